Context: an optimization exercise on an open-source flow, tuned for small area, a short achievable clock period and few clock cycles per item. The choices shown serve that exercise and are no tape-out recipe. RTL that was checked went through simulation tests only; none was proved equivalent to the original. Order is by start time. A run may have started before the one above it ended, and the first run may already hold edits. The series may have gaps, and a smaller design here may also do less where the tests do not look. No functional check of the RTL was part of runs 1 and 5.

==> design.v <==
module sdiv_unit #(parameter STEP = 4) (
		input clk,
		input rst,
		input [63 : 0] data_in_bus,
		input [1 : 0] valid_in_bus,
		output [1 : 0] ready_in_bus,
		output [31 : 0] data_out_bus,
		output [0 : 0] valid_out_bus,
		input [0 : 0] ready_out_bus
);
	localparam NCH = 32 / STEP;           
	localparam CW = $clog2(NCH) > 0 ? $clog2(NCH) : 1;
	localparam S_IDLE = 2'd0, S_PREP = 2'd1, S_ITER = 2'd2, S_DONE = 2'd3;
	reg [1:0] st;
	reg got_a, got_b;
	reg [31:0] rem;       
	reg [31:0] aq;        
	reg [31:0] bd;        
	reg [CW-1:0] cnt;     
	reg qneg;
	wire accept = (st == S_IDLE) | (st == S_DONE);
	assign ready_in_bus = {accept & ~got_b, accept & ~got_a};
	assign valid_out_bus = (st == S_DONE);
	assign data_out_bus = rem;
	wire take_a = valid_in_bus[0] & accept & ~got_a;
	wire take_b = valid_in_bus[1] & accept & ~got_b;
	wire have_a = got_a | take_a;
	wire have_b = got_b | take_b;
	wire start = have_a & have_b & ((st == S_IDLE) | ready_out_bus[0]);
	wire aneg = aq[31];
	wire bneg = bd[31];
	wire [31:0] absa = aneg ? -aq : aq;
	wire [31:0] bx = bd ^ {32{bneg}};    
	function [5:0] blen(input [31:0] x);
		integer i;
		begin
			blen = 6'd0;
			for (i = 0; i < 32; i = i + 1)
				if (x[i]) blen = i + 1;
		end
	endfunction
	wire [5:0] la = blen(absa);
	wire [5:0] lb = blen(bx);
	wire signed [7:0] nq = $signed({2'b0, la}) - $signed({2'b0, lb}) + 8'sd1;  
	wire qzero = (nq <= 0);
	wire [7:0] nqc = (nq > 32) ? 8'd32 : nq[7:0];
	wire [CW:0] nch = (nqc + STEP - 1) / STEP;    
	wire [5:0] sh = 6'd32 - nch * STEP;           
	wire [63:0] fun = {32'd0, absa} << sh;
	reg [31:0] r_i, q_i;
	reg [32:0] t;
	wire [32:0] dneg = {1'b1, bd ^ {32{~bneg}}};    
	integer k;
	always @(*) begin
		r_i = rem;
		q_i = aq;
		for (k = 0; k < STEP; k = k + 1) begin
			t = {r_i, q_i[31]} + dneg + {32'd0, ~bneg};
			q_i = {q_i[30:0], ~t[32]};
			r_i = t[32] ? {r_i[30:0], aq[31-k]} : t[31:0];
		end
	end
	wire [31:0] qs = qneg ? -q_i : q_i;
	always @(posedge clk, posedge rst)
		if (rst) begin
			st <= S_IDLE;
			got_a <= 1'b0;
			got_b <= 1'b0;
		end else begin
			case (st)
				S_IDLE, S_DONE: begin
					if (start) begin
						st <= S_PREP;
						got_a <= 1'b0;
						got_b <= 1'b0;
					end else begin
						if (st == S_DONE && ready_out_bus[0]) st <= S_IDLE;
						got_a <= have_a;
						got_b <= have_b;
					end
				end
				S_PREP: st <= qzero ? S_DONE : S_ITER;
				S_ITER: if (cnt == 0) st <= S_DONE;
			endcase
		end
	always @(posedge clk) begin
		if (take_a) aq <= data_in_bus[31:0];
		if (take_b) bd <= data_in_bus[63:32];
		case (st)
			S_PREP: begin
				qneg <= aneg ^ bneg;
				cnt <= nch - 1'b1;
				rem <= qzero ? 32'd0 : fun[63:32];
				if (!qzero) aq <= fun[31:0];
			end
			S_ITER: begin
				cnt <= cnt - 1'b1;
				aq <= q_i;
				rem <= (cnt == 0) ? qs : r_i;
			end
			default: ;
		endcase
	end
endmodule
==> run.sh <==
#!/bin/bash
# synth_recipe.tcl (not shown) runs the flow's synth.tcl, then flattens the netlist and writes it again
# the make line also repeats each setting of config.mk as NAME=value (left out here)
make -C /OpenROAD-flow-scripts/flow DESIGN_CONFIG=/design/flow/config.mk WORK_HOME=/design/flow/orfs CLKGATE_MAP_FILE= SYNTH_SCRIPT=/design/flow/synth_recipe.tcl finish
==> config.mk <==
export PLATFORM = sky130hd
export DESIGN_NAME = sdiv_unit
export DESIGN_NICKNAME = sdiv_unit
export VERILOG_FILES = /design/flow/design.v
export SDC_FILE = /design/flow/constraint.sdc
export NUM_CORES = 4
export LEC_CHECK = 0
export CAP_MARGIN = 20
export CORE_MARGIN = 2
export CORE_UTILIZATION = 40
export SLEW_MARGIN = 20
==> constraint.sdc <==
create_clock -name core_clock -period 110.0 [get_ports {clk}]
set_input_delay 22.0000 -clock core_clock [delete_from_list [all_inputs] [get_ports {clk}]]
set_output_delay 22.0000 -clock core_clock [all_outputs]
set_load 0.01 [all_outputs]
==> flow_metrics.tcl, run 1 <==
set metrics [dict create \
    place.gp.congestion 1.02 \
    yosysUniqueCellTypes 91 \
    crit_required_ns 88.00 \
    dieArea_um2 44200 \
    post-cts-setup-buffers 0 \
    crit_family "buffers and inverters" \
    drc_errors 0 \
    cts_made_buffers 9 \
    cp-end-kind "output pin" \
    yosys_register_bits 104 \
    path_cells "inv_1 -> ha_2 -> nor2_1 -> clkdlybuf4s50_1" \
    setup_viol 0 \
    worst-setup-path-type "reg2out" \
    multi_input_area_um2 13500 \
    port_buffers 103 \
    die_width_um 210 \
    synth_cells 2292 \
    fin_crit_ns 23.96 \
    finalCritPeriodShare_pct 21.8 \
    clk_pin_slew_ns 0.07 \
    ys_seq_area_share_pct 16.3 \
    core_um2 41900 \
    regArea_um2 2780 \
    finalWirelength_um 70500 \
    synth_edf_count 68 \
    crit_buf_inv 2 \
    synthFlopType "edfxtp_1" \
    diodes 0 \
    die_h_um 210 \
    dp_hpwl_um 55300 \
    antenna_left 0 \
    final_core_util_pct 44.9 \
    gr-total-overflow 0 \
    pin_count 104 \
    rows 75 \
    worst_hold_slack_ns 0.559 \
    clock-root-buffer "clkbuf_16" \
    tns_ns 0 \
    cts_tree "built" \
    status "complete, no violations" \
    fin_area_um2 18800 \
    hold_viol_final 0 \
    worstPathMaxFanout 4 \
    drt_iter0_markers 1614 \
    dr.pass1.iters 7 \
    start_util_pct 40.6 \
    clk-insertion-delay-late_ns 0.40 \
    syn_area_um2 17000 \
    postCtsHoldBufs 0 \
    slew_violations 0 \
    cts_resized 0 \
    final_common_cell "nand2_1" \
    hold_path.class "reg2reg" \
    grt_max_degree 55 \
    grt_usage_pct 31.4 \
    start_kind "flop" \
    clock_skew_ns 0.0149 \
    maxCapViolations 0 \
    critPathArrivalTime_ns 1.96 \
    synth_nets 2500 \
    rsz0062_at_grt "false" \
    syn2layout_area_growth_pct 10.6 \
    cp_slowest_cell "clkdlybuf4s50_1" \
    clk_path_buf_depth 2 \
    tightest_slew_ns 1.12 \
    via_count 18300 \
    layout.nets 2528 \
    ys_warn_count 1 \
    avgSynthCellArea_um2 7.43 \
    antenna_found_initial 2 \
    nFillCells 4260 \
    clock-sinks 104 \
    place_area_um2 18500 \
    max_slew_margin_pct 24.9 \
    crit_path_max_incr_delay_ns 0.57 \
    layout-drive-gt1-share_pct 5.12 \
    grt_pass1_vias 17200 \
    cts_htree_levels 3 \
    vias_per_cell 6.39 \
    postSynth.asyncResetShare_pct 3.85 \
    clock.fmax_mhz 41.7 \
    grt_first_pass_wirelength_um 105000 \
    final_cell_mix "nand2_1, a21oi_1, nor2_1" \
    avgRoutedWirePerCell_um 24.6 \
]
-- state kept, by name (all words and copies together), names as in the netlist --
name and count:
st 2, aq 32, bd 32, got_b 1
qneg 1, got_a 1, cnt 3, rem 32
-- cell type report --
type | count | share of cell area, %
tap | 539 | 3.58
timing repair buffer | 145 | 7.13
sequential | 104 | 14.8
inverter | 71 | 1.41
clock inverter | 5 | 0.213
multi-input combinational | 1989 | 71.7
clock buffer | 11 | 1.24
-- tightest hold or removal path, delay by kind of cell (launching register included) --
| family | cells | cell delay [ns] |
|---|---|---|
| DFF | 1 | 0.39 |
| and+or+nand+nor | 1 | 0.07 |
| AOI/OAI and AO/OA | 1 | 0.06 |
-- cell usage after synthesis, types with 52 or more instances --
| master | count | area, um^2 |
|---|---|---|
| o22ai_1 | 52 | 325 |
| a21o_1 | 62 | 465 |
| edfxtp_1 | 68 | 2040 |
| inv_1 | 68 | 255 |
| xnor2_1 | 125 | 1090 |
| nor2_1 | 190 | 713 |
| nand2_1 | 231 | 867 |
| mux2i_1 | 92 | 921 |
| clkbuf_1 | 95 | 357 |
| nand3_1 | 59 | 295 |
| ha_1 | 134 | 1680 |
| xor2_1 | 82 | 718 |
| a21oi_1 | 228 | 1140 |
| o21ai_0 | 158 | 791 |
-- per-layer routing --
layer | part of all wire [%] | routed length, um | track usage [%] | vias to the layer above
met5 | 0 | 0 | 0 | -
met4 | 4.6 | 3240 | 14.1 | 0
met3 | 6.3 | 4430 | 4.23 | 147
met2 | 47 | 32800 | 52.5 | 766
met1 | 43 | 30000 | 40.4 | 8752
li1 | - | - | - | 8642
-- stage by stage --
step,worst slack [ns],cells
after global placement,85.92,2847
after floorplan,86.16,2292
final,86.04,2864
after detailed placement,85.84,2847
after CTS,86.00,2863
after global routing,85.91,2864
-- cells by family (layout without fill, tap and decap cells) --
group           after synthesis  count (layout)  synth area share [%]
compound gates              796             796                  29.9
xor+xnor                    208             208                  10.8
fa+ha+maj                   139             139                  10.4
buf+inv                     199             232                  4.70
flops                       104             104                  16.3
mux                         117             117                  7.39
simple gates                729             729                  20.5
-- worst paths after layout --
kind                             start               to  slack, ns  cells after the start
max in group asynchronous          rst            got_a      88.05                      2
worst max-delay path             st[0]  ready_in_bus[0]      86.04                      4
worst max register to register  bd[31]           rem[8]      89.66                     63
worst min register to register   got_a            got_a       0.56                      2
worst min-delay path             got_a            got_a       0.56                      2
min in group asynchronous          rst            st[0]      21.80                      2
Power of run 1 is not shown: default switching activity piles up to over one toggle a cycle in this logic, so the estimate is an artifact.
==> inputs of run 2 (changes only) <==
==> design.v (replaced) <==
module sdiv_unit #(parameter STEP = 4) (
		input clk,
		input rst,
		input [63 : 0] data_in_bus,
		input [1 : 0] valid_in_bus,
		output [1 : 0] ready_in_bus,
		output [31 : 0] data_out_bus,
		output [0 : 0] valid_out_bus,
		input [0 : 0] ready_out_bus
);
	localparam NCH = 32 / STEP;           
	localparam CW = 3;                    
	reg iter;             
	reg vout;             
	reg got_a, got_b;     
	reg rdy_a, rdy_b;     
	reg [31:0] rem;       
	reg [31:0] aq;        
	reg [31:0] bd;        
	reg [CW-1:0] cnt;     
	reg qneg;
	assign ready_in_bus = {rdy_b, rdy_a};
	assign valid_out_bus = vout;
	assign data_out_bus = aq;
	wire take_a = valid_in_bus[0] & rdy_a;
	wire take_b = valid_in_bus[1] & rdy_b;
	wire last = iter & (cnt == 0);
	wire prep = ~iter & got_a & got_b & (~vout | ready_out_bus[0]);
	function [32:0] bkadd(input [32:0] x, input [32:0] y, input ci);
		reg [32:0] g, p, p0;
		integer d, i;
		begin
			p0 = x ^ y;
			g = x & y;
			p = p0;
			g[0] = g[0] | (p[0] & ci);
			for (d = 1; d < 33; d = d * 2)
				for (i = 2 * d - 1; i < 33; i = i + 2 * d) begin
					g[i] = g[i] | (p[i] & g[i - d]);
					p[i] = p[i] & p[i - d];
				end
			for (d = 16; d >= 1; d = d / 2)
				for (i = 3 * d - 1; i < 33; i = i + 2 * d) begin
					g[i] = g[i] | (p[i] & g[i - d]);
					p[i] = p[i] & p[i - d];
				end
			bkadd = p0 ^ {g[31:0], ci};
		end
	endfunction
	function [31:0] cneg(input [31:0] x, input c);
		reg [31:0] o;
		integer d, i;
		begin
			o = {x[30:0], 1'b0};    
			for (d = 1; d < 32; d = d * 2)
				for (i = 31; i >= d; i = i - 1)
					o[i] = o[i] | o[i - d];
			cneg = x ^ ({32{c}} & o);
		end
	endfunction
	function [5:0] blen(input [31:0] x);
		integer i;
		begin
			blen = 6'd0;
			for (i = 0; i < 32; i = i + 1)
				if (x[i]) blen = i + 1;
		end
	endfunction
	wire aneg = rem[31];
	wire bneg = bd[31];
	wire [31:0] absa = cneg(rem, aneg);
	wire [31:0] bx = bd ^ {32{bneg}};    
	wire [5:0] la = blen(absa);
	wire [5:0] lb = blen(bx);
	wire qzero = (la < lb);                       
	wire [6:0] nq = la - lb + 1;                  
	wire [6:0] nqc = (nq > 32) ? 7'd32 : nq;
	wire [CW:0] nch = (nqc + STEP - 1) / STEP;    
	wire [CW-1:0] shc = NCH - nch;                
	wire [63:0] fun = {32'd0, absa} << (shc * STEP);
	reg [31:0] r_i, q_i;
	reg [32:0] t;
	wire [32:0] dneg = {1'b1, bd ^ {32{~bneg}}};    
	integer k;
	always @(*) begin
		r_i = rem;
		q_i = aq;
		for (k = 0; k < STEP; k = k + 1) begin
			t = bkadd({r_i, q_i[31]}, dneg, ~bneg);
			r_i = t[32] ? {r_i[30:0], q_i[31]} : t[31:0];
			q_i = {q_i[30:0], ~t[32]};
		end
	end
	wire got_a_n = ~prep & (got_a | take_a);
	wire got_b_n = ~prep & (got_b | take_b);
	wire iter_n = prep ? ~qzero : (iter & ~last);
	wire [CW-1:0] cnt_n = prep ? nch - 1'b1 : cnt - 1'b1;
	always @(posedge clk, posedge rst)
		if (rst) begin
			iter <= 1'b0;
			vout <= 1'b0;
			got_a <= 1'b0;
			got_b <= 1'b0;
			rdy_a <= 1'b1;
			rdy_b <= 1'b1;
		end else begin
			iter <= iter_n;
			vout <= prep ? qzero : (last | (vout & ~ready_out_bus[0]));
			got_a <= got_a_n;
			got_b <= got_b_n;
			rdy_a <= ~got_a_n & (~iter_n | (cnt_n == 0));
			rdy_b <= ~got_b_n & (~iter_n | (cnt_n == 0));
		end
	always @(posedge clk) begin
		if (take_b) bd <= data_in_bus[63:32];
		if (take_a) rem <= data_in_bus[31:0];
		else if (prep) rem <= fun[63:32];
		else if (iter) rem <= r_i;
		if (prep) begin
			qneg <= aneg ^ bneg;
			cnt <= nch - 1'b1;
			aq <= qzero ? 32'd0 : fun[31:0];
		end else if (iter) begin
			cnt <= cnt - 1'b1;
			aq <= cneg(q_i, last & qneg);
		end
	end
endmodule
==> flow_metrics.tcl, run 2 <==
set metrics [dict create \
    synth_cells 1778 \
    synth_nets 2045 \
    cts_htree_levels 3 \
    syn2layout_area_growth_pct 12.6 \
    maxCapViolations 0 \
    core_um2 37700 \
    rows 71 \
    yosysTopAreaCell "edfxtp_1" \
    synth_edf_count 100 \
    dieArea_um2 39800 \
    postSynth.asyncResetShare_pct 5.66 \
    synthTopCellsByArea "edfxtp_1, ha_1, fa_1, mux2i_1, xnor2_1" \
    clock-sinks 106 \
    die_h_um 199 \
    via_count 14000 \
    grt_first_pass_wirelength_um 76700 \
    grt_pass1_vias 13300 \
    ys_seq_area_share_pct 20.7 \
    max_slew_margin_pct 28.8 \
    worst-r2r-setup-slack_ns 93.47 \
    postCtsHoldBufs 0 \
    avgRoutedWirePerCell_um 21.3 \
    grt_max_degree 62 \
    port_buffers 103 \
    clk_path_buf_depth 2 \
    synthFlopType "edfxtp_1" \
    tns_ns 0 \
    slew_violations 0 \
    clock_skew_ns 0.0185 \
    cp-end-kind "flop" \
    drc_errors 0 \
    start_util_pct 40.5 \
    busiest_layer "met2" \
    drt_iter0_markers 1057 \
    dp_hpwl_um 40400 \
    yosys-top-cells-count "nand2_1, ha_1, o21ai_0" \
    gr-total-overflow 0 \
    antenna_found_initial 0 \
    place.gp.congestion 0.928 \
    hold_viol_final 0 \
    ys_warn_count 1 \
    worst-setup-path-type "in2reg" \
    yosysUniqueCellTypes 90 \
    tightest_slew_ns 1.07 \
    cts_resized 0 \
    grt_use_met1_pct 34.8 \
    die_width_um 199 \
    hold_path.class "reg2reg" \
    met2_usage_pct 41.9 \
    clk-insertion-delay-late_ns 0.40 \
    setup_viol 0 \
    yosysMostFrequentCell "nand2_1" \
    dr.pass1.iters 5 \
    vias_per_cell 5.94 \
    start_kind "primary input" \
    clock.fmax_mhz 39.7 \
    status "complete, no violations" \
    layout.nets 2114 \
    critPathArrivalTime_ns 25.32 \
    synth_top_area_share_pct 19.7 \
    use_met3_pct 3.27 \
    finalWirelength_um 50300 \
    rsz0062_at_grt "false" \
    layout-drive-gt1-share_pct 6.16 \
    worst_hold_slack_ns 0.559 \
    yosys_register_bits 106 \
    antenna_left 0 \
    reg.largest.list "aq x32, bd x32, rem x32" \
    nFillCells 3690 \
    syn_area_um2 15300 \
    finalCritPeriodShare_pct 22.9 \
    grt_usage_pct 25.4 \
    final_common_cell "nand2_1" \
    cts_tree "built" \
    cts_made_buffers 9 \
    crit_required_ns 110.14 \
    clk_pin_slew_ns 0.08 \
    diodes 0 \
    worstPathMaxFanout 61 \
    avgSynthCellArea_um2 8.59 \
    pin_count 104 \
    final_cell_mix "nand2_1, ha_1, o21ai_0" \
    clock-root-buffer "clkbuf_16" \
    fin_crit_ns 25.18 \
    post-cts-setup-buffers 0 \
]
## run 2: metal layers
metal,part of all wire (%),vias up
met5,0,-
met4,2.6,0
met3,6.3,50
met2,46,470
met1,45,6792
li1,-,6723
## run 2: metrics by stage
step	setup slack [ns]	cells	utilization (%)	area (um^2)
floorplan	86.01	1778	-	15300
global placement	84.56	2347	44.9	16900
detailed placement	84.44	2347	44.9	16900
CTS	84.84	2363	45.7	17200
global route	84.61	2363	45.7	17200
finish	84.82	2363	45.7	17200
## run 2: critical path, stage by stage
cell and delay (ns):
clkdlybuf4s50_1 0.39, nand2b_1 0.18, nand4_1 0.11, buf_4 0.53, inv_1 0.35, buf_4 0.32
and2_1 0.42, nand2_1 0.32, nor2_1 0.13, a32o_1 0.26, a311o_1 0.26
## run 2: final cells by class
type	instances	area, um^2	share of cell area, %
tap	511	639	3.72
clock inverter	7	63.8	0.371
sequential	106	3160	18.3
multi-input combinational	1474	11400	66.1
clock buffer	9	225	1.31
timing repair buffer	139	1300	7.57
inverter	117	442	2.57
## run 2: path summary, 6_finish.rpt
kind	startpoint	cells after the start	endpoint
max	ready_out_bus[0]	11	aq[4]
max reg2reg	bd[31]	54	aq[4]
min	got_b	2	rdy_b
min reg2reg	got_b	2	rdy_b
max in group asynchronous	rst	2	rdy_a
min in group asynchronous	rst	2	got_b
## run 2: cell families after synthesis
family / share of synthesized area (%)
muxes: 8.51
buffers and inverters: 5.23
adders and majority gates: 19.5
DFF: 20.7
xor gates and xnor gates: 7.57
and+or+nand+nor: 16.7
AOI/OAI and AO/OA: 21.9
Testbench counts for the RTL of run 2, summed over its fixed seeds: cycles 37,884, items 12,000.
Power of run 2 is left out for the same reason.
==> inputs of run 3 (changes only) <==
==> design.v (replaced) <==
module sdiv_unit #(parameter STEP = 4) (
		input clk,
		input rst,
		input [63 : 0] data_in_bus,
		input [1 : 0] valid_in_bus,
		output [1 : 0] ready_in_bus,
		output [31 : 0] data_out_bus,
		output [0 : 0] valid_out_bus,
		input [0 : 0] ready_out_bus
);
	localparam NCH = 32 / STEP;           
	localparam CW = 3;                    
	reg [31:0] ia, ib;
	reg fa, fb;           
	reg rdy_a, rdy_b;     
	reg iter;
	reg [31:0] rem;       
	reg [31:0] aq;        
	reg [31:0] bd;        
	reg [CW-1:0] cnt;     
	reg qneg;
	reg [1:0] nq;         
	reg vout;             
	reg hnz;              
	reg [31:0] odat;      
	assign ready_in_bus = {rdy_b, rdy_a};
	assign valid_out_bus = vout;
	assign data_out_bus = odat;
	function [32:0] bkadd(input [32:0] x, input [32:0] y, input ci);
		reg [32:0] g, p, p0;
		integer d, i;
		begin
			p0 = x ^ y;
			g = x & y;
			p = p0;
			g[0] = g[0] | (p[0] & ci);
			for (d = 1; d < 33; d = d * 2)
				for (i = 2 * d - 1; i < 33; i = i + 2 * d) begin
					g[i] = g[i] | (p[i] & g[i - d]);
					p[i] = p[i] & p[i - d];
				end
			for (d = 16; d >= 1; d = d / 2)
				for (i = 3 * d - 1; i < 33; i = i + 2 * d) begin
					g[i] = g[i] | (p[i] & g[i - d]);
					p[i] = p[i] & p[i - d];
				end
			bkadd = p0 ^ {g[31:0], ci};
		end
	endfunction
	function [31:0] cneg(input [31:0] x, input c);
		reg [31:0] o;
		integer d, i;
		begin
			o = {x[30:0], 1'b0};    
			for (d = 1; d < 32; d = d * 2)
				for (i = 31; i >= d; i = i - 1)
					o[i] = o[i] | o[i - d];
			cneg = x ^ ({32{c}} & o);
		end
	endfunction
	function [5:0] blen(input [31:0] x);
		integer i;
		begin
			blen = 6'd0;
			for (i = 0; i < 32; i = i + 1)
				if (x[i]) blen = i + 1;
		end
	endfunction
	wire aneg = ia[31];
	wire [31:0] absa = cneg(ia, aneg);
	wire [31:0] bx = ib ^ {32{ib[31]}};   
	wire [5:0] la = blen(absa);
	wire [5:0] lb = blen(bx);
	wire qzero = (la < lb);                       
	wire [6:0] nqb = la - lb + 1;                 
	wire [6:0] nqc = (nqb > 32) ? 7'd32 : nqb;
	wire [CW:0] nch = (nqc + STEP - 1) / STEP;    
	wire [CW-1:0] shc = NCH - nch;                
	wire [63:0] fun = {32'd0, absa} << (shc * STEP);
	wire bneg = bd[31];
	reg [31:0] r_i, q_i;
	reg [32:0] t;
	wire [32:0] dneg = {1'b1, bd ^ {32{~bneg}}};    
	integer k;
	always @(*) begin
		r_i = rem;
		q_i = aq;
		for (k = 0; k < STEP; k = k + 1) begin
			t = bkadd({r_i, q_i[31]}, dneg, ~bneg);
			r_i = t[32] ? {r_i[30:0], q_i[31]} : t[31:0];
			q_i = {q_i[30:0], ~t[32]};
		end
	end
	wire take_a = valid_in_bus[0] & rdy_a;
	wire take_b = valid_in_bus[1] & rdy_b;
	wire take_o = vout & ready_out_bus[0];
	wire last = iter & (cnt == 0);
	wire nzw = last & (nq == 2'd0);    
	wire unit_free = ~iter | nzw;
	wire consume = fa & fb & unit_free & (~qzero | (nq != 2'd3));
	wire start = consume & ~qzero;     
	wire zw = consume & qzero;         
	wire fa_n = (fa & ~consume) | take_a;
	wire fb_n = (fb & ~consume) | take_b;
	wire iter_n = start | (iter & ~nzw);
	wire [CW-1:0] cnt_n = start ? nch - 1'b1 : (iter & ~last) ? cnt - 1'b1 : cnt;
	wire [1:0] nq_n = nq - take_o + nzw + zw;
	wire sure_n = (~iter_n & (nq_n != 2'd3)) | (iter_n & (cnt_n == 0) & (nq_n == 2'd0));
	always @(posedge clk, posedge rst)
		if (rst) begin
			fa <= 1'b0;
			fb <= 1'b0;
			rdy_a <= 1'b1;
			rdy_b <= 1'b1;
			iter <= 1'b0;
			nq <= 2'd0;
			vout <= 1'b0;
			hnz <= 1'b0;
		end else begin
			fa <= fa_n;
			fb <= fb_n;
			rdy_a <= ~fa_n | (fb_n & sure_n);
			rdy_b <= ~fb_n | (fa_n & sure_n);
			iter <= iter_n;
			nq <= nq_n;
			vout <= (nq_n != 2'd0);
			hnz <= nzw | (hnz & ~take_o);
		end
	always @(posedge clk) begin
		if (rdy_a) ia <= data_in_bus[31:0];
		if (rdy_b) ib <= data_in_bus[63:32];
		cnt <= cnt_n;
		if (start) begin
			qneg <= ia[31] ^ ib[31];
			bd <= ib;
			rem <= fun[63:32];
			aq <= fun[31:0];
		end else if (iter & ~last) begin
			rem <= r_i;
			aq <= q_i;
		end
		if (nzw) odat <= cneg(q_i, qneg);
		else if ((take_o & hnz) | (zw & (nq == 2'd0))) odat <= 32'd0;
	end
endmodule
==> flow_metrics.tcl, run 3 <==
set metrics [dict create \
    synth_compound_area_share_pct 17.7 \
    clk-insertion-delay-late_ns 0.56 \
    final_common_cell "edfxtp_1" \
    clock.fmax_mhz 41.1 \
    place.gp.congestion 0.898 \
    multi_input_area_um2 11600 \
    synthTopCellsByArea "edfxtp_1, ha_1, fa_1, mux2i_1, xor2_1" \
    cp-end-kind "output pin" \
    dr.pass1.iters 5 \
    avgRoutedWirePerCell_um 19.2 \
    clock_skew_ns 0.0300 \
    drc_errors 0 \
    die_width_um 219 \
    cts_made_buffers 25 \
    postSynth.asyncResetShare_pct 4.39 \
    clock-sinks 205 \
    fin_crit_ns 24.31 \
    post-cts-setup-buffers 0 \
    clk_pin_slew_ns 0.06 \
    crit_required_ns 88.00 \
    finalWirelength_um 50200 \
    status "complete, no violations" \
    grt_pass1_vias 14600 \
    cts_htree_levels 1 \
    pin_count 104 \
    worstPathMaxFanout 34 \
    synthXorXnorAreaFrac_pct 7.54 \
    start_util_pct 40.6 \
    setup_viol 0 \
    port_buffers 103 \
    layout.nets 2267 \
    die_h_um 219 \
    avgSynthCellArea_um2 9.52 \
    rsz0062_at_grt "false" \
    final_cell_mix "edfxtp_1, nand2_1, ha_1" \
    hold_viol_final 0 \
    syn_area_um2 18500 \
    cts_tree "built" \
    hold_path.class "reg2reg" \
    yosysMostFrequentCell "edfxtp_1" \
    grt_max_degree 82 \
    grt_usage_pct 21.0 \
    antenna_found_initial 0 \
    ys_warn_count 1 \
    yosys_register_bits 205 \
    synth_nets 2211 \
    synth_top_family_by_area "compound AO/OA/AOI/OAI gates" \
    postCtsHoldBufs 0 \
    via_count 14800 \
    synth_adder_area_share_pct 16.3 \
    synthFlopType "edfxtp_1" \
    worst-setup-path-type "reg2out" \
    synth_top_area_share_pct 31.4 \
    yosysUniqueCellTypes 87 \
    diodes 0 \
    dp_hpwl_um 38900 \
    path_cells "clkdlybuf4s50_1" \
    dieArea_um2 47900 \
    rows 78 \
    critPathArrivalTime_ns 2.31 \
    muxShareOfSynthArea_pct 6.89 \
    crit_family "flip-flops" \
    vias_per_cell 5.65 \
    cts_resized 0 \
    cp_slowest_cell "dfstp_2" \
    layout-drive-gt1-share_pct 5.75 \
    maxCapViolations 0 \
    start_kind "flop" \
    antenna_left 0 \
    slew_violations 0 \
    worst_hold_slack_ns 0.481 \
    syn2layout_area_growth_pct 12.4 \
    crit_buf_inv 1 \
    clk_path_buf_depth 3 \
    synthSimpleGateAreaFrac_pct 14.1 \
    ys_seq_area_share_pct 32.9 \
    synth_edf_count 193 \
    regArea_um2 6080 \
    synth_cells 1942 \
    yosys-top-cells-count "edfxtp_1, nand2_1, ha_1" \
    gr-total-overflow 0 \
    finalCritPeriodShare_pct 22.1 \
    core_um2 45500 \
    yosysTopAreaCell "edfxtp_1" \
    clock-root-buffer "clkbuf_16" \
    tightest_slew_ns 1.05 \
    grt_first_pass_wirelength_um 79600 \
    drt_iter0_markers 1038 \
    crit_path_max_incr_delay_ns 1.04 \
    tns_ns 0 \
    max_slew_margin_pct 29.5 \
    nFillCells 4376 \
]
## run 3: kinds of logic (layout without fill, tap and decap cells)
logic type / Yosys count / after routing
buffers and inverters: 209 / 284
AND/OR/NAND/NOR: 543 / 543
flip-flops: 205 / 205
XOR/XNOR: 159 / 159
adder cells (fa/ha/maj): 200 / 200
AO/OA/AOI/OAI: 503 / 503
multiplexers: 123 / 123
## run 3: final timing paths
| check | start | to | slack [ns] | depth (start not counted) |
|---|---|---|---|---|
| worst max-delay path | rdy_b | ready_in_bus[1] | 85.69 | 1 |
| worst min-delay path | ib[0] | bd[0] | 0.48 | 0 |
| worst max register to register | bd[31] | rem[17] | 93.40 | 51 |
| worst min register to register | ib[0] | bd[0] | 0.48 | 0 |
| max in group asynchronous | rst | rdy_a | 88.00 | 2 |
| min in group asynchronous | rst | nq[1] | 21.70 | 2 |
## run 3: through the flow
step / setup WS (ns) / util (%) / instance area, um^2 / instances
after floorplan: 86.09 / - / 18500 / 1942
after global routing: 85.56 / 45.7 / 20800 / 2617
after global placement: 85.75 / 44.0 / 20000 / 2571
after detailed placement: 85.69 / 44.0 / 20000 / 2571
final: 85.69 / 45.7 / 20800 / 2617
after CTS: 85.61 / 45.7 / 20800 / 2617
## run 3: layer usage
| layer | wire (um) | track usage [%] | up-vias |
|---|---|---|---|
| met3 | 2600 | 2.62 | 66 |
| li1 | - | - | 7202 |
| met4 | 1290 | 5.83 | 0 |
| met1 | 22700 | 28.6 | 7160 |
| met2 | 23600 | 35.1 | 371 |
| met5 | 0 | 0 | - |
## run 3: final cells by class
class | instances | area share (%)
clock inverters | 15 | 0.554
flip-flops and latches | 205 | 29.3
clock buffers | 31 | 3.12
repair buffers | 121 | 5.61
inverters | 117 | 2.13
multi-input cells | 1528 | 55.7
well taps | 600 | 3.61
Testbench counts for the RTL of run 3, summed over its fixed seeds: cycles 27,293, items 12,000.
Power of run 3 is left out for the same reason.
==> inputs of run 4 (changes only) <==
--- a/design.v
+++ b/design.v
@@ -127,8 +127,8 @@
 			hnz <= nzw | (hnz & ~take_o);
 		end
 	always @(posedge clk) begin
-		if (rdy_a) ia <= data_in_bus[31:0];
-		if (rdy_b) ib <= data_in_bus[63:32];
+		if (~fa | consume) ia <= data_in_bus[31:0];
+		if (~fb | consume) ib <= data_in_bus[63:32];
 		cnt <= cnt_n;
 		if (start) begin
 			qneg <= ia[31] ^ ib[31];
--- a/config.mk
+++ b/config.mk
@@ -7,5 +7,5 @@
 export LEC_CHECK = 0
 export CAP_MARGIN = 20
 export CORE_MARGIN = 2
-export CORE_UTILIZATION = 40
+export CORE_UTILIZATION = 65
 export SLEW_MARGIN = 20
==> flow_metrics.tcl, run 4 <==
set metrics [dict create \
    status "complete, no violations" \
    slew_violations 0 \
    multi_input_area_um2 11300 \
    crit_path_max_incr_delay_ns 0.45 \
    clk_path_buf_depth 3 \
    final_common_cell "nand2_1" \
    cp_slowest_cell "clkdlybuf4s50_1" \
    die_width_um 171 \
    crit_required_ns 110.45 \
    setup_viol 0 \
    reg2regPathDepth 49 \
    clk-insertion-delay-late_ns 0.54 \
    yosysMostFrequentCell "nand2_1" \
    crit_start "ready_out_bus[0]" \
    die_h_um 171 \
    tns_ns 0 \
    postCtsHoldBufs 0 \
    hold_path.class "reg2reg" \
    hold_viol_final 0 \
    antenna_found_initial 0 \
    synth_edf_count 193 \
    max_slew_margin_pct 25.2 \
    clk_pin_slew_ns 0.06 \
    clock.fmax_mhz 42.0 \
    cts_made_buffers 23 \
    pin_count 104 \
    clock_skew_ns 0.0237 \
    cp-end-kind "flop" \
    gr-total-overflow 0 \
    pre_cts_slack_ns 85.62 \
    rr_startpoint "bd[31]" \
    dr.pass1.iters 5 \
    post-cts-setup-buffers 0 \
    rsz0062_at_grt "false" \
    maxCapViolations 0 \
    grt_max_degree 69 \
    place.gp.congestion 0.970 \
    fin_crit_ns 23.82 \
    ys_seq_area_share_pct 33.5 \
    crit_buf_inv 1 \
    tightest_slew_ns 1.12 \
    synth_top_area_share_pct 31.9 \
    grt_usage_pct 31.0 \
    grt_pass1_vias 13700 \
    layout-drive-gt1-share_pct 5.93 \
    antenna_left 0 \
    avgRoutedWirePerCell_um 19.0 \
    cp-endpoint "rdy_b" \
    syn_area_um2 18100 \
    cp.depth 10 \
    place_area_um2 19500 \
    clock-root-buffer "clkbuf_16" \
    dp_hpwl_um 34900 \
    synth_cells 1904 \
    fin_area_um2 20200 \
    rows 61 \
    via_count 14700 \
    setup_slack_ns 86.18 \
    rr_endpoint "rem[19]" \
    final_cell_mix "nand2_1, edfxtp_1, o21ai_0" \
    path_cells "clkdlybuf4s50_1 -> and2_1 -> ha_1 -> fa_1 -> xor2_1 -> xnor2_1 -> nand2b_1 -> nor4_1 -> nor2_1 -> o21ai_0" \
    synth_nets 2173 \
    worst-setup-path-type "in2reg" \
    finalWirelength_um 44900 \
    drc_errors 0 \
    synthFlopType "edfxtp_1" \
    clock-sinks 205 \
    synthTopCellsByArea "edfxtp_1, ha_1, fa_1, mux2i_1, xnor2_1" \
    core_um2 27600 \
    yosysTopAreaCell "edfxtp_1" \
    syn2layout_area_growth_pct 11.6 \
    ys_warn_count 1 \
    finalCritPeriodShare_pct 21.7 \
    nFillCells 2122 \
    drt_iter0_markers 1471 \
    port_buffers 103 \
    yosys_register_bits 205 \
    crit_family "simple AND/OR/NAND/NOR gates" \
    yosys-top-cells-count "nand2_1, edfxtp_1, o21ai_0" \
    cts_resized 0 \
    worst-r2r-setup-slack_ns 92.35 \
    cts_htree_levels 1 \
    start_util_pct 65.7 \
    grt_first_pass_wirelength_um 71100 \
    postSynth.asyncResetShare_pct 4.39 \
    diodes 0 \
    critPathArrivalTime_ns 24.27 \
    vias_per_cell 6.20 \
    avgSynthCellArea_um2 9.53 \
    cts_tree "built" \
    hold_depth 0 \
    start_kind "primary input" \
    dieArea_um2 29300 \
    layout.nets 2246 \
    worstPathMaxFanout 3 \
    regArea_um2 6080 \
    yosysUniqueCellTypes 87 \
]
-- run 4: cell types whose count changed after synthesis, moves of 8 or more --
cell,before,now
buf_1,14,4
xor2_1,89,80
nand4_1,21,13
nor2_1,123,132
mux2i_1,99,85
xnor2_1,70,84
o21ai_1,21,8
o21ai_0,122,146
nand2_1,174,195
nand3_1,60,32
a21oi_1,108,134
nor3_1,45,23
-- run 4: cells by family after synthesis --
| logic type | synth area share (%) |
|---|---|
| AOI/OAI and AO/OA | 17.8 |
| buffers and inverters | 4.25 |
| adders and majority gates | 16.6 |
| DFF | 33.5 |
| xor gates and xnor gates | 8.16 |
| and+or+nand+nor | 13.6 |
| muxes | 6.12 |
-- run 4: worst min-delay path by stage --
stage                     startpoint    end
after global routing           ib[0]  bd[0]
after CTS                      ib[0]  bd[0]
after floorplan                ib[0]  bd[0]
after global placement         ib[0]  bd[0]
final                          ib[0]  bd[0]
after detailed placement       ib[0]  bd[0]
-- run 4: per-stage QoR --
| stage | cells | hold slack, ns | util (%) |
|---|---|---|---|
| CTS | 2368 | 0.461 | 73.2 |
| global placement | 2330 | 0.444 | 70.7 |
| detailed placement | 2330 | 0.448 | 70.7 |
| finish | 2368 | 0.466 | 73.3 |
| global route | 2368 | 0.478 | 73.3 |
| floorplan | 1904 | 0.432 | - |
-- run 4: routing by layer --
metal / vias up / part of all wire [%] / track usage [%]
met3: 78 / 8.9 / 5.99
met4: 0 / 3.7 / 11.2
li1: 7048 / - / -
met5: - / 0 / 0
met2: 571 / 44 / 47.9
met1: 6983 / 43 / 43.7
-- run 4: final cells by class --
| class | instances | share of cell area [%] |
|---|---|---|
| clock buffers | 26 | 2.90 |
| clock inverters | 12 | 0.569 |
| inverters | 113 | 2.10 |
| multi-input cells | 1506 | 56.0 |
| flip-flops and latches | 205 | 30.0 |
| well taps | 378 | 2.34 |
| repair buffers | 128 | 6.02 |
Testbench counts for the RTL of run 4, summed over its fixed seeds: cycles 27,293, items 12,000.
Power of run 4 is left out for the same reason.
==> inputs of run 5 (changes only) <==
--- a/design.v
+++ b/design.v
@@ -104,8 +104,13 @@
 	wire fb_n = (fb & ~consume) | take_b;
 	wire iter_n = start | (iter & ~nzw);
 	wire [CW-1:0] cnt_n = start ? nch - 1'b1 : (iter & ~last) ? cnt - 1'b1 : cnt;
-	wire [1:0] nq_n = nq - take_o + nzw + zw;
-	wire sure_n = (~iter_n & (nq_n != 2'd3)) | (iter_n & (cnt_n == 0) & (nq_n == 2'd0));
+	wire [1:0] nq_s = nq + nzw + zw;
+	wire [1:0] nq_t = nq_s - 1'b1;
+	wire [1:0] nq_n = take_o ? nq_t : nq_s;
+	wire last_n = iter_n & (cnt_n == 0);
+	wire sure_s = (~iter_n & (nq_s != 2'd3)) | (last_n & (nq_s == 2'd0));
+	wire sure_t = (~iter_n & (nq_t != 2'd3)) | (last_n & (nq_t == 2'd0));
+	wire sure_n = take_o ? sure_t : sure_s;
 	always @(posedge clk, posedge rst)
 		if (rst) begin
 			fa <= 1'b0;
@@ -123,7 +128,7 @@
 			rdy_b <= ~fb_n | (fa_n & sure_n);
 			iter <= iter_n;
 			nq <= nq_n;
-			vout <= (nq_n != 2'd0);
+			vout <= take_o ? (nq_t != 2'd0) : (nq_s != 2'd0);
 			hnz <= nzw | (hnz & ~take_o);
 		end
 	always @(posedge clk) begin
==> flow_metrics.tcl, run 5 <==
set metrics [dict create \
    clock-root-buffer "clkbuf_16" \
    cts_made_buffers 24 \
    drc_errors 0 \
    vias_per_cell 6.34 \
    max_slew_margin_pct 35.8 \
    synth_nets 2293 \
    setup_viol 0 \
    port_buffers 103 \
    synth_top_area_share_pct 31.0 \
    crit_required_ns 88.00 \
    final_cell_mix "edfxtp_1, nand2_1, nor2_1" \
    grt_max_degree 83 \
    start_kind "flop" \
    post-cts-setup-buffers 0 \
    cp-end-kind "output pin" \
    place.gp.congestion 0.954 \
    yosysTopAreaCell "edfxtp_1" \
    gr-total-overflow 0 \
    hold_path.class "reg2reg" \
    dr.pass1.iters 9 \
    hold_depth 0 \
    pin_count 104 \
    clk_pin_slew_ns 0.06 \
    synth_cells 2021 \
    clk_path_buf_depth 3 \
    antenna_left 0 \
    yosysMostFrequentCell "edfxtp_1" \
    finalCritPeriodShare_pct 21.5 \
    crit_buf_inv 1 \
    postSynth.asyncResetShare_pct 4.39 \
    via_count 15700 \
    ys_warn_count 1 \
    cts_htree_levels 1 \
    grt_pass1_vias 15000 \
    grt_usage_pct 31.9 \
    drt_iter0_markers 1353 \
    syn2layout_area_growth_pct 11.3 \
    dp_hpwl_um 36500 \
    tns_ns 0 \
    cts_resized 0 \
    finalWirelength_um 48000 \
    reg2regPathDepth 49 \
    nFillCells 2199 \
    synthTopCellsByArea "edfxtp_1, ha_1, fa_1, mux2i_1, xor2_1" \
    dieArea_um2 30200 \
    synth_edf_count 193 \
    synthFlopType "edfxtp_1" \
    start_util_pct 65.6 \
    ys_seq_area_share_pct 32.5 \
    clock.fmax_mhz 42.3 \
    worstPathMaxFanout 2 \
    fin_crit_ns 23.61 \
    crit_family "flip-flops" \
    slew_violations 0 \
    cp_slowest_cell "dfstp_2" \
    grt_first_pass_wirelength_um 78200 \
    die_width_um 174 \
    die_h_um 174 \
    rsz0062_at_grt "false" \
    yosysUniqueCellTypes 89 \
    worst-setup-path-type "reg2out" \
    avgSynthCellArea_um2 9.26 \
    layout.nets 2353 \
    layout-drive-gt1-share_pct 5.77 \
    status "complete, no violations" \
    maxCapViolations 0 \
    yosys-top-cells-count "edfxtp_1, nand2_1, nor2_1" \
    antenna_found_initial 1 \
    clock-sinks 205 \
    clock_skew_ns 0.0226 \
    path_cells "clkdlybuf4s50_1" \
    postCtsHoldBufs 0 \
    syn_area_um2 18700 \
    tightest_slew_ns 0.963 \
    avgRoutedWirePerCell_um 19.3 \
    crit_path_max_incr_delay_ns 0.53 \
    clk-insertion-delay-late_ns 0.55 \
    final_common_cell "edfxtp_1" \
    cts_tree "built" \
    cp.depth 1 \
    critPathArrivalTime_ns 1.61 \
    diodes 0 \
    yosys_register_bits 205 \
    hold_viol_final 0 \
    core_um2 28500 \
    rows 62 \
]
[run 5: changes by cell type after synthesis, moves of 14 or more]
cell	change
nand3_1	+14
nor2_1	+39
nor3_1	+14
o211ai_1	+15
o21ai_0	-24
[run 5: cell type report]
cell class,instances,area (um^2),area share [%]
multi-input combinational,1597,11800,56.7
sequential,205,6080,29.2
timing repair buffer,128,1240,5.95
clock buffer,26,608,2.92
tap,384,480,2.31
inverter,125,469,2.25
clock inverter,17,141,0.679
[run 5: final timing paths]
| check | endpoint | slack [ns] | start |
|---|---|---|---|
| setup / recovery | ready_in_bus[1] | 86.39 | rdy_b |
| hold / removal | bd[0] | 0.48 | ib[0] |
| setup reg to reg | rem[9] | 93.20 | bd[31] |
| hold reg to reg | bd[0] | 0.48 | ib[0] |
| max in group asynchronous | rdy_b | 87.99 | rst |
| min in group asynchronous | vout | 21.71 | rst |
[run 5: cells by family (layout without fill, tap and decap cells)]
group | after synthesis | in the layout | synth area share, %
multiplexers | 92 | 92 | 5.05
AND/OR/NAND/NOR | 611 | 611 | 15.6
flip-flops | 205 | 205 | 32.5
buffers and inverters | 219 | 296 | 4.65
XOR/XNOR | 164 | 164 | 7.72
adder cells (fa/ha/maj) | 203 | 203 | 16.3
AO/OA/AOI/OAI | 527 | 527 | 18.3
[run 5: through the flow]
stage	utilization (%)	hold slack, ns	setup slack, ns	instances	cell area, um^2
3_3_place_gp	70.2	0.462	86.55	2438	20000
2_1_floorplan	-	0.424	85.79	2021	18700
5_1_grt	72.9	0.509	86.35	2482	20800
3_5_place_dp	70.2	0.467	86.50	2438	20000
4_1_cts	72.8	0.483	86.37	2481	20800
6_report	72.9	0.480	86.39	2482	20800
[run 5: metal layers]
metal / global-route usage (%) / routed length, um / vias to the layer above
met1: 46.4 / 21200 / 7474
met4: 7.74 / 1200 / 0
li1: - / - / 7465
met2: 50.0 / 21300 / 700
met3: 5.46 / 4260 / 95
met5: 0 / 0 / -
Power of run 5 is left out for the same reason.
==> inputs of run 6 (changes only) <==
--- a/design.v
+++ b/design.v
@@ -104,13 +104,8 @@
 	wire fb_n = (fb & ~consume) | take_b;
 	wire iter_n = start | (iter & ~nzw);
 	wire [CW-1:0] cnt_n = start ? nch - 1'b1 : (iter & ~last) ? cnt - 1'b1 : cnt;
-	wire [1:0] nq_s = nq + nzw + zw;
-	wire [1:0] nq_t = nq_s - 1'b1;
-	wire [1:0] nq_n = take_o ? nq_t : nq_s;
-	wire last_n = iter_n & (cnt_n == 0);
-	wire sure_s = (~iter_n & (nq_s != 2'd3)) | (last_n & (nq_s == 2'd0));
-	wire sure_t = (~iter_n & (nq_t != 2'd3)) | (last_n & (nq_t == 2'd0));
-	wire sure_n = take_o ? sure_t : sure_s;
+	wire [1:0] nq_n = nq - take_o + nzw + zw;
+	wire sure_n = (~iter_n & (nq_n != 2'd3)) | (iter_n & (cnt_n == 0) & (nq_n == 2'd0));
 	always @(posedge clk, posedge rst)
 		if (rst) begin
 			fa <= 1'b0;
@@ -128,7 +123,7 @@
 			rdy_b <= ~fb_n | (fa_n & sure_n);
 			iter <= iter_n;
 			nq <= nq_n;
-			vout <= take_o ? (nq_t != 2'd0) : (nq_s != 2'd0);
+			vout <= (nq_n != 2'd0);
 			hnz <= nzw | (hnz & ~take_o);
 		end
 	always @(posedge clk) begin
==> flow/run.sh (new file) <==
#!/bin/bash
# The standard layout (standard.sh, standard synthesis unchanged), with every port
# buffered by a plain sky130 buf_1 instead of the buffer the resizer picks by default.
set -euo pipefail
bash standard.sh 'BUFFER_PORTS_ARGS=-buffer_cell sky130_fd_sc_hd__buf_1' finish > flow_make.log 2>&1
==> standard.sh (new file) <==
#!/bin/bash
# synth_recipe.tcl (not shown) runs the flow's synth.tcl, then flattens the netlist and writes it again
# the make line also repeats each setting of config.mk as NAME=value (left out here)
make -C /OpenROAD-flow-scripts/flow DESIGN_CONFIG=/design/flow/config.mk WORK_HOME=/design/flow/orfs CLKGATE_MAP_FILE= SYNTH_SCRIPT=/design/flow/synth_recipe.tcl "${@:-finish}"
removed: run.sh
==> flow_metrics.tcl, run 6 <==
set metrics [dict create \
    max_slew_margin_pct 35.0 \
    rr_startpoint "bd[31]" \
    vias_per_cell 6.19 \
    cts_tree "built" \
    drt_iter0_markers 1423 \
    clock-root-buffer "clkbuf_16" \
    layout.nets 2249 \
    yosysMostFrequentCell "nand2_1" \
    antenna_found_initial 1 \
    start_util_pct 65.7 \
    grt_pass1_vias 13800 \
    die_h_um 171 \
    grt_max_degree 71 \
    clock-sinks 205 \
    drc_errors 0 \
    tns_ns 0 \
    setup_viol 0 \
    syn2layout_area_growth_pct 8.60 \
    hold_depth 0 \
    status "complete, no violations" \
    die_width_um 171 \
    postCtsHoldBufs 0 \
    grt_use_met1_pct 44.5 \
    clock_skew_ns 0.0192 \
    crit_required_ns 110.46 \
    grt_first_pass_wirelength_um 71500 \
    postSynth.asyncResetShare_pct 4.39 \
    finalCritPeriodShare_pct 21.4 \
    clk_path_buf_depth 3 \
    dr.pass1.iters 7 \
    reg2regPathDepth 51 \
    met2_usage_pct 47.8 \
    slew_violations 0 \
    nFillCells 2182 \
    min_from "ib[0]" \
    diodes 0 \
    yosysTopAreaCell "edfxtp_1" \
    use_met3_pct 5.02 \
    tightest_slew_ns 0.960 \
    hold_path.class "reg2reg" \
    avgRoutedWirePerCell_um 18.9 \
    cts_made_buffers 24 \
    yosys-top-cells-count "nand2_1, edfxtp_1, o21ai_0" \
    synth_nets 2173 \
    rr_endpoint "rem[20]" \
    hold_viol_final 0 \
    rows 61 \
    avgSynthCellArea_um2 9.53 \
    cts_htree_levels 1 \
    via_count 14700 \
    worst-setup-path-type "in2reg" \
    grt_usage_pct 30.9 \
    ys_seq_area_share_pct 33.5 \
    clk_pin_slew_ns 0.07 \
    final_cell_mix "nand2_1, edfxtp_1, o21ai_0" \
    cts_resized 0 \
    layout-drive-gt1-share_pct 6.36 \
    maxCapViolations 0 \
    whs_endpoint "bd[0]" \
    syn_area_um2 18100 \
    ys_warn_count 1 \
    synth_edf_count 193 \
    start_kind "primary input" \
    dp_hpwl_um 34700 \
    clock.fmax_mhz 42.4 \
    yosysUniqueCellTypes 87 \
    worst-r2r-setup-slack_ns 92.68 \
    port_buffers 103 \
    fin_crit_ns 23.58 \
    finalWirelength_um 44900 \
    critPathArrivalTime_ns 24.04 \
    cp-end-kind "flop" \
    place.gp.congestion 0.958 \
    clk-insertion-delay-late_ns 0.54 \
    synth_top_area_share_pct 31.9 \
    busiest_layer "met2" \
    gr-total-overflow 0 \
    post-cts-setup-buffers 0 \
    synthFlopType "edfxtp_1" \
    core_um2 27600 \
    final_common_cell "nand2_1" \
    antenna_left 0 \
    yosys_register_bits 205 \
    rsz0062_at_grt "false" \
    pin_count 104 \
    synthTopCellsByArea "edfxtp_1, ha_1, fa_1, mux2i_1, xnor2_1" \
    worstPathMaxFanout 3 \
    synth_cells 1904 \
    dieArea_um2 29300 \
]
==> run 6: area by class of cell <==
cell class              instances  area, um^2  share of cell area [%]
multi-input cells            1506       11300                    57.6
flip-flops and latches        205        6080                    30.9
clock buffers                  27         612                    3.10
repair buffers                130         589                    2.99
well taps                     378         473                    2.40
inverters                     113         424                    2.15
clock inverters                16         184                   0.933
==> run 6: per-stage QoR <==
step | hold slack [ns] | instances | util [%] | setup WS [ns] | cell area, um^2
2_1_floorplan | 0.432 | 1904 | - | 85.64 | 18100
3_3_place_gp | 0.446 | 2332 | 68.4 | 86.06 | 18900
3_5_place_dp | 0.460 | 2332 | 68.4 | 85.91 | 18900
4_1_cts | 0.489 | 2375 | 71.3 | 86.47 | 19700
5_1_grt | 0.511 | 2375 | 71.3 | 86.29 | 19700
6_report | 0.478 | 2375 | 71.3 | 86.42 | 19700
==> run 6: cells by family after synthesis <==
group                      count (synthesis)  share of synthesized area [%]
and+or+nand+nor                          523                           13.6
AOI/OAI and AO/OA                        509                           17.8
DFF                                      205                           33.5
adders and majority gates                200                           16.6
buffers and inverters                    193                           4.25
xor gates and xnor gates                 166                           8.16
muxes                                    108                           6.12
==> run 6: worst max-delay path by stage <==
stage                                start       to  slack (ns)  cells after the start
final                     ready_out_bus[0]    rdy_a       86.42                     10
after global routing      ready_out_bus[0]    rdy_a       86.29                     10
after CTS                 ready_out_bus[0]    rdy_a       86.47                     10
after detailed placement  ready_out_bus[0]    rdy_a       85.91                     10
after global placement    ready_out_bus[0]    rdy_b       86.06                     10
after floorplan           ready_out_bus[0]  odat[0]       85.64                      3
==> run 6: routing by layer <==
layer  vias to the layer above  share of wire (%)
met4                         0                3.4
met1                      6960                 44
li1                       7052                  -
met2                       610                 44
met3                        91                8.7
met5                         -                  0
==> run 6: critical path, cell delays in order <==
cell	delay, ns
buf_1	0.06
and2_1	0.16
ha_1	0.29
fa_1	0.38
xor2_1	0.18
xnor2_1	0.16
nand2b_1	0.18
nor4_1	0.31
nor2_1	0.11
o21ai_0	0.20
Testbench counts for the RTL of run 6, summed over its fixed seeds: cycles 27,293, items 12,000.
Power of run 6 is left out for the same reason.
==> inputs of run 7 (changes only) <==
--- a/config.mk
+++ b/config.mk
@@ -8,4 +8,5 @@
 export CAP_MARGIN = 20
 export CORE_MARGIN = 2
 export CORE_UTILIZATION = 65
+export CTS_BUF_LIST = sky130_fd_sc_hd__clkbuf_4
 export SLEW_MARGIN = 20
==> flow_metrics.tcl, run 7 <==
set metrics [dict create \
    tns_ns 0 \
    max_slew_margin_pct 34.0 \
    place.gp.congestion 0.958 \
    vias_per_cell 6.12 \
    dieArea_um2 29300 \
    dr.pass1.iters 7 \
    syn_area_um2 18100 \
    clock_skew_ns 0.0499 \
    synth_top_area_share_pct 31.9 \
    synth_adder_area_share_pct 16.6 \
    rows 61 \
    layout-drive-gt1-share_pct 8.77 \
    clk_pin_slew_ns 0.07 \
    synth_nets 2173 \
    cts_made_buffers 54 \
    grt_first_pass_wirelength_um 71700 \
    crit_path_max_incr_delay_ns 0.38 \
    finalCritPeriodShare_pct 21.3 \
    grt_usage_pct 31.1 \
    gr-total-overflow 0 \
    synth_compound_area_share_pct 17.8 \
    ys_seq_area_share_pct 33.5 \
    antenna_found_initial 2 \
    yosysUniqueCellTypes 87 \
    die_width_um 171 \
    rsz0062_at_grt "false" \
    via_count 14900 \
    worstPathMaxFanout 3 \
    antenna_left 0 \
    m1WireLength_um 19600 \
    cp-end-kind "flop" \
    critPathArrivalTime_ns 24.03 \
    synthTopCellsByArea "edfxtp_1, ha_1, fa_1, mux2i_1, xnor2_1" \
    dp_hpwl_um 34700 \
    path_cells "buf_1 -> and2_1 -> ha_1 -> fa_1 -> xor2_1 -> xnor2_1 -> nand2b_1 -> nor4_1 -> nor2_1 -> o21ai_0" \
    grt_pass1_vias 14000 \
    final_cell_mix "nand2_1, edfxtp_1, o21ai_0" \
    final_common_cell "nand2_1" \
    tightest_slew_ns 0.990 \
    slew_violations 0 \
    yosys-top-cells-count "nand2_1, edfxtp_1, o21ai_0" \
    yosysMostFrequentCell "nand2_1" \
    maxCapViolations 0 \
    postCtsHoldBufs 0 \
    top_layer "met4" \
    post-cts-setup-buffers 0 \
    yosys_register_bits 205 \
    nFillCells 2204 \
    synth_cells 1904 \
    finalWirelength_um 45000 \
    synthSimpleGateAreaFrac_pct 13.6 \
    drc_errors 0 \
    cts_resized 0 \
    syn2layout_area_growth_pct 8.49 \
    cts_tree "built" \
    crit_family "simple AND/OR/NAND/NOR gates" \
    muxShareOfSynthArea_pct 6.12 \
    ys_warn_count 1 \
    die_h_um 171 \
    synth_edf_count 193 \
    pin_count 104 \
    clk_path_buf_depth 3 \
    drt_iter0_markers 1332 \
    layout.nets 2279 \
    clock.fmax_mhz 42.7 \
    setup_viol 0 \
    avgRoutedWirePerCell_um 18.5 \
    hold_viol_final 0 \
    start_util_pct 65.7 \
    synthFlopType "edfxtp_1" \
    wl_met2_um 19700 \
    cp_slowest_cell "fa_1" \
    clock-sinks 205 \
    yosysTopAreaCell "edfxtp_1" \
    postSynth.asyncResetShare_pct 4.39 \
    crit_required_ns 110.62 \
    cts_htree_levels 2 \
    status "complete, no violations" \
    grt_max_degree 71 \
    worst-setup-path-type "in2reg" \
    core_um2 27600 \
    synth_top_family_by_area "compound AO/OA/AOI/OAI gates" \
    avgSynthCellArea_um2 9.53 \
    port_buffers 103 \
    crit_buf_inv 1 \
    fin_crit_ns 23.40 \
    synthXorXnorAreaFrac_pct 8.16 \
    clk-insertion-delay-late_ns 0.73 \
    start_kind "primary input" \
    hold_path.class "reg2reg" \
    clock-root-buffer "clkbuf_4" \
    wl_met3_um 4080 \
]
==> run 7: cell counts after synthesis <==
No cell type changed its count.
==> run 7: cell families (layout without fill, tap and decap cells) <==
kind of cell    after synthesis  after routing
simple gates                523            523
compound gates              509            509
fa+ha+maj                   200            200
buf+inv                     193            342
mux                         108            108
flops                       205            205
other cells                   0              1
xor+xnor                    166            166
==> run 7: final timing paths <==
check	start	to	slack, ns	depth (start not counted)
max	ready_out_bus[0]	rdy_a	86.60	10
min	ib[0]	bd[0]	0.47	0
max reg2reg	bd[31]	rem[20]	92.81	51
min reg2reg	ib[0]	bd[0]	0.47	0
max in group asynchronous	rst	rdy_b	88.48	2
min in group asynchronous	rst	fb	21.21	2
==> run 7: metal layers <==
metal,vias to the layer above,global-route usage (%)
met1,6988,43.9
li1,7154,-
met3,105,6.15
met5,-,0
met4,0,11.5
met2,638,47.8
==> run 7: stage by stage <==
step	setup WS [ns]	std cells	instance area [um^2]	hold WS [ns]	util (%)
final	86.60	2432	19700	0.474	71.3
after global routing	86.50	2432	19700	0.507	71.3
after floorplan	85.64	1904	18100	0.432	-
after global placement	86.06	2332	18900	0.446	68.4
after CTS	86.57	2431	19700	0.475	71.2
after detailed placement	85.91	2332	18900	0.460	68.4
==> run 7: area by class of cell <==
cell class / count / area (um^2) / share of cell area [%]
clock buffers: 82 / 616 / 3.13
flip-flops and latches: 205 / 6080 / 30.9
well taps: 378 / 473 / 2.40
clock inverters: 17 / 156 / 0.794
inverters: 113 / 424 / 2.15
diodes: 1 / 2.50 / 0.0127
repair buffers: 130 / 589 / 2.99
multi-input cells: 1506 / 11300 / 57.6
Power of run 7 is left out for the same reason.
==> inputs of run 8 (changes only) <==
--- a/design.v
+++ b/design.v
@@ -14,7 +14,7 @@
 	reg fa, fb;           
 	reg rdy_a, rdy_b;     
 	reg iter;
-	reg [31:0] rem;       
+	reg [30:0] rem;       
 	reg [31:0] aq;        
 	reg [31:0] bd;        
 	reg [CW-1:0] cnt;     
@@ -78,7 +78,8 @@
 	wire [CW-1:0] shc = NCH - nch;                
 	wire [63:0] fun = {32'd0, absa} << (shc * STEP);
 	wire bneg = bd[31];
-	reg [31:0] r_i, q_i;
+	reg [30:0] r_i;
+	reg [31:0] q_i;
 	reg [32:0] t;
 	wire [32:0] dneg = {1'b1, bd ^ {32{~bneg}}};    
 	integer k;
@@ -86,8 +87,8 @@
 		r_i = rem;
 		q_i = aq;
 		for (k = 0; k < STEP; k = k + 1) begin
-			t = bkadd({r_i, q_i[31]}, dneg, ~bneg);
-			r_i = t[32] ? {r_i[30:0], q_i[31]} : t[31:0];
+			t = bkadd({1'b0, r_i, q_i[31]}, dneg, ~bneg);
+			r_i = t[32] ? {r_i[29:0], q_i[31]} : t[30:0];
 			q_i = {q_i[30:0], ~t[32]};
 		end
 	end
@@ -104,8 +105,13 @@
 	wire fb_n = (fb & ~consume) | take_b;
 	wire iter_n = start | (iter & ~nzw);
 	wire [CW-1:0] cnt_n = start ? nch - 1'b1 : (iter & ~last) ? cnt - 1'b1 : cnt;
-	wire [1:0] nq_n = nq - take_o + nzw + zw;
-	wire sure_n = (~iter_n & (nq_n != 2'd3)) | (iter_n & (cnt_n == 0) & (nq_n == 2'd0));
+	wire [1:0] nq_s = nq + nzw + zw;
+	wire [1:0] nq_t = nq_s - 1'b1;
+	wire [1:0] nq_n = take_o ? nq_t : nq_s;
+	wire last_n = iter_n & (cnt_n == 0);
+	wire sure_s = (~iter_n & (nq_s != 2'd3)) | (last_n & (nq_s == 2'd0));
+	wire sure_t = (~iter_n & (nq_t != 2'd3)) | (last_n & (nq_t == 2'd0));
+	wire sure_n = take_o ? sure_t : sure_s;
 	always @(posedge clk, posedge rst)
 		if (rst) begin
 			fa <= 1'b0;
@@ -123,7 +129,7 @@
 			rdy_b <= ~fb_n | (fa_n & sure_n);
 			iter <= iter_n;
 			nq <= nq_n;
-			vout <= (nq_n != 2'd0);
+			vout <= take_o ? (nq_t != 2'd0) : (nq_s != 2'd0);
 			hnz <= nzw | (hnz & ~take_o);
 		end
 	always @(posedge clk) begin
@@ -133,7 +139,7 @@
 		if (start) begin
 			qneg <= ia[31] ^ ib[31];
 			bd <= ib;
-			rem <= fun[63:32];
+			rem <= fun[62:32];
 			aq <= fun[31:0];
 		end else if (iter & ~last) begin
 			rem <= r_i;
==> flow_metrics.tcl, run 8 <==
set metrics [dict create \
    status "complete, no violations" \
    avgRoutedWirePerCell_um 18.7 \
    clock-root-buffer "clkbuf_4" \
    drc_errors 0 \
    muxShareOfSynthArea_pct 5.96 \
    dieArea_um2 29100 \
    core_um2 27100 \
    rr_startpoint "bd[31]" \
    synth_compound_area_share_pct 17.8 \
    die_width_um 171 \
    synth_edf_count 192 \
    synth_adder_area_share_pct 16.4 \
    yosys-top-cells-count "edfxtp_1, nand2_1, nor2_1" \
    critPathArrivalTime_ns 1.37 \
    ys_warn_count 1 \
    max_slew_margin_pct 31.6 \
    finalCritPeriodShare_pct 21.2 \
    layout.nets 2241 \
    place.gp.congestion 0.981 \
    clock-sinks 204 \
    layout-drive-gt1-share_pct 9.18 \
    start_kind "flop" \
    grt_max_degree 93 \
    synth_cells 1864 \
    crit_buf_inv 1 \
    synthSimpleGateAreaFrac_pct 14.2 \
    via_count 14600 \
    tightest_slew_ns 1.03 \
    syn2layout_area_growth_pct 7.98 \
    grt_usage_pct 31.3 \
    maxCapViolations 0 \
    dp_hpwl_um 35000 \
    hold_viol_final 0 \
    hold_path.class "reg2reg" \
    worst-r2r-setup-slack_ns 95.33 \
    yosysMostFrequentCell "edfxtp_1" \
    synthFlopType "edfxtp_1" \
    rr_endpoint "rem[4]" \
    yosys_register_bits 204 \
    cts_htree_levels 2 \
    syn_area_um2 18000 \
    hold_depth 2 \
    clk-insertion-delay-late_ns 0.70 \
    drt_iter0_markers 1292 \
    cts_tree "built" \
    cts_made_buffers 53 \
    finalWirelength_um 44800 \
    final_cell_mix "edfxtp_1, nand2_1, nor2_1" \
    cp_slowest_cell "dfstp_2" \
    start_util_pct 66.6 \
    worst-setup-path-type "reg2out" \
    nFillCells 2150 \
    pin_count 104 \
    synthXorXnorAreaFrac_pct 8.03 \
    yosysTopAreaCell "edfxtp_1" \
    synth_top_family_by_area "compound AO/OA/AOI/OAI gates" \
    path_cells "buf_1" \
    gr-total-overflow 0 \
    whs_endpoint "hnz" \
    synth_top_area_share_pct 32.0 \
    die_h_um 171 \
    crit_required_ns 88.00 \
    worstPathMaxFanout 2 \
    crit_family "flip-flops" \
    grt_pass1_vias 13600 \
    postSynth.asyncResetShare_pct 4.41 \
    avgSynthCellArea_um2 9.68 \
    synth_nets 2132 \
    grt_first_pass_wirelength_um 71200 \
    clock_skew_ns 0.0423 \
    vias_per_cell 6.13 \
    yosysUniqueCellTypes 91 \
    crit_path_max_incr_delay_ns 0.53 \
    tns_ns 0 \
    rows 60 \
    clk_path_buf_depth 3 \
    ys_seq_area_share_pct 33.5 \
    port_buffers 103 \
    synthTopCellsByArea "edfxtp_1, ha_1, fa_1, mux2i_1, xnor2_1" \
    cp-end-kind "output pin" \
    antenna_found_initial 1 \
    clock.fmax_mhz 42.8 \
    setup_viol 0 \
    cts_resized 0 \
    final_common_cell "edfxtp_1" \
    slew_violations 0 \
    postCtsHoldBufs 0 \
    reg2regPathDepth 40 \
    post-cts-setup-buffers 0 \
    min_from "hnz" \
    fin_crit_ns 23.37 \
    dr.pass1.iters 5 \
    clk_pin_slew_ns 0.07 \
    antenna_left 0 \
    rsz0062_at_grt "false" \
]
run 8: cell count changes after synthesis, sizes merged, moves of 11 or more:
cell    delta
a21o      -16
nand2     -17
o21ai     -46
nand3     +12
clkbuf    -25
buf       +19
o31ai     +18
inv       -11
run 8: worst max-delay path by stage:
stage,slack (ns),end,cells after the start,start
after floorplan,85.79,odat[0],2,ready_out_bus[0]
after global placement,86.98,rdy_b,6,ready_out_bus[0]
after detailed placement,86.90,rdy_b,6,ready_out_bus[0]
after CTS,86.57,ready_in_bus[1],1,rdy_b
after global routing,86.56,ready_in_bus[1],1,rdy_b
final,86.63,ready_in_bus[1],1,rdy_b
run 8: through the flow:
step	setup slack (ns)	instance area (um^2)	hold WS (ns)	std cells	utilization, %
detailed placement	86.90	18800	0.504	2289	69.4
global placement	86.98	18800	0.463	2289	69.4
finish	86.63	19500	0.512	2389	71.9
floorplan	85.79	18000	0.424	1864	-
CTS	86.57	19500	0.520	2387	71.8
global route	86.56	19500	0.541	2389	71.9
run 8: cell type report:
class / instances / area (um^2) / share of cell area, %
Tap cell: 372 / 465 / 2.39
Sequential cell: 204 / 6050 / 31.1
Timing Repair Buffer: 128 / 594 / 3.05
Antenna cell: 1 / 2.50 / 0.0128
Inverter: 102 / 383 / 1.96
Clock inverter: 26 / 119 / 0.610
Clock buffer: 72 / 541 / 2.77
Multi-Input combinational cell: 1484 / 11300 / 58.1
run 8: worst min-delay path: stages, from the launching register on:
cell,delay [ns]
dfrtp_1,0.36
nand2_1,0.05
nand2_1,0.07
run 8: layer usage:
| layer | vias up | wire, um | GRT usage [%] |
|---|---|---|---|
| met5 | - | 0 | 0 |
| met3 | 70 | 3730 | 6.41 |
| li1 | 7107 | - | - |
| met1 | 6915 | 19800 | 44.4 |
| met4 | 0 | 1360 | 11.3 |
| met2 | 557 | 19800 | 47.7 |
run 8: kinds of logic (layout without fill, tap and decap cells):
| logic type | after synthesis | in the layout |
|---|---|---|
| flops | 204 | 204 |
| compound gates | 483 | 483 |
| xor+xnor | 163 | 163 |
| mux | 104 | 104 |
| buf+inv | 176 | 328 |
| other cells | 0 | 1 |
| fa+ha+maj | 199 | 199 |
| simple gates | 535 | 535 |
Testbench counts for the RTL of run 8, summed over its fixed seeds: cycles 27,293, items 12,000.
Power of run 8 is left out for the same reason.
==> inputs of run 9 (changes only) <==
==> flow/run.sh (replaced) <==
#!/bin/bash
# The standard layout (standard.sh, standard synthesis unchanged), with every port
# buffered by a plain sky130 buf_1 instead of the buffer the resizer picks by default, and a
# clock tree of clkbuf_16 leaves over clusters of up to 30 sinks, without dummy loads.
set -euo pipefail
bash standard.sh \
  'BUFFER_PORTS_ARGS=-buffer_cell sky130_fd_sc_hd__buf_1' \
  'CTS_ARGS=-sink_clustering_enable -repair_clock_nets -dont_use_dummy_load -buf_list sky130_fd_sc_hd__clkbuf_16 -sink_clustering_size 30 -sink_clustering_max_diameter 100' \
  finish > flow_make.log 2>&1
--- a/config.mk
+++ b/config.mk
@@ -8,5 +8,4 @@
 export CAP_MARGIN = 20
 export CORE_MARGIN = 2
 export CORE_UTILIZATION = 65
-export CTS_BUF_LIST = sky130_fd_sc_hd__clkbuf_4
 export SLEW_MARGIN = 20
==> flow_metrics.tcl, run 9 <==
set metrics [dict create \
    path_cells "buf_1" \
    final_common_cell "edfxtp_1" \
    slew_violations 0 \
    cts_made_buffers 13 \
    grt_max_degree 93 \
    core_um2 27100 \
    start_util_pct 66.6 \
    yosysUniqueCellTypes 91 \
    yosysTopAreaCell "edfxtp_1" \
    postSynth.asyncResetShare_pct 4.41 \
    synth_compound_area_share_pct 17.8 \
    yosysMostFrequentCell "edfxtp_1" \
    synth_edf_count 192 \
    syn_area_um2 18000 \
    fin_crit_ns 23.16 \
    max_slew_margin_pct 31.9 \
    port_buffers 103 \
    cts_htree_levels 1 \
    layout.nets 2201 \
    die_h_um 171 \
    synth_nets 2132 \
    clock-sinks 204 \
    worst-setup-path-type "reg2out" \
    ys_seq_area_share_pct 33.5 \
    min_from "hnz" \
    drt_iter0_markers 1247 \
    grt_pass1_vias 13200 \
    tightest_slew_ns 1.02 \
    dr.pass1.iters 5 \
    clock-root-buffer "clkbuf_16" \
    clock_skew_ns 0.0711 \
    ys_warn_count 1 \
    clk_path_buf_depth 3 \
    crit_buf_inv 1 \
    rr_startpoint "bd[31]" \
    layout-drive-gt1-share_pct 5.85 \
    avgSynthCellArea_um2 9.68 \
    clock.fmax_mhz 43.2 \
    syn2layout_area_growth_pct 6.12 \
    crit_path_max_incr_delay_ns 0.54 \
    synthXorXnorAreaFrac_pct 8.03 \
    drc_errors 0 \
    worstPathMaxFanout 2 \
    grt_usage_pct 30.8 \
    cp_slowest_cell "dfstp_2" \
    crit_start "rdy_b" \
    synth_cells 1864 \
    yosys-top-cells-count "edfxtp_1, nand2_1, nor2_1" \
    clk_pin_slew_ns 0.10 \
    die_width_um 171 \
    dieArea_um2 29100 \
    avgRoutedWirePerCell_um 19.3 \
    synth_top_area_share_pct 32.0 \
    status "complete, no violations" \
    setup_viol 0 \
    maxCapViolations 0 \
    synthFlopType "edfxtp_1" \
    dp_hpwl_um 35000 \
    rsz0062_at_grt "false" \
    gr-total-overflow 0 \
    hold_path.class "reg2reg" \
    finalCritPeriodShare_pct 21.1 \
    diodes 0 \
    start_kind "flop" \
    critPathArrivalTime_ns 1.16 \
    synth_adder_area_share_pct 16.4 \
    synth_top_family_by_area "compound AO/OA/AOI/OAI gates" \
    crit_family "flip-flops" \
    cp-end-kind "output pin" \
    via_count 14400 \
    cts_tree "built" \
    clk-insertion-delay-late_ns 0.51 \
    postCtsHoldBufs 0 \
    synthTopCellsByArea "edfxtp_1, ha_1, fa_1, mux2i_1, xnor2_1" \
    muxShareOfSynthArea_pct 5.96 \
    antenna_found_initial 0 \
    cts_resized 0 \
    place.gp.congestion 0.981 \
    grt_first_pass_wirelength_um 70500 \
    crit_required_ns 88.00 \
    rows 60 \
    final_cell_mix "edfxtp_1, nand2_1, nor2_1" \
    post-cts-setup-buffers 0 \
    final_core_util_pct 70.7 \
    pin_count 104 \
    tns_ns 0 \
    finalWirelength_um 44400 \
    hold_viol_final 0 \
    antenna_left 0 \
    vias_per_cell 6.27 \
    synthSimpleGateAreaFrac_pct 14.2 \
    yosys_register_bits 204 \
]
[run 9: worst register-to-register path: cells and delay by family, from the launching register on]
kind | cells | cell delay (ns)
adder cells (fa/ha/maj) | 4 | 1.56
AO/OA/AOI/OAI | 18 | 5.62
multiplexers | 2 | 0.82
buffers and inverters | 5 | 1.96
XOR/XNOR | 2 | 0.86
AND/OR/NAND/NOR | 9 | 3.35
flip-flops | 1 | 0.37
[run 9: path summary, 6_finish.rpt]
check / to / slack, ns / depth (start not counted)
worst max-delay path: ready_in_bus[1] / 86.84 / 1
worst min-delay path: hnz / 0.51 / 2
worst max register to register: rem[4] / 95.26 / 40
worst min register to register: hnz / 0.51 / 2
max in group asynchronous: rdy_a / 88.24 / 2
min in group asynchronous: fb / 21.45 / 2
[run 9: metrics by stage]
step	hold slack, ns	cell area (um^2)	cells	setup WS [ns]
finish	0.515	19100	2303	86.84
CTS	0.518	19100	2302	86.81
global route	0.539	19100	2303	86.80
global placement	0.463	18800	2289	86.98
detailed placement	0.504	18800	2289	86.90
floorplan	0.424	18000	1864	85.79
[run 9: cell families (layout without fill, tap and decap cells)]
group | count (synthesis) | count (layout)
simple gates | 535 | 535
mux | 104 | 104
fa+ha+maj | 199 | 199
buf+inv | 176 | 243
flops | 204 | 204
compound gates | 483 | 483
xor+xnor | 163 | 163
[run 9: cell type report]
| class | instances | area [um^2] |
|---|---|---|
| sequential | 204 | 6050 |
| multi-input combinational | 1484 | 11300 |
| clock buffer | 13 | 325 |
| inverter | 102 | 383 |
| tap | 372 | 465 |
| timing repair buffer | 128 | 594 |
| fill | 2167 | 7950 |
[run 9: metal layers]
layer	up-vias	part of all wire, %	wire [um]	track usage, %
met2	551	44	19600	47.7
met3	71	7.6	3390	4.83
met4	0	3.3	1460	9.03
met5	-	0	0	0
li1	6969	-	-	-
met1	6844	45	19900	44.9
Power of run 9 is left out for the same reason.
==> inputs of run 10 (changes only) <==
--- a/config.mk
+++ b/config.mk
@@ -5,7 +5,7 @@
 export SDC_FILE = /design/flow/constraint.sdc
 export NUM_CORES = 4
 export LEC_CHECK = 0
-export CAP_MARGIN = 20
+export CAP_MARGIN = 0
 export CORE_MARGIN = 2
 export CORE_UTILIZATION = 65
-export SLEW_MARGIN = 20
+export SLEW_MARGIN = 0
==> flow_metrics.tcl, run 10 <==
set metrics [dict create \
    status "complete, no violations" \
    synth_edf_count 192 \
    cts_made_buffers 13 \
    clk-insertion-delay-late_ns 0.51 \
    gr-total-overflow 0 \
    tns_ns 0 \
    synthTopCellsByArea "edfxtp_1, ha_1, fa_1, mux2i_1, xnor2_1" \
    reg2regPathDepth 40 \
    diodes 0 \
    avgRoutedWirePerCell_um 19.3 \
    clock-root-buffer "clkbuf_16" \
    clock-sinks 204 \
    yosysUniqueCellTypes 91 \
    yosysMostFrequentCell "edfxtp_1" \
    antenna_found_initial 0 \
    place.gp.congestion 0.981 \
    crit_path_max_incr_delay_ns 0.54 \
    layout.nets 2200 \
    pin_count 104 \
    cts_tree "built" \
    final_cell_mix "edfxtp_1, nand2_1, nor2_1" \
    dp_cells 2289 \
    cts_htree_levels 1 \
    clk_pin_slew_ns 0.10 \
    postCtsHoldBufs 0 \
    cp_slowest_cell "dfstp_2" \
    fin_crit_ns 23.16 \
    synthFlopType "edfxtp_1" \
    postSynth.asyncResetShare_pct 4.41 \
    ys_seq_area_share_pct 33.5 \
    yosys-top-cells-count "edfxtp_1, nand2_1, nor2_1" \
    drt_iter0_markers 1304 \
    synth_cells 1864 \
    synth_nets 2132 \
    critPathArrivalTime_ns 1.16 \
    maxCapViolations 0 \
    worst-setup-path-type "reg2out" \
    hold_viol_final 0 \
    rsz0062_at_grt "false" \
    post-cts-setup-buffers 0 \
    via_count 14400 \
    ys_warn_count 1 \
    cp-end-kind "output pin" \
    dieArea_um2 29100 \
    cts_resized 0 \
    layout-drive-gt1-share_pct 5.80 \
    cp.depth 1 \
    grt_first_pass_wirelength_um 70500 \
    final_common_cell "edfxtp_1" \
    antenna_left 0 \
    clock.fmax_mhz 43.2 \
    worstPathMaxFanout 2 \
    clk_path_buf_depth 3 \
    tightest_slew_ns 1.06 \
    path_cells "buf_1" \
    die_h_um 171 \
    crit_buf_inv 1 \
    hold_path.class "reg2reg" \
    finalCritPeriodShare_pct 21.1 \
    slew_violations 0 \
    max_slew_margin_pct 29.2 \
    drc_errors 0 \
    avgSynthCellArea_um2 9.68 \
    yosysTopAreaCell "edfxtp_1" \
    grt_usage_pct 30.8 \
    crit_required_ns 88.00 \
    nFillCells 2170 \
    start_kind "flop" \
    vias_per_cell 6.27 \
    port_buffers 103 \
    start_util_pct 66.6 \
    core_um2 27100 \
    clock_skew_ns 0.0679 \
    yosys_register_bits 204 \
    rows 60 \
    setup_viol 0 \
    grt_pass1_vias 13200 \
    crit_family "flip-flops" \
    dr.pass1.iters 5 \
    syn_area_um2 18000 \
    dp_hpwl_um 35000 \
    stdcell_count 2302 \
    hold_depth 2 \
    finalWirelength_um 44300 \
    grt_max_degree 93 \
    die_width_um 171 \
    synth_top_area_share_pct 32.0 \
    syn2layout_area_growth_pct 5.96 \
]
==> run 10: cell counts after synthesis <==
Identical to the previous run, type by type.
==> run 10: path summary, 6_finish.rpt <==
| path | from | to | slack (ns) |
|---|---|---|---|
| worst max-delay path | rdy_b | ready_in_bus[1] | 86.84 |
| worst min-delay path | hnz | hnz | 0.52 |
| worst max register to register | bd[31] | rem[4] | 95.26 |
| worst min register to register | hnz | hnz | 0.52 |
| max in group asynchronous | rst | rdy_a | 88.25 |
| min in group asynchronous | rst | fb | 21.45 |
==> run 10: stage by stage <==
stage / setup WS (ns) / cell area [um^2] / utilization, % / hold slack (ns)
6_report: 86.84 / 19100 / 70.6 / 0.516
5_1_grt: 86.80 / 19100 / 70.6 / 0.539
4_1_cts: 86.81 / 19100 / 70.6 / 0.518
2_1_floorplan: 85.79 / 18000 / - / 0.424
3_5_place_dp: 86.90 / 18800 / 69.4 / 0.504
3_3_place_gp: 86.98 / 18800 / 69.4 / 0.463
==> run 10: area by class of cell <==
| class | count | area, um^2 | area share [%] |
|---|---|---|---|
| Clock buffer | 13 | 325 | 1.70 |
| Inverter | 102 | 383 | 2.00 |
| Multi-Input combinational cell | 1484 | 11300 | 59.2 |
| Sequential cell | 204 | 6050 | 31.7 |
| Tap cell | 372 | 465 | 2.43 |
| Timing Repair Buffer | 127 | 567 | 2.96 |
==> run 10: logic make-up after synthesis <==
group | Yosys count | synth area share (%)
AND/OR/NAND/NOR | 535 | 14.2
AO/OA/AOI/OAI | 483 | 17.8
flip-flops | 204 | 33.5
adder cells (fa/ha/maj) | 199 | 16.4
buffers and inverters | 176 | 4.01
XOR/XNOR | 163 | 8.03
multiplexers | 104 | 5.96
==> run 10: worst register-to-register path, delay by kind of cell, from the launching register on <==
family / cells / cell delay [ns]
AND/OR/NAND/NOR: 9 / 3.36
flip-flops: 1 / 0.37
XOR/XNOR: 2 / 0.87
buffers and inverters: 5 / 1.96
adder cells (fa/ha/maj): 4 / 1.57
AO/OA/AOI/OAI: 18 / 5.58
multiplexers: 2 / 0.81
==> run 10: per-layer routing <==
metal / up-vias / GRT usage (%) / wire length [um]
met3: 65 / 4.83 / 3340
met4: 0 / 9.03 / 1410
met1: 6878 / 44.9 / 20000
met5: - / 0 / 0
li1: 6962 / - / -
met2: 533 / 47.7 / 19600
Power of run 10 is left out for the same reason.
==> inputs of run 11 (changes only) <==
--- a/config.mk
+++ b/config.mk
@@ -8,4 +8,6 @@
 export CAP_MARGIN = 0
 export CORE_MARGIN = 2
 export CORE_UTILIZATION = 65
+export GPL_ROUTABILITY_DRIVEN = 0
+export GPL_TIMING_DRIVEN = 0
 export SLEW_MARGIN = 0
==> flow_metrics.tcl, run 11 <==
set metrics [dict create \
    postCtsHoldBufs 0 \
    setup_slack_ns 86.77 \
    clk_path_buf_depth 3 \
    antenna_found_initial 0 \
    worst-setup-path-type "reg2out" \
    muxShareOfSynthArea_pct 5.96 \
    synth_cells 1864 \
    cts_made_buffers 13 \
    status "complete, no violations" \
    synth_nets 2132 \
    pin_count 104 \
    crit_required_ns 88.00 \
    drt_iter0_markers 1505 \
    gr-total-overflow 0 \
    vias_per_cell 6.39 \
    post-cts-setup-buffers 0 \
    min_from "ib[31]" \
    yosysUniqueCellTypes 91 \
    cts_tree "built" \
    synthFlopType "edfxtp_1" \
    postSynth.asyncResetShare_pct 4.41 \
    worst-r2r-setup-slack_ns 94.38 \
    grt_max_degree 64 \
    start_util_pct 66.6 \
    grt_usage_pct 33.7 \
    clk_pin_slew_ns 0.10 \
    worstPathMaxFanout 2 \
    tns_ns 0 \
    port_buffers 103 \
    hold_viol_final 0 \
    reg2regPathDepth 48 \
    synth_top_family_by_area "compound AO/OA/AOI/OAI gates" \
    clock_skew_ns 0.0440 \
    rr_endpoint "rem[15]" \
    max_slew_margin_pct 19.4 \
    synthXorXnorAreaFrac_pct 8.03 \
    cts_htree_levels 1 \
    dieArea_um2 29100 \
    hold_depth 0 \
    grt_pass1_vias 14100 \
    final_cell_mix "edfxtp_1, nand2_1, nor2_1" \
    rr_startpoint "bd[31]" \
    ys_warn_count 1 \
    tightest_slew_ns 1.20 \
    cts_resized 0 \
    cp-end-kind "output pin" \
    core_um2 27100 \
    synth_compound_area_share_pct 17.8 \
    yosys-top-cells-count "edfxtp_1, nand2_1, nor2_1" \
    synthTopCellsByArea "edfxtp_1, ha_1, fa_1, mux2i_1, xnor2_1" \
    pre_cts_slack_ns 86.62 \
    finalWirelength_um 48800 \
    syn_area_um2 18000 \
    synth_adder_area_share_pct 16.4 \
    avgRoutedWirePerCell_um 20.7 \
    yosysMostFrequentCell "edfxtp_1" \
    clock-root-buffer "clkbuf_16" \
    die_width_um 171 \
    avgSynthCellArea_um2 9.68 \
    rsz0062_at_grt "false" \
    diodes 0 \
    synth_edf_count 192 \
    yosysTopAreaCell "edfxtp_1" \
    setup_viol 0 \
    clock-sinks 204 \
    rows 60 \
    ys_seq_area_share_pct 33.5 \
    dr.pass1.iters 6 \
    dp_hpwl_um 38900 \
    maxCapViolations 0 \
    antenna_left 0 \
    drc_errors 0 \
    via_count 15100 \
    syn2layout_area_growth_pct 6.84 \
    synth_top_area_share_pct 32.0 \
    layout.nets 2253 \
    hold_path.class "reg2reg" \
    whs_endpoint "bd[31]" \
    finalCritPeriodShare_pct 21.1 \
    fin_crit_ns 23.23 \
    slew_violations 0 \
    yosys_register_bits 204 \
    grt_first_pass_wirelength_um 75900 \
    final_common_cell "edfxtp_1" \
    die_h_um 171 \
    synthSimpleGateAreaFrac_pct 14.2 \
    layout-drive-gt1-share_pct 6.10 \
    clock.fmax_mhz 43.1 \
    start_kind "flop" \
    critPathArrivalTime_ns 1.23 \
    clk-insertion-delay-late_ns 0.49 \
]
[run 11: changes by cell type in the layout (fill, tap and decap cells not counted), moves of 2 or more]
cell	previous run	this run
buf_4	24	6
buf_6	0	2
clkbuf_1	0	33
buf_1	103	111
buf_2	0	26
[run 11: through the flow]
step                hold slack (ns)  utilization (%)  cell area (um^2)  cells
finish                        0.489             71.1             19300   2355
global route                  0.508             71.1             19300   2355
CTS                           0.498             71.1             19300   2355
detailed placement            0.473             69.9             18900   2342
global placement              0.461             69.7             18900   2339
floorplan                     0.424                -             18000   1864
[run 11: kinds of logic after synthesis]
kind of cell / count (synthesis)
AOI/OAI and AO/OA: 483
xor gates and xnor gates: 163
adders and majority gates: 199
buffers and inverters: 176
DFF: 204
muxes: 104
and+or+nand+nor: 535
[run 11: worst max-delay path by stage]
stage                     start         endpoint  slack [ns]
2_1_floorplan  ready_out_bus[0]          odat[0]       85.79
3_3_place_gp   ready_out_bus[0]          odat[0]       85.07
3_5_place_dp   ready_out_bus[0]          odat[0]       86.62
4_1_cts                   rdy_a  ready_in_bus[0]       86.76
5_1_grt                   rdy_b  ready_in_bus[1]       86.74
6_report                  rdy_a  ready_in_bus[0]       86.77
[run 11: cell type report]
type,instances,area (um^2)
buffer,74,342
clock buffer,13,325
sequential,204,6050
inverter,102,383
fill,2137,7820
timing repair buffer,106,422
tap,372,465
multi-input combinational,1484,11300
[run 11: layer usage]
layer	global-route usage, %	up-vias	routed length (um)
met5	0	-	0
met4	13.0	0	2040
met3	7.22	121	4880
met2	52.5	742	21600
met1	46.4	7112	20400
li1	-	7076	-
[run 11: critical path: stages, from the launching register on]
cell and delay [ns]:
dfstp_2 0.53, buf_4 0.09, buf_1 0.14
Power of run 11 is left out for the same reason.
==> inputs of run 12 (changes only) <==
--- a/design.v
+++ b/design.v
@@ -116,8 +116,8 @@
 		if (rst) begin
 			fa <= 1'b0;
 			fb <= 1'b0;
-			rdy_a <= 1'b1;
-			rdy_b <= 1'b1;
+			rdy_a <= 1'b0;
+			rdy_b <= 1'b0;
 			iter <= 1'b0;
 			nq <= 2'd0;
 			vout <= 1'b0;
==> config.mk (replaced) <==
export PLATFORM = sky130hd
export DESIGN_NAME = sdiv_unit
export DESIGN_NICKNAME = sdiv_unit
export VERILOG_FILES = /design/flow/design.v
export SDC_FILE = /design/flow/constraint.sdc
export NUM_CORES = 4
export LEC_CHECK = 0
export CAP_MARGIN = 20
export CORE_MARGIN = 2
export CORE_UTILIZATION = 65
export SLEW_MARGIN = 20
==> flow_metrics.tcl, run 12 <==
set metrics [dict create \
    max_slew_margin_pct 29.0 \
    synth_compound_area_share_pct 17.8 \
    worst-setup-path-type "reg2out" \
    cts_made_buffers 12 \
    die_h_um 171 \
    slew_violations 0 \
    cp_slowest_cell "dfrtp_1" \
    grt_usage_pct 30.3 \
    diodes 0 \
    synthXorXnorAreaFrac_pct 8.03 \
    hold_path.class "reg2reg" \
    dr.pass1.iters 6 \
    pin_count 104 \
    grt_first_pass_wirelength_um 69700 \
    clk_path_buf_depth 3 \
    layout.nets 2198 \
    critPathArrivalTime_ns 1.07 \
    cts_resized 0 \
    setup_viol 0 \
    grt_max_degree 94 \
    cts_tree "built" \
    tns_ns 0 \
    fin_area_um2 19100 \
    reg2regPathDepth 45 \
    place_area_um2 18800 \
    nFillCells 2183 \
    rows 60 \
    crit_path_max_incr_delay_ns 0.39 \
    synth_edf_count 192 \
    dieArea_um2 29100 \
    final_common_cell "edfxtp_1" \
    cp-end-kind "output pin" \
    vias_per_cell 6.34 \
    port_buffers 103 \
    clk_pin_slew_ns 0.12 \
    rr_startpoint "bd[31]" \
    crit_buf_inv 1 \
    hold_viol_final 0 \
    clock-sinks 204 \
    cp.depth 1 \
    synthTopCellsByArea "edfxtp_1, ha_1, fa_1, mux2i_1, xnor2_1" \
    synth_cells 1864 \
    clock-root-buffer "clkbuf_16" \
    cp-endpoint "valid_out_bus[0]" \
    synthSimpleGateAreaFrac_pct 14.2 \
    synth_nets 2132 \
    drc_errors 0 \
    finalCritPeriodShare_pct 21.0 \
    status "complete, no violations" \
    syn2layout_area_growth_pct 5.89 \
    gr-total-overflow 0 \
    yosys_register_bits 204 \
    synth_top_family_by_area "compound AO/OA/AOI/OAI gates" \
    crit_required_ns 88.00 \
    clk-insertion-delay-late_ns 0.51 \
    avgRoutedWirePerCell_um 19.2 \
    dp_hpwl_um 34600 \
    synthFlopType "edfxtp_1" \
    final_cell_mix "edfxtp_1, nand2_1, nor2_1" \
    postSynth.asyncResetShare_pct 4.41 \
    clock.fmax_mhz 43.4 \
    muxShareOfSynthArea_pct 5.96 \
    antenna_found_initial 0 \
    worstPathMaxFanout 3 \
    synth_top_area_share_pct 32.0 \
    ys_warn_count 1 \
    yosysMostFrequentCell "edfxtp_1" \
    start_util_pct 66.6 \
    syn_area_um2 18000 \
    core_um2 27100 \
    die_width_um 171 \
    yosysUniqueCellTypes 90 \
    finalWirelength_um 44100 \
    grt_pass1_vias 13300 \
    yosysTopAreaCell "edfxtp_1" \
    cts_htree_levels 1 \
    start_kind "flop" \
    rr_endpoint "rem[6]" \
    postCtsHoldBufs 0 \
    via_count 14600 \
    antenna_left 0 \
    avgSynthCellArea_um2 9.68 \
    tightest_slew_ns 1.07 \
    synth_adder_area_share_pct 16.4 \
    drt_iter0_markers 1431 \
    min_from "hnz" \
    maxCapViolations 0 \
    crit_family "flip-flops" \
    layout-drive-gt1-share_pct 5.60 \
    fin_crit_ns 23.07 \
    path_cells "buf_1" \
    crit_start "vout" \
    worst-r2r-setup-slack_ns 96.04 \
    post-cts-setup-buffers 0 \
    clock_skew_ns 0.0796 \
    rsz0062_at_grt "false" \
    place.gp.congestion 0.970 \
    ys_seq_area_share_pct 33.5 \
    yosys-top-cells-count "edfxtp_1, nand2_1, nor2_1" \
]
run 12: cell types whose count changed after synthesis, sizes merged:
cell   delta
dfstp     -2
dfrtp     +2
run 12: final cells by class:
type / instances / area, um^2 / area share [%]
flip-flops and latches: 204 / 6050 / 31.7
inverters: 102 / 383 / 2.00
clock buffers: 12 / 300 / 1.57
repair buffers: 126 / 579 / 3.03
well taps: 372 / 465 / 2.44
multi-input cells: 1484 / 11300 / 59.3
run 12: cells by family after synthesis:
group | count (synthesis)
buffers and inverters | 176
adders and majority gates | 199
and+or+nand+nor | 535
DFF | 204
AOI/OAI and AO/OA | 483
xor gates and xnor gates | 163
muxes | 104
run 12: worst min path at each step:
stage / slack, ns / endpoint / cells after the start
3_3_place_gp: 0.46 / hnz / 2
3_5_place_dp: 0.47 / hnz / 2
5_1_grt: 0.56 / bd[2] / 0
4_1_cts: 0.50 / hnz / 2
2_1_floorplan: 0.42 / bd[31] / 0
6_report: 0.50 / hnz / 2
run 12: layer usage:
layer | part of all wire, % | vias to the layer above | wire length (um) | GRT usage, %
met5 | 0 | - | 0 | 0
met4 | 2.1 | 0 | 916 | 6.69
met3 | 8.9 | 71 | 3900 | 3.40
met2 | 45 | 648 | 19700 | 47.9
met1 | 44 | 6917 | 19500 | 45.1
li1 | - | 6954 | - | -
run 12: tightest hold or removal path, cell delays in order (launching register included):
cell and delay [ns]:
dfrtp_1 0.37, nand2_1 0.05, nand2_1 0.05
run 12: per-stage QoR:
step                setup slack, ns  utilization [%]  hold slack [ns]  std cells
floorplan                     85.79                -            0.424       1864
global placement              86.96             69.3            0.461       2287
detailed placement            86.93             69.3            0.474       2287
CTS                           86.91             70.4            0.501       2299
global route                  86.89             70.5            0.560       2300
finish                        86.93             70.5            0.501       2300
Testbench counts for the RTL of run 12, summed over its fixed seeds: cycles 27,301, items 12,000.
Power of run 12 is left out for the same reason.
==> inputs of run 13 (changes only) <==
--- a/flow/run.sh
+++ b/flow/run.sh
@@ -6,4 +6,5 @@
 bash standard.sh \
   'BUFFER_PORTS_ARGS=-buffer_cell sky130_fd_sc_hd__buf_1' \
   'CTS_ARGS=-sink_clustering_enable -repair_clock_nets -dont_use_dummy_load -buf_list sky130_fd_sc_hd__clkbuf_16 -sink_clustering_size 30 -sink_clustering_max_diameter 100' \
+  RECOVER_POWER=50 \
   finish > flow_make.log 2>&1
==> flow_metrics.tcl, run 13 <==
set metrics [dict create \
    place_area_um2 18800 \
    rows 60 \
    postSynth.asyncResetShare_pct 4.41 \
    cp.depth 1 \
    layout-drive-gt1-share_pct 5.24 \
    crit_family "flip-flops" \
    pre_cts_slack_ns 86.93 \
    start_kind "flop" \
    yosys_register_bits 204 \
    synth_nets 2132 \
    crit_start "vout" \
    setup_viol 0 \
    place.gp.congestion 0.970 \
    cp-endpoint "valid_out_bus[0]" \
    fin_area_um2 19100 \
    min_from "hnz" \
    avgSynthCellArea_um2 9.68 \
    vias_per_cell 6.31 \
    syn2layout_area_growth_pct 5.77 \
    die_h_um 171 \
    ys_warn_count 1 \
    synth_edf_count 192 \
    crit_path_max_incr_delay_ns 0.42 \
    synthTopCellsByArea "edfxtp_1, ha_1, fa_1, mux2i_1, xnor2_1" \
    clk-insertion-delay-late_ns 0.52 \
    dp_cells 2287 \
    max_slew_margin_pct -151 \
    cp_slowest_cell "dfrtp_1" \
    cts_made_buffers 12 \
    yosysMostFrequentCell "edfxtp_1" \
    tns_ns 0 \
    nFillCells 2190 \
    clock_skew_ns 0.0809 \
    avgRoutedWirePerCell_um 19.2 \
    hold_path.class "reg2reg" \
    clock-sinks 204 \
    dieArea_um2 29100 \
    yosysUniqueCellTypes 90 \
    synth_top_family_by_area "compound AO/OA/AOI/OAI gates" \
    synth_top_area_share_pct 32.0 \
    cts_htree_levels 1 \
    slew_violations 321 \
    muxShareOfSynthArea_pct 5.96 \
    layout.nets 2198 \
    rr_endpoint "rem[20]" \
    finalWirelength_um 44000 \
    setup_slack_ns 86.93 \
    clk_pin_slew_ns 0.12 \
    crit_buf_inv 1 \
    crit_required_ns 88.00 \
    cp-end-kind "output pin" \
    syn_area_um2 18000 \
    worst-r2r-setup-slack_ns 96.07 \
    gr-total-overflow 0 \
    via_count 14500 \
    synthFlopType "edfxtp_1" \
    start_util_pct 66.6 \
    rsz0062_at_grt "false" \
    maxCapViolations 6 \
    status "failed layout checks" \
    drc_errors 0 \
    die_width_um 171 \
    grt_first_pass_wirelength_um 69700 \
    cts_tree "built" \
    grt_max_degree 94 \
    clock-root-buffer "clkbuf_16" \
    dr.pass1.iters 5 \
    so_faults "max-capacitance violations, max-slew violations" \
    yosys-top-cells-count "edfxtp_1, nand2_1, nor2_1" \
    diodes 0 \
    postCtsHoldBufs 0 \
    cts_resized 0 \
    synth_adder_area_share_pct 16.4 \
    grt_pass1_vias 13300 \
    post-cts-setup-buffers 0 \
    stdcell_count 2300 \
    worstPathMaxFanout 3 \
    worst-setup-path-type "reg2out" \
    synth_compound_area_share_pct 17.8 \
    tightest_slew_ns 3.76 \
    grt_usage_pct 30.3 \
    dp_hpwl_um 34600 \
    final_cell_mix "edfxtp_1, nand2_1, nor2_1" \
    ys_seq_area_share_pct 33.5 \
    fin_crit_ns 23.07 \
    final_common_cell "edfxtp_1" \
    hold_viol_final 0 \
    critPathArrivalTime_ns 1.07 \
    clock.fmax_mhz 43.3 \
    synth_cells 1864 \
    synthSimpleGateAreaFrac_pct 14.2 \
    path_cells "buf_1" \
    synthXorXnorAreaFrac_pct 8.03 \
    rr_startpoint "bd[31]" \
    pin_count 104 \
    reg2regPathDepth 46 \
    finalCritPeriodShare_pct 21.0 \
    antenna_left 0 \
    core_um2 27100 \
    drt_iter0_markers 1458 \
    antenna_found_initial 0 \
    clk_path_buf_depth 3 \
    yosysTopAreaCell "edfxtp_1" \
    port_buffers 103 \
]
[run 13: cell counts after synthesis]
No cell type changed its count.
[run 13: kinds of logic after synthesis]
group	count (synthesis)
simple gates	535
buf+inv	176
fa+ha+maj	199
xor+xnor	163
flops	204
compound gates	483
mux	104
[run 13: per-stage QoR]
step / hold WS, ns / utilization, %
floorplan: 0.424 / -
global placement: 0.461 / 69.3
detailed placement: 0.474 / 69.3
CTS: 0.501 / 70.4
global route: 0.560 / 70.4
finish: 0.502 / 70.4
[run 13: final cells by class]
cell class	count	area, um^2	area share, %
Inverter	102	383	2.01
Multi-Input combinational cell	1484	11300	59.4
Tap cell	372	465	2.44
Timing Repair Buffer	126	557	2.92
Clock buffer	12	300	1.57
Sequential cell	204	6050	31.7
[run 13: how the worst min path moves through the flow]
stage                     slack [ns]  depth (start not counted)      to
after floorplan                 0.42                          0  bd[31]
after global placement          0.46                          2     hnz
after detailed placement        0.47                          2     hnz
after CTS                       0.50                          2     hnz
after global routing            0.56                          0   bd[2]
final                           0.50                          2     hnz
[run 13: per-layer routing]
metal | vias to the layer above | share of wire, % | global-route usage [%]
met5 | - | 0 | 0
met4 | 0 | 2.2 | 6.69
met3 | 73 | 8.4 | 3.40
met2 | 622 | 45 | 47.9
met1 | 6865 | 45 | 45.1
li1 | 6950 | - | -
[run 13: worst reg2reg max path, delay by kind of cell (launching register included)]
family	cells	cell delay, ns
buffers and inverters	5	1.91
adder cells (fa/ha/maj)	5	2.02
AND/OR/NAND/NOR	11	2.11
XOR/XNOR	4	1.20
AO/OA/AOI/OAI	21	6.06
flip-flops	1	0.36
Power of run 13 is left out for the same reason.
==> inputs of run 14 (changes only) <==
--- a/flow/run.sh
+++ b/flow/run.sh
@@ -5,6 +5,5 @@
 set -euo pipefail
 bash standard.sh \
   'BUFFER_PORTS_ARGS=-buffer_cell sky130_fd_sc_hd__buf_1' \
-  'CTS_ARGS=-sink_clustering_enable -repair_clock_nets -dont_use_dummy_load -buf_list sky130_fd_sc_hd__clkbuf_16 -sink_clustering_size 30 -sink_clustering_max_diameter 100' \
-  RECOVER_POWER=50 \
+  'CTS_ARGS=-sink_clustering_enable -repair_clock_nets -dont_use_dummy_load -buf_list sky130_fd_sc_hd__clkbuf_16 -sink_clustering_size 20 -sink_clustering_max_diameter 80' \
   finish > flow_make.log 2>&1
==> flow_metrics.tcl, run 14 <==
set metrics [dict create \
    start_util_pct 66.6 \
    cts_made_buffers 15 \
    syn_area_um2 18000 \
    slew_violations 0 \
    clk_path_buf_depth 3 \
    diodes 0 \
    cts_htree_levels 1 \
    cts_resized 0 \
    via_count 14500 \
    synthFlopType "edfxtp_1" \
    layout.nets 2201 \
    crit_path_max_incr_delay_ns 0.41 \
    start_kind "flop" \
    rsz0062_at_grt "false" \
    drc_errors 0 \
    synth_edf_count 192 \
    yosys-top-cells-count "edfxtp_1, nand2_1, nor2_1" \
    grt_max_degree 94 \
    layout-drive-gt1-share_pct 5.75 \
    die_h_um 171 \
    cts_tree "built" \
    pin_count 104 \
    avgSynthCellArea_um2 9.68 \
    tns_ns 0 \
    hold_path.class "reg2reg" \
    dieArea_um2 29100 \
    worst-setup-path-type "reg2out" \
    rows 60 \
    yosys_register_bits 204 \
    yosysMostFrequentCell "edfxtp_1" \
    finalCritPeriodShare_pct 20.9 \
    antenna_left 0 \
    postCtsHoldBufs 0 \
    synth_top_area_share_pct 32.0 \
    vias_per_cell 6.31 \
    port_buffers 103 \
    clock.fmax_mhz 43.4 \
    postSynth.asyncResetShare_pct 4.41 \
    maxCapViolations 0 \
    crit_family "flip-flops" \
    clk_pin_slew_ns 0.09 \
    gr-total-overflow 0 \
    grt_first_pass_wirelength_um 69700 \
    critPathArrivalTime_ns 1.04 \
    yosysTopAreaCell "edfxtp_1" \
    clock_skew_ns 0.0313 \
    synthTopCellsByArea "edfxtp_1, ha_1, fa_1, mux2i_1, xnor2_1" \
    antenna_found_initial 0 \
    finalWirelength_um 43900 \
    cp-end-kind "output pin" \
    core_um2 27100 \
    final_cell_mix "edfxtp_1, nand2_1, nor2_1" \
    crit_buf_inv 1 \
    clock-root-buffer "clkbuf_16" \
    hold_viol_final 0 \
    tightest_slew_ns 1.02 \
    synth_nets 2132 \
    cp_slowest_cell "dfrtp_1" \
    grt_usage_pct 30.3 \
    ys_seq_area_share_pct 33.5 \
    max_slew_margin_pct 31.6 \
    setup_slack_ns 86.96 \
    clk-insertion-delay-late_ns 0.49 \
    setup_viol 0 \
    pre_cts_slack_ns 86.93 \
    post-cts-setup-buffers 0 \
    place.gp.congestion 0.970 \
    status "complete, no violations" \
    worstPathMaxFanout 3 \
    path_cells "buf_1" \
    yosysUniqueCellTypes 90 \
    crit_required_ns 88.00 \
    fin_crit_ns 23.04 \
    die_width_um 171 \
    ys_warn_count 1 \
    grt_pass1_vias 13400 \
    dr.pass1.iters 6 \
    drt_iter0_markers 1462 \
    clock-sinks 204 \
    synth_cells 1864 \
    avgRoutedWirePerCell_um 19.1 \
    final_common_cell "edfxtp_1" \
    syn2layout_area_growth_pct 6.31 \
    dp_hpwl_um 34600 \
    worst_hold_slack_ns 0.501 \
]
==> run 14: metal layers <==
| layer | share of wire [%] | wire, um | track usage [%] | vias up |
|---|---|---|---|---|
| met5 | 0 | 0 | 0 | - |
| met2 | 45 | 19700 | 47.5 | 587 |
| li1 | - | - | - | 6970 |
| met3 | 8.0 | 3510 | 3.86 | 68 |
| met1 | 45 | 19700 | 44.8 | 6914 |
| met4 | 2.3 | 1010 | 7.43 | 0 |
==> run 14: logic make-up after synthesis <==
group	Yosys count	synth area share, %
xor gates and xnor gates	163	8.03
adders and majority gates	199	16.4
muxes	104	5.96
buffers and inverters	176	4.01
and+or+nand+nor	535	14.2
DFF	204	33.5
AOI/OAI and AO/OA	483	17.8
==> run 14: worst paths after layout <==
path | from | to | slack (ns) | cells past startpoint
max | vout | valid_out_bus[0] | 86.96 | 1
min | hnz | hnz | 0.50 | 2
max reg2reg | bd[31] | odat[19] | 96.00 | 44
min reg2reg | hnz | hnz | 0.50 | 2
max in group asynchronous | rst | iter | 88.29 | 2
min in group asynchronous | rst | nq[0] | 21.43 | 2
==> run 14: worst min-delay path, cell delays in order (launching register included) <==
cell and delay [ns]:
dfrtp_1 0.37, nand2_1 0.05, nand2_1 0.05
==> run 14: area by class of cell <==
type / instances / area [um^2]
repair buffers: 126 / 579
inverters: 102 / 383
clock buffers: 15 / 375
fillers: 2162 / 7920
multi-input cells: 1484 / 11300
flip-flops and latches: 204 / 6050
well taps: 372 / 465
==> run 14: stage by stage <==
| step | cell area, um^2 | instances | utilization (%) |
|---|---|---|---|
| 6_report | 19200 | 2303 | 70.8 |
| 5_1_grt | 19200 | 2303 | 70.8 |
| 4_1_cts | 19200 | 2302 | 70.7 |
| 3_5_place_dp | 18800 | 2287 | 69.3 |
| 3_3_place_gp | 18800 | 2287 | 69.3 |
| 2_1_floorplan | 18000 | 1864 | - |
Power of run 14 is left out for the same reason.
==> inputs of run 15 (changes only) <==
--- a/flow/run.sh
+++ b/flow/run.sh
@@ -1,7 +1,7 @@
 #!/bin/bash
 # The standard layout (standard.sh, standard synthesis unchanged), with every port
 # buffered by a plain sky130 buf_1 instead of the buffer the resizer picks by default, and a
-# clock tree of clkbuf_16 leaves over clusters of up to 30 sinks, without dummy loads.
+# clock tree of clkbuf_16 leaves over clusters of up to 20 sinks, without dummy loads.
 set -euo pipefail
 bash standard.sh \
   'BUFFER_PORTS_ARGS=-buffer_cell sky130_fd_sc_hd__buf_1' \
==> flow_metrics.tcl, run 15 <==
set metrics [dict create \
    regArea_um2 6050 \
    synth_nets 2132 \
    tightest_slew_ns 1.02 \
    hold_path.class "reg2reg" \
    pin_count 104 \
    antenna_found_initial 0 \
    cts_resized 0 \
    status "complete, no violations" \
    drt_iter0_markers 1462 \
    yosysUniqueCellTypes 90 \
    clock-sinks 204 \
    nFillCells 2162 \
    worstPathMaxFanout 3 \
    yosysMostFrequentCell "edfxtp_1" \
    layout.nets 2201 \
    crit_family "flip-flops" \
    avgRoutedWirePerCell_um 19.1 \
    synthFlopType "edfxtp_1" \
    cp_slowest_cell "dfrtp_1" \
    path_cells "buf_1" \
    hold_viol_final 0 \
    synth_cells 1864 \
    dp_hpwl_um 34600 \
    clock_skew_ns 0.0313 \
    port_buffers 103 \
    dr.pass1.iters 6 \
    cts_tree "built" \
    ys_warn_count 1 \
    multi_input_area_um2 11300 \
    tns_ns 0 \
    gr-total-overflow 0 \
    critPathArrivalTime_ns 1.04 \
    max_slew_margin_pct 31.6 \
    setup_viol 0 \
    vias_per_cell 6.31 \
    cp-end-kind "output pin" \
    postCtsHoldBufs 0 \
    drc_errors 0 \
    antenna_left 0 \
    grt_pass1_vias 13400 \
    clk_pin_slew_ns 0.09 \
    die_h_um 171 \
    dieArea_um2 29100 \
    via_count 14500 \
    cts_made_buffers 15 \
    syn2layout_area_growth_pct 6.31 \
    grt_first_pass_wirelength_um 69700 \
    yosysTopAreaCell "edfxtp_1" \
    rsz0062_at_grt "false" \
    avgSynthCellArea_um2 9.68 \
    fin_crit_ns 23.04 \
    maxCapViolations 0 \
    diodes 0 \
    crit_path_max_incr_delay_ns 0.41 \
    post-cts-setup-buffers 0 \
    yosys_register_bits 204 \
    core_um2 27100 \
    clk-insertion-delay-late_ns 0.49 \
    clock.fmax_mhz 43.4 \
    cts_htree_levels 1 \
    postSynth.asyncResetShare_pct 4.41 \
    grt_usage_pct 30.3 \
    die_width_um 171 \
    clock-root-buffer "clkbuf_16" \
    crit_required_ns 88.00 \
    slew_violations 0 \
    place.gp.congestion 0.970 \
    finalWirelength_um 43900 \
    yosys-top-cells-count "edfxtp_1, nand2_1, nor2_1" \
    grt_max_degree 94 \
    finalCritPeriodShare_pct 20.9 \
    synth_top_area_share_pct 32.0 \
    layout-drive-gt1-share_pct 5.75 \
    rows 60 \
    worst-setup-path-type "reg2out" \
    final_cell_mix "edfxtp_1, nand2_1, nor2_1" \
    crit_buf_inv 1 \
    synthTopCellsByArea "edfxtp_1, ha_1, fa_1, mux2i_1, xnor2_1" \
    start_util_pct 66.6 \
    final_common_cell "edfxtp_1" \
    synth_edf_count 192 \
    start_kind "flop" \
    clk_path_buf_depth 3 \
    syn_area_um2 18000 \
    ys_seq_area_share_pct 33.5 \
]
==> run 15: cell counts after synthesis <==
No cell type changed its count.
==> run 15: logic make-up (layout without fill, tap and decap cells) <==
group	after synthesis	count (layout)	synth area share, %
AOI/OAI and AO/OA	483	483	17.8
buffers and inverters	176	243	4.01
adders and majority gates	199	199	16.4
xor gates and xnor gates	163	163	8.03
DFF	204	204	33.5
and+or+nand+nor	535	535	14.2
muxes	104	104	5.96
==> run 15: routing by layer <==
metal / GRT usage [%] / wire length, um / part of all wire [%] / vias up
met3: 3.86 / 3510 / 8.0 / 68
met4: 7.43 / 1010 / 2.3 / 0
met1: 44.8 / 19700 / 45 / 6914
li1: - / - / - / 6970
met5: 0 / 0 / 0 / -
met2: 47.5 / 19700 / 45 / 587
==> run 15: cell type report <==
cell class	count	share of cell area, %
clock buffers	15	1.96
well taps	372	2.43
multi-input cells	1484	59.1
repair buffers	126	3.02
flip-flops and latches	204	31.5
inverters	102	2.00
==> run 15: metrics by stage <==
step                      instances  area [um^2]  hold WS, ns  util [%]  worst slack, ns
final                          2303        19200        0.501      70.8            86.96
after global placement         2287        18800        0.461      69.3            86.96
after detailed placement       2287        18800        0.474      69.3            86.93
after floorplan                1864        18000        0.424         -            85.79
after CTS                      2302        19200        0.494      70.7            86.95
after global routing           2303        19200        0.557      70.8            86.93
==> run 15: path summary, 6_finish.rpt <==
check / from / depth (start not counted) / endpoint / slack [ns]
setup / recovery: vout / 1 / valid_out_bus[0] / 86.96
hold / removal: hnz / 2 / hnz / 0.50
setup reg to reg: bd[31] / 44 / odat[19] / 96.00
hold reg to reg: hnz / 2 / hnz / 0.50
max in group asynchronous: rst / 2 / iter / 88.29
min in group asynchronous: rst / 2 / nq[0] / 21.43
Power of run 15 is left out for the same reason.
==> inputs of run 16 (changes only) <==
--- a/config.mk
+++ b/config.mk
@@ -7,5 +7,6 @@
 export LEC_CHECK = 0
 export CAP_MARGIN = 20
 export CORE_MARGIN = 2
-export CORE_UTILIZATION = 65
+export CORE_UTILIZATION = 75
+export PLACE_DENSITY = 0.8
 export SLEW_MARGIN = 20
==> flow_metrics.tcl, run 16 <==
set metrics [dict create \
    post-cts-setup-buffers 0 \
    path_cells "buf_1" \
    status "complete, no violations" \
    slew_violations 0 \
    crit_required_ns 88.00 \
    finalWirelength_um 44600 \
    setup_viol 0 \
    yosysUniqueCellTypes 90 \
    synth_edf_count 192 \
    vias_per_cell 6.60 \
    die_h_um 159 \
    ys_warn_count 1 \
    clk-insertion-delay-late_ns 0.49 \
    max_slew_margin_pct 29.8 \
    avgRoutedWirePerCell_um 19.8 \
    tightest_slew_ns 1.05 \
    fin_crit_ns 23.02 \
    cts_tree "built" \
    clk_pin_slew_ns 0.08 \
    ys_seq_area_share_pct 33.5 \
    drt_iter0_markers 1504 \
    dieArea_um2 25300 \
    cts_htree_levels 1 \
    antenna_left 0 \
    diodes 0 \
    clk_path_buf_depth 3 \
    cp-end-kind "output pin" \
    antenna_found_initial 1 \
    syn_area_um2 18000 \
    synth_top_area_share_pct 32.0 \
    gr-total-overflow 0 \
    grt_max_degree 94 \
    synthTopCellsByArea "edfxtp_1, ha_1, fa_1, mux2i_1, xnor2_1" \
    worstPathMaxFanout 1 \
    stdcell_count 2248 \
    port_buffers 103 \
    clock_skew_ns 0.0401 \
    crit_family "flip-flops" \
    finalCritPeriodShare_pct 20.9 \
    die_width_um 159 \
    synthFlopType "edfxtp_1" \
    tns_ns 0 \
    syn2layout_area_growth_pct 5.87 \
    crit_path_max_incr_delay_ns 0.40 \
    postSynth.asyncResetShare_pct 4.41 \
    grt_first_pass_wirelength_um 72000 \
    synth_cells 1864 \
    layout.nets 2199 \
    pin_count 104 \
    yosys_register_bits 204 \
    postCtsHoldBufs 0 \
    cp_slowest_cell "edfxtp_1" \
    yosysTopAreaCell "edfxtp_1" \
    cts_resized 0 \
    critPathArrivalTime_ns 1.02 \
    worst-setup-path-type "reg2out" \
    clock.fmax_mhz 43.4 \
    rows 56 \
    layout-drive-gt1-share_pct 5.70 \
    grt_pass1_vias 13900 \
    hold_path.class "reg2reg" \
    yosysMostFrequentCell "edfxtp_1" \
    drc_errors 0 \
    start_util_pct 76.6 \
    place.gp.congestion 0.954 \
    clock-sinks 204 \
    avgSynthCellArea_um2 9.68 \
    crit_buf_inv 1 \
    maxCapViolations 0 \
    final_cell_mix "edfxtp_1, nand2_1, nor2_1" \
    start_kind "flop" \
    dp_hpwl_um 34700 \
    hold_viol_final 0 \
    final_common_cell "edfxtp_1" \
    yosys-top-cells-count "edfxtp_1, nand2_1, nor2_1" \
    dr.pass1.iters 6 \
    core_um2 23500 \
    cts_made_buffers 15 \
    clock-root-buffer "clkbuf_16" \
    grt_usage_pct 35.2 \
    synth_nets 2132 \
    rsz0062_at_grt "false" \
    via_count 14800 \
    dp_cells 2232 \
]
run 16: final cells by class:
class / count / area (um^2)
well taps: 319 / 399
repair buffers: 124 / 564
multi-input cells: 1484 / 11300
clock buffers: 15 / 375
inverters: 102 / 383
fillers: 1537 / 4440
flip-flops and latches: 204 / 6050
run 16: worst reg2reg max path: cells and delay by family, from the launching register on:
kind | cells | cell delay, ns
buffers and inverters | 5 | 1.83
DFF | 1 | 0.36
adders and majority gates | 4 | 1.60
xor gates and xnor gates | 4 | 1.38
and+or+nand+nor | 11 | 2.61
AOI/OAI and AO/OA | 21 | 6.69
run 16: per-stage QoR:
step | util, % | setup slack (ns) | hold slack [ns] | area [um^2]
floorplan | - | 85.79 | 0.424 | 18000
global placement | 79.4 | 86.97 | 0.462 | 18700
detailed placement | 79.4 | 86.94 | 0.486 | 18700
CTS | 81.0 | 86.97 | 0.501 | 19100
global route | 81.1 | 86.95 | 0.505 | 19100
finish | 81.1 | 86.98 | 0.493 | 19100
run 16: worst paths after layout:
| path | from | to | slack, ns | cells past startpoint |
|---|---|---|---|---|
| hold reg to reg | ib[0] | bd[0] | 0.49 | 0 |
| hold / removal | ib[0] | bd[0] | 0.49 | 0 |
| max in group asynchronous | rst | hnz | 88.31 | 2 |
| setup reg to reg | bd[31] | odat[9] | 95.28 | 45 |
| setup / recovery | odat[23] | data_out_bus[23] | 86.98 | 1 |
| min in group asynchronous | rst | rdy_b | 21.43 | 2 |
run 16: logic make-up (layout without fill, tap and decap cells):
family,count (synthesis),in the layout,synth area share [%]
flip-flops,204,204,33.5
adder cells (fa/ha/maj),199,199,16.4
XOR/XNOR,163,163,8.03
AO/OA/AOI/OAI,483,483,17.8
multiplexers,104,104,5.96
buffers and inverters,176,241,4.01
AND/OR/NAND/NOR,535,535,14.2
run 16: layer usage:
layer  wire length, um  track usage (%)  up-vias
li1                  -                -     6961
met2             20600             57.6      792
met5                13                0        -
met1             18100             50.2     6987
met3              4560             4.53      104
met4              1360             9.17        2
Power of run 16 is left out for the same reason.

[static timing again, ports no longer ideal]
Ports are ideal in the flow. The routed layouts listed here were re-timed in OpenROAD. Step 1 (the two cells are an assumption about what drives the block):
set clk [get_ports {clk}]
set_driving_cell -lib_cell sky130_fd_sc_hd__clkbuf_16 $clk
set_driving_cell -lib_cell sky130_fd_sc_hd__buf_2 [delete_from_list [all_inputs] $clk]
Step 2 adds t to the input delays and takes it off the output delays; t is the mean of the earliest and latest rising clock arrival at the registers after step 1. Input paths then give back, and output paths get back, about the clock's delay inside the block. Three values: ideal ports, drivers, drivers and shift; two values: the first two.
run | t (ns) | setup WS [ns] | worst data-port slew with drivers (ns)
run 1 | 0.450 | 86.039 / 85.985 / 85.795 | 0.06
run 2 | 0.441 | 84.821 / 84.851 / 84.410 | 0.04
run 3 | 0.605 | 85.690 / 85.634 / 85.686 | 0.04
run 4 | 0.577 | 86.176 / 86.200 / 85.623 | 0.04
run 5 | 0.591 | 86.385 / 86.336 / 86.430 | 0.04
run 6 | 0.580 | 86.417 / 86.445 / 85.865 | 0.03
run 7 | 0.752 | 86.596 / 86.567 / 85.867 | 0.03
run 8 | 0.728 | 86.627 / 86.579 / 86.902 | 0.04
run 9 | 0.526 | 86.842 / 86.792 / 86.894 | 0.04
run 10 | 0.524 | 86.838 / 86.788 / 86.897 | 0.04
run 11 | 0.524 | 86.774 / 86.723 / 86.649 | 0.04
run 12 | 0.525 | 86.934 / 86.883 / 86.933 | 0.04
run 13 | 0.526 | 86.931 / 86.881 / 86.909 | 0.04
run 14 | 0.528 | 86.964 / 86.914 / 86.904 | 0.04
run 15 | 0.528 | 86.964 / 86.914 / 86.904 | 0.04
run 16 | 0.516 | 86.980 / 86.932 / 86.940 | 0.04
For run 7, which loses most, drivers alone change the setup slack by -0.029 ns; drivers and shift together by -0.729 ns.
